What follows belongs to an exercise in optimizing a design on an open flow for small area; a production flow would make more cautious choices.
RTL that was checked went through simulation tests only; none was proved equivalent to the original.
The runs stand in the order in which they began. Some may have run side by side, so a run need not build on the results above it, and the first need not be the original design.
The series may have gaps, and a smaller design here may also do less where the tests do not look.
Only the layout flow was run in run 4; the RTL was not checked for function there.
No activity file was given, so power comes from the tool's default toggle rates.

==> design/flow/design.v <==
module button_sync (
  input   clk100_i,
  input   btn_i,
  output  btn_was_pressed
);
reg  [2:0] btn_start_sync;
always @( posedge clk100_i )
begin
  btn_start_sync[0] <= ~btn_i;
  btn_start_sync[1] <= btn_start_sync[0];
  btn_start_sync[2] <= btn_start_sync[1];
end
assign btn_was_pressed = ~btn_start_sync[2] & btn_start_sync[1];
endmodule
module fifo (
  input        clk100_i,
  input        rstn_i,
  input  [7:0] data_i,
  input        we_i,
  input        re_i,
  output reg [7:0] data_o,
  output       full_o,
  output       empty_o
);
localparam fifo_size =  4;  
integer i;
reg [7:0] mem [0 : fifo_size**2 - 1];
reg [fifo_size - 1 : 0] read_address;
reg [fifo_size - 1 : 0] write_address;
reg                     full_reg;
wire do_write = we_i && ~full_reg;
wire do_read  = re_i && ~empty_o;
assign empty_o = (write_address == 0) && ~full_reg;
assign full_o  = full_reg;
always @( posedge clk100_i or negedge rstn_i ) begin
  if ( !rstn_i ) begin
    read_address <= 0;
    write_address <= 0;
    full_reg <= 0;
    for (i = 0; i < fifo_size**2; i = i + 1)
      mem[i] <= 0;
  end
  else begin
    if ( do_read ) begin
      data_o <= mem[0];
      for (i = 1; i < fifo_size**2; i = i + 1)
        mem[i-1] <= mem[i];
    end
    if ( do_write ) begin
      if ( do_read )
        mem[write_address - 1] <= data_i;
      else
        mem[write_address] <= data_i;
    end
    if ( do_write && ~do_read ) begin
      write_address <= write_address + 1;
      if (write_address == fifo_size**2 - 1)
        full_reg <= 1'b1;
    end
    else if ( do_read && ~do_write ) begin
      write_address <= write_address - 1;
      full_reg <= 1'b0;
    end
  end
end
endmodule
module transmitter (
  input               clk100_i,
  input               rstn_i,
  input               start_i,
  input       [7:0]   data_i,
  output              busy,
  output reg  [7:0]   tx
);
reg [3:0] counter;
reg device_running;
assign busy = device_running;
always @( posedge clk100_i or negedge rstn_i ) begin
  if ( ~rstn_i ) begin
    tx                <= 0;
    counter           <= 0;
    device_running    <= 0;
  end
  else begin
    if ( start_i == 1'b1 && ~device_running ) begin
      counter        <= 1'b1;
      device_running <= 1'b1;
    end
    else if ( device_running && counter == 4'b1111 ) begin
      tx                <= data_i;
      counter           <= 0;
      device_running    <= 0;
    end
    else if ( device_running ) begin
      counter <= counter + 1;
    end
  end
end
endmodule
module fsm_with_fifo(
  input       clk100_i,
  input       rstn_i,
  input       btn_i,
  output      full_o,
  output  [7:0]    transmit_lane_o
);
localparam idle = 2'b00;
localparam load = 2'b01;
localparam transmit = 2'b10;
localparam w8_trans_to_compl =  2'b11;
reg  [1:0] state;
reg  [7:0] counter;
wire       btn_was_pressed;
wire [7:0] data_from_fifo_to_transmitter;
wire       fifo_is_empty;
wire       fifo_re;
wire       transmitter_is_busy;
wire       start_transaction;
always @(posedge clk100_i or negedge rstn_i) begin
  if ( !rstn_i ) begin
    state <= 2'b00;
  end
  else begin    
  case (state)
    idle:
      if (fifo_is_empty | transmitter_is_busy)
        state <= idle;
      else 
        state <= load;
    load: state <= transmit;
    transmit: state <= idle;
  endcase
  end
end
assign fifo_re = (state == load);
assign start_transaction = (state == transmit);
always @(posedge clk100_i or negedge rstn_i) begin
  if ( !rstn_i ) begin
    counter <= 8'b0;
  end
  else if ( btn_was_pressed ) begin
    if (counter == 8'b1111_1111) counter <= 0;
    else counter <= counter + 1;
  end
end
button_sync bs1(
  .clk100_i        ( clk100_i               ),
  .btn_i           ( btn_i           ),
  .btn_was_pressed ( btn_was_pressed  )
);
fifo fifo_input_buffer(
  .clk100_i  (clk100_i),
  .rstn_i    (rstn_i),
  .we_i      (btn_was_pressed),
  .re_i      (fifo_re),
  .data_i    (counter),
  .data_o    (data_from_fifo_to_transmitter),
  .empty_o   (fifo_is_empty),
  .full_o    (full_o)
);
 transmitter my_transmitter(
  .clk100_i  (clk100_i),
  .rstn_i    (rstn_i),
  .start_i     (start_transaction),
  .busy      (transmitter_is_busy),
  .data_i      (data_from_fifo_to_transmitter),
  .tx        (transmit_lane_o)
 );
endmodule
==> design/flow/run.sh <==
#!/bin/bash
# synth_recipe.tcl (not shown) runs the flow's synth.tcl, then flattens the netlist and writes it again
# the make line also repeats each setting of config.mk as NAME=value (left out here)
make -C /OpenROAD-flow-scripts/flow DESIGN_CONFIG=/design/flow/config.mk WORK_HOME=/design/flow/orfs CLKGATE_MAP_FILE= SYNTH_SCRIPT=/design/flow/synth_recipe.tcl finish
==> design/flow/config.mk <==
export PLATFORM = sky130hd
export DESIGN_NAME = fsm_with_fifo
export DESIGN_NICKNAME = fsm_with_fifo
export VERILOG_FILES = /design/flow/design.v
export SDC_FILE = /design/flow/constraint.sdc
export NUM_CORES = 4
export LEC_CHECK = 0
export CAP_MARGIN = 20
export CORE_MARGIN = 2
export CORE_UTILIZATION = 40
export SLEW_MARGIN = 20
==> design/flow/constraint.sdc <==
create_clock -name core_clock -period 5.0 [get_ports {clk100_i}]
set_input_delay 1.0000 -clock core_clock [delete_from_list [all_inputs] [get_ports {clk100_i}]]
set_output_delay 1.0000 -clock core_clock [all_outputs]
set_load 0.01 [all_outputs]
==> flow_summary.toml, run 1 <==
[run_status]
status = "complete, no violations"

[worst_setup_path]
largest_fanout_on_the_critical_path = 40
crit_chain = "inv_1 > ha_1 > nor4b_4 > nor2_4 > inv_2 > ha_1 > or4_1 > a21oi_1 > xor2_1"
startpoint_type = "flip-flop"
cp_common_cell = "ha_1"
worst_ep_required_time_ns = 5.35
critical_path.startpoint = "fifo_input_buffer.write_address[0]"
cp.arrival_ns = 4.03
max_stage_delay_ns = 0.78
cpLargestDelayFamily = "simple AND/OR/NAND/NOR gates"
standard_cell_with_the_maximum_stage_delay_on_the_critical_path = "nor2_4"
cp-end-kind = "flip-flop"
path_class = "reg2reg"
crit-reg2reg-launch = "fifo_input_buffer.write_address[0]"
total_buffers_and_inverters_traversed_by_the_critical_path = 2

[detailed_routing]
final_ant_viol_nets = 0
wl_per_cell_um = 19.81
dr.first_iter.drc_count = 387
route.detailed.vias_per_inst = 5.994
vias = 5724
wirelength_mm = 18.92
first_pass_iters = 8
drcViolationCount = 0

[sta]
max_slew_margin = 0.3400
fin_skew_ns = 0.008226
rsz_0062_raised_after_global_routing = "false"
layout_worst_path_cycle_share = 0.7363
achievable-frequency_mhz = 271.6
final-hold-violation-count = 0
layout_min_cycle_time_ns = 3.681
finalSetupTns_ns = 0
timing.final.setup_violations = 0
final_max_slew_viol_count = 0
worst-slew-pin-transition_ns = 0.9876

[clock_network]
cts.reportedPaths.clkPinSlew_ns = 0.06
tritoncts = "done"
cts_sinks = 167
cts.repair.resized = 0
clk_path_buf_depth = 2
cts_root_buf = "clkbuf_16"
cts.hold.buffers_added = 0
clk-insertion-delay-late_ns = 0.43
post-cts-setup-buffer-count = 0
numCtsBuffers = 17
clock_tree.htree_level_count = 4

[yosys]
postSynth.topFlopCell = "dfrtp_1"
postSynth.asyncResetShare = 0.9341
yosysSeqAreaShare = 0.5506
synthesized_instance_count = 709
synth-seq-cells = 167
synth_enable_flop_cells = 8
post-synth-top-area-cell = "dfrtp_1"
synth_most_common_cell = "dfrtp_1"
synthesis.area_per_instance_um2 = 10.77
synth.top_cell.area_share = 0.5113
syn_area_um2 = 7635
syn-num-nets = 723
synthDistinctLibCells = 63
count_of_warnings_emitted_by_yosys = 5
synth.area.top_cells = "dfrtp_1 (51%), o22ai_1 (5.1%), nor2_1 (4.6%)"
ys_top_cells_by_count = "dfrtp_1 (156), nor2_1 (93), o22ai_1 (62)"

[die]
placeableCoreArea_um2 = 18710
fp-row-count = 50
count_of_pins_on_the_block_boundary = 12
die_h_um = 142.2
die_area_um2 = 20210
floorplan.initialDensity = 0.4082
dieWidth_um = 142.2

[hold_path]
min_path_type = "reg2reg"
worstHoldStart = "bs1.btn_start_sync[0]"

[place]
dp.final_hpwl_mm = 12.62
numPortBuffers = 11
placed_cells = 923
gp_congestion = 0.9111

[global_routing]
global_route_wire_length_before_repair_mm = 31.23
pin_count_of_the_biggest_net_entering_global_routing = 68
global_route.peak_usage_layer = "met2"
global_route.usage.met3 = 0.04206
grt_util_met2 = 0.3336
grt.total_usage = 0.1972
grt_pass1_vias = 5860
grt.met1_usage = 0.2509
grt_remaining_overflow = 0
number_of_antenna_violations_at_the_first_check_in_global_routing = 0

[layout]
n_fill_cell = 1718
post_layout_nonfiller_instances = 955
area_delta_synth_final_pct = 10.77
nets = 722
insertedDiodeCount = 0
layout-drive-gt1-share = 0.1262
registers.top_by_ff_count = "fifo_input_buffer.mem"
largest_register_ffs = 128

[run]
drv.max_cap_violation_count = 0

[power_and_ir_drop]
vdd.ir_drop.worst_mv = 0.4696
cellPowerDensity_nw_per_um2 = 678.7
leakage_nw = 3.508
## worst paths after layout
kind	end	slack [ns]	cells after the start
max	fifo_input_buffer.write_address[3]	1.32	9
min	bs1.btn_start_sync[1]	0.33	0
max reg2reg	fifo_input_buffer.write_address[3]	1.32	9
min reg2reg	bs1.btn_start_sync[1]	0.33	0
max in group asynchronous	fifo_input_buffer.mem[10][5]	3.34	2
min in group asynchronous	my_transmitter.tx[4]	0.56	1
## cell type report
class	count	area, um2	area share
clock buffer	20	436.7	0.05163
clock inverter	12	128.9	0.01524
inverter	22	82.58	0.009765
multi-input combinational	487	3186	0.3767
sequential	167	4204	0.4971
tap	234	292.8	0.03462
timing repair buffer	13	126.4	0.01494
## per-stage QoR
step	instance area [um2]	utilization	power [mW]	hold slack, ns	setup slack (ns)
final	8457	0.4521	5.740	0.3293	1.319
after global routing	8457	0.4521	6.115	0.3461	1.088
after CTS	8457	0.4521	5.757	0.3319	1.366
after detailed placement	7891	0.4219	4.468	0.3164	1.407
after global placement	7891	0.4219	4.375	0.3121	1.609
after floorplan	7635	-	3.906	0.3096	2.398
## layout by cell type (no fill, tap or decap), drive strengths merged, types with 8 or more instances in the layout
master,count
o21ai,28
o22ai,62
nand2,58
nand3,8
nand2b,35
edfxtp,8
or3,13
a21oi,33
a22oi,8
inv,24
clkbuf,20
nor2,96
mux2,8
dfrtp,156
o221a,48
clkdlybuf4s50,10
ha,11
## cell families after synthesis
family	count (synthesis)	synth area share
AO/OA/AOI/OAI	210	0.2129
XOR/XNOR	11	0.01262
flip-flops	167	0.5506
adder cells (fa/ha/maj)	11	0.01803
buffers and inverters	55	0.03278
multiplexers	9	0.01311
AND/OR/NAND/NOR	246	0.1599
## metal layers
metal  wire length [um]  share of wire  up-vias
met2               9501           0.50      137
met5                  0              0        -
met3                765          0.040       26
met4                391          0.021        0
met1               8259           0.44     2946
li1                   -              -     2615
## power by group
group	total (mW)	leakage, nW	switching, mW	internal, mW
registers	2.53	1.93	0.549	1.98
clock network	1.27	0.264	0.532	0.734
logic	1.95	1.31	1.02	0.926
==> inputs of run 2 (changes only) <==
==> design/flow/design.v (replaced) <==
module fsm_with_fifo(
  input        clk100_i,
  input        rstn_i,
  input        btn_i,
  output       full_o,
  output [7:0] transmit_lane_o
);
reg  [2:0] sync;
always @(posedge clk100_i) begin
  sync[0] <= ~btn_i;
  sync[1] <= sync[0];
  sync[2] <= sync[1];
end
wire press = sync[1] & ~sync[2];
reg  [4:0] n;
wire full  = n[4];
wire empty = ~|n;
assign full_o = full;
reg  [4:0] ph;
wire rd  = (ph == 5'd1);
wire fin = (ph == 5'd17);
wire wr  = press & ~full;
wire drop = press & full;
reg  [3:0] k;
reg  [3:0] mem [0:15];
integer i;
always @(posedge clk100_i) begin
  if (wr) begin
    mem[0] <= k;
    for (i = 1; i < 16; i = i + 1)
      mem[i] <= mem[i-1];
  end
end
reg  [3:0] head;
always @* begin
  head = mem[4'd15];
  for (i = 1; i < 16; i = i + 1)
    if (n[3:0] == i) head = mem[i-1];
end
reg  [3:0] dd;
always @(posedge clk100_i)
  if (rd) dd <= head;
reg  [7:0] tx;
assign transmit_lane_o = tx;
always @(posedge clk100_i or negedge rstn_i) begin
  if (!rstn_i) begin
    n  <= 5'd0;
    ph <= 5'd0;
    k  <= 4'd0;
    tx <= 8'd0;
  end
  else begin
    if (wr & ~rd)
      n <= n + 5'd1;
    else if (rd & ~wr)
      n <= n - 5'd1;
    if (wr)
      k <= 4'd1;
    else if (drop)
      k <= k + 4'd1;
    if (fin) begin
      ph <= 5'd0;
      tx <= tx + {4'd0, dd};
    end
    else if (ph != 5'd0 || !empty)
      ph <= ph + 5'd1;
  end
end
endmodule
==> run 2 against run 1 <==
  * Still clean on timing, DRC and antenna
  * Clock-buffer cell count is 9 lower
  * Flip-flop and latch count down 74
  * Synthesized area decreased by 43%
  * Synthesized cell count down 52%
  * Setup slack better by 0.74 ns
  * Core utilization down 0.95 points
  * Routed wire length is 58% lower
  * Design area down 44%
==> flow_summary.toml, run 2 <==
[yosys]
postSynth.asyncResetShare = 0.2366
synth-seq-cells = 93
syn-num-nets = 356
synth.top_cell.area_share = 0.4703
ys_top_cells_by_count = "edfxtp_1 (68), dfrtp_1 (22), o21ai_0 (22)"
synthesis.area_per_instance_um2 = 12.81
syn_area_um2 = 4342
post-synth-top-area-cell = "edfxtp_1"
postSynth.topFlopCell = "edfxtp_1"
synth_enable_flop_cells = 68
synthDistinctLibCells = 62
synthesized_instance_count = 339
yosysSeqAreaShare = 0.6110
synth_most_common_cell = "edfxtp_1"
count_of_warnings_emitted_by_yosys = 2
synth.area.top_cells = "edfxtp_1 (47%), dfrtp_1 (13%), ha_1 (3.5%)"

[detailed_routing]
final_ant_viol_nets = 0
dr.first_iter.drc_count = 191
route.detailed.vias_per_inst = 5.340
wirelength_mm = 7.948
wl_per_cell_um = 16.09
first_pass_iters = 4
drcViolationCount = 0
vias = 2638

[global_routing]
number_of_antenna_violations_at_the_first_check_in_global_routing = 0
grt_remaining_overflow = 0
grt_pass1_vias = 2611
pin_count_of_the_biggest_net_entering_global_routing = 66
grt.total_usage = 0.1524
global_route_wire_length_before_repair_mm = 13.57

[layout]
nets = 366
most-common-layout-cells = "edfxtp_1 (68), o21ai_0 (22), dfrtp_1 (22)"
area_delta_synth_final_pct = 9.049
multi_input_area_um2 = 1521
mostFrequentLayoutCell = "edfxtp_1"
registers.top_by_ff_count = "mem"
n_fill_cell = 991
insertedDiodeCount = 0
layout-drive-gt1-share = 0.1243
biggestRegsByFlops = "mem (64), tx (8)"
seq_area_um2 = 2653
largest_register_ffs = 64

[sta]
fin_skew_ns = 0.01507
final-hold-violation-count = 0
final_max_slew_viol_count = 0
finalSetupTns_ns = 0
layout_worst_path_cycle_share = 0.5873
achievable-frequency_mhz = 340.5
layout_min_cycle_time_ns = 2.937
worst-slew-pin-transition_ns = 0.9329
timing.final.setup_violations = 0
rsz_0062_raised_after_global_routing = "false"
max_slew_margin = 0.3780

[power_and_ir_drop]
cellPowerDensity_nw_per_um2 = 581.4
leakage_nw = 1.761
pwr-share-comb = 0.391
internal-power_mw = 1.729
vdd.ir_drop.worst_mv = 0.3250
seq_power_share = 0.434
switching_share = 0.3720
switching_power_mw = 1.024
clkPwrFrac = 0.176
p_total_mw = 2.753

[place]
gp_congestion = 0.7689
dp.final_hpwl_mm = 5.146
numPortBuffers = 11

[die]
fp-row-count = 38
placeableCoreArea_um2 = 10700
die_area_um2 = 11700
die_h_um = 108.2
floorplan.initialDensity = 0.4058
dieWidth_um = 108.2
count_of_pins_on_the_block_boundary = 12

[clock_network]
clk_path_buf_depth = 2
clock_tree.htree_level_count = 3
cts_sinks = 93
cts_root_buf = "clkbuf_8"
cts.hold.buffers_added = 0
clk-insertion-delay-late_ns = 0.37
cts.repair.resized = 0
tritoncts = "done"
numCtsBuffers = 9
cts.reportedPaths.clkPinSlew_ns = 0.08
post-cts-setup-buffer-count = 0

[worst_setup_path]
worst_ep_required_time_ns = 5.25
largest_fanout_on_the_critical_path = 65
startpoint_type = "flip-flop"
cp.arrival_ns = 3.18
cp-end-kind = "flip-flop"
path_class = "reg2reg"

[hold_path]
min_path_type = "reg2reg"

[run]
drv.max_cap_violation_count = 0

[run_status]
status = "complete, no violations"
## run 2: cell count changes in the layout (fill, tap and decap cells not counted), moves of 9 or more
cell and delta:
dfrtp_1 -134, nor2_1 -75, edfxtp_1 +60, o22ai_1 -57, nand2_1 -38, nand2b_1 -27
o221a_1 -27, o221a_2 -20, clkbuf_16 -16, or3_1 -12, clkbuf_8 +10, o21ai_0 +10
a21oi_1 -9, o21ai_2 -9
## run 2: final cells by class
| type | count | share of cell area |
|---|---|---|
| Sequential cell | 93 | 0.5603 |
| Multi-Input combinational cell | 215 | 0.3214 |
| Tap cell | 140 | 0.03700 |
| Clock buffer | 11 | 0.03436 |
| Timing Repair Buffer | 15 | 0.02854 |
| Inverter | 15 | 0.01189 |
| Clock inverter | 5 | 0.006607 |
## run 2: worst max-delay path, cell delays in order, from the launching register on
cell and delay (ns):
dfxtp_1 0.30, nand2b_1 0.27, nor2_4 0.12, buf_4 0.64
ha_1 0.31, inv_1 0.10, fa_1 0.41, a21o_1 0.17
a21oi_1 0.16, xnor2_1 0.14, nor2_1 0.07, xor2_1 0.14
## run 2: per-layer routing
layer | up-vias | part of all wire | GRT usage
met2 | 31 | 0.45 | 0.2129
li1 | 1280 | - | -
met4 | 0 | 0.018 | 0.06593
met5 | - | 0 | 0
met1 | 1316 | 0.50 | 0.2206
met3 | 11 | 0.034 | 0.04400
## run 2: per-stage QoR
step	cells	util	area (um2)	hold WS, ns	worst slack, ns
floorplan	339	-	4344	0.3096	1.066
global placement	478	0.4249	4546	0.3260	2.070
detailed placement	478	0.4249	4546	0.3154	2.015
CTS	494	0.4430	4740	0.3426	2.014
global route	494	0.4426	4735	0.3544	1.772
finish	494	0.4426	4735	0.3392	2.063
## run 2: cell families (layout without fill, tap and decap cells)
family                     Yosys count  count (layout)  synth area share
adders and majority gates           14              14           0.04380
xor gates and xnor gates            12              12           0.02421
muxes                               14              14           0.03833
and+or+nand+nor                     87              87            0.1086
DFF                                 93              93            0.6110
buffers and inverters               31              46           0.04035
AOI/OAI and AO/OA                   88              88            0.1337
## run 2: power by group through the flow
stage | sequential, mW | combinational (mW) | clock (mW)
6_report | 1.19 | 1.08 | 0.484
2_1_floorplan | 1.14 | 0.903 | 0
5_1_grt | 1.22 | 1.22 | 0.533
3_3_place_gp | 1.20 | 1.06 | 0
4_1_cts | 1.19 | 1.08 | 0.507
3_5_place_dp | 1.21 | 1.08 | 0
## run 2: worst paths after layout
kind / startpoint / to / slack (ns) / cells past startpoint
worst max register to register: sync[2] / n[4] / 2.06 / 11
min in group asynchronous: rstn_i / tx[3] / 0.59 / 1
worst max-delay path: sync[2] / n[4] / 2.06 / 11
worst min-delay path: sync[0] / sync[1] / 0.34 / 0
worst min register to register: sync[0] / sync[1] / 0.34 / 0
max in group asynchronous: rstn_i / k[1] / 4.06 / 1
==> inputs of run 3 (changes only) <==
--- a/design/flow/design.v
+++ b/design/flow/design.v
@@ -20,13 +20,12 @@
 wire rd  = (ph == 5'd1);
 wire fin = (ph == 5'd17);
 wire wr  = press & ~full;
-wire drop = press & full;
-reg  [3:0] k;
+reg  [3:0] cnt;
 reg  [3:0] mem [0:15];
 integer i;
 always @(posedge clk100_i) begin
   if (wr) begin
-    mem[0] <= k;
+    mem[0] <= cnt;
     for (i = 1; i < 16; i = i + 1)
       mem[i] <= mem[i-1];
   end
@@ -37,30 +36,30 @@
   for (i = 1; i < 16; i = i + 1)
     if (n[3:0] == i) head = mem[i-1];
 end
-reg  [3:0] dd;
+reg  [3:0] dout;
 always @(posedge clk100_i)
-  if (rd) dd <= head;
+  if (rd) dout <= head;
 reg  [7:0] tx;
 assign transmit_lane_o = tx;
 always @(posedge clk100_i or negedge rstn_i) begin
   if (!rstn_i) begin
-    n  <= 5'd0;
-    ph <= 5'd0;
-    k  <= 4'd0;
-    tx <= 8'd0;
+    n   <= 5'd0;
+    ph  <= 5'd0;
+    cnt <= 4'd0;
+    tx  <= 8'd0;
   end
   else begin
     if (wr & ~rd)
       n <= n + 5'd1;
     else if (rd & ~wr)
       n <= n - 5'd1;
-    if (wr)
-      k <= 4'd1;
-    else if (drop)
-      k <= k + 4'd1;
+    if (press)
+      cnt <= cnt + 4'd1;
     if (fin) begin
       ph <= 5'd0;
-      tx <= tx + {4'd0, dd};
+      tx[3:0] <= dout;
+      if (dout < tx[3:0])
+        tx[7:4] <= tx[7:4] + 4'd1;
     end
     else if (ph != 5'd0 || !empty)
       ph <= ph + 5'd1;
==> run 3 against run 2 <==
  * Synthesized area fell by 6.3%
  * Clock skew fell by 0.0063 ns
  * Sequential power fell by 3%
  * Flip-flop and latch count did not move
  * Clock power fell by 9.9%
  * Setup slack improved by 0.42 ns
==> flow_summary.toml, run 3 <==
[yosys]
count_of_warnings_emitted_by_yosys = 2
synthesized_instance_count = 290
synth_most_common_cell = "edfxtp_1"
postSynth.topFlopCell = "edfxtp_1"
postSynth.asyncResetShare = 0.2366
synthDistinctLibCells = 48
synth.area.top_cells = "edfxtp_1 (50%), dfrtp_1 (14%), ha_1 (3.7%)"
synth-seq-cells = 93
synth_enable_flop_cells = 68
ys_top_cells_by_count = "edfxtp_1 (68), dfrtp_1 (22), a21oi_1 (17), nand2_1 (17), o21ai_0 (17)"
yosysSeqAreaShare = 0.6517
synthesis.area_per_instance_um2 = 14.04
synth.top_cell.area_share = 0.5017
syn-num-nets = 306
syn_area_um2 = 4070
post-synth-top-area-cell = "edfxtp_1"

[sta]
worst-slew-pin-transition_ns = 0.8116
fin_skew_ns = 0.008753
max_slew_margin = 0.4589
final_max_slew_viol_count = 0
finalSetupTns_ns = 0
rsz_0062_raised_after_global_routing = "false"
layout_min_cycle_time_ns = 2.517
achievable-frequency_mhz = 397.3
layout_worst_path_cycle_share = 0.5034
timing.final.setup_violations = 0
final-hold-violation-count = 0

[layout]
nets = 318
layout-drive-gt1-share = 0.1173
largest_register_ffs = 64
biggestRegsByFlops = "mem (64), tx (8)"
most-common-layout-cells = "edfxtp_1 (68), dfrtp_1 (22), nand2_1 (17), o21ai_0 (17), a21oi_1 (17)"
registers.top_by_ff_count = "mem"
area_delta_synth_final_pct = 9.407
postLayoutCellArea_um2 = 4453
mostFrequentLayoutCell = "edfxtp_1"
insertedDiodeCount = 0

[die]
dieWidth_um = 104.9
die_h_um = 104.9
count_of_pins_on_the_block_boundary = 12
floorplan.initialDensity = 0.4145
die_area_um2 = 11000
placeableCoreArea_um2 = 9819
fp-row-count = 36

[worst_setup_path]
cp_common_cell = "ha_1"
reg2reg_slack_ns = 2.48
crit-reg2reg-launch = "ph[1]"
startpoint_type = "flip-flop"
standard_cell_with_the_maximum_stage_delay_on_the_critical_path = "dfrtp_1"
max_stage_delay_ns = 0.41
cp-end-kind = "flip-flop"
timing.rr.end = "n[4]"
worst_ep_required_time_ns = 5.24
crit_chain = "inv_1 > ha_1 > nand2b_1 > or3_1 > ha_1 > inv_1 > ha_1 > a21o_1 > a21oi_1 > xnor2_1 > nor2_1 > xor2_1"
timing.reg2reg.worst_path_depth = 12
path_class = "reg2reg"
cp.arrival_ns = 2.76
largest_fanout_on_the_critical_path = 4

[global_routing]
global_route_wire_length_before_repair_mm = 11.84
grt_pass1_vias = 2245
number_of_antenna_violations_at_the_first_check_in_global_routing = 0
grt.total_usage = 0.1390
pin_count_of_the_biggest_net_entering_global_routing = 65
grt_remaining_overflow = 0

[place]
numPortBuffers = 11
gp_congestion = 0.7695
dp.final_hpwl_mm = 4.627
placedInstanceArea_um2 = 4295

[power_and_ir_drop]
cellPowerDensity_nw_per_um2 = 549.2
vdd.ir_drop.worst_mv = 0.2734
leakage_nw = 1.598
p_total_mw = 2.446

[clock_network]
clock_tree.htree_level_count = 3
numCtsBuffers = 9
cts.repair.resized = 0
clk-insertion-delay-late_ns = 0.36
cts_sinks = 93
clk_path_buf_depth = 2
post-cts-setup-buffer-count = 0
cts.reportedPaths.clkPinSlew_ns = 0.08
tritoncts = "done"
cts.hold.buffers_added = 0
cts_root_buf = "clkbuf_8"

[detailed_routing]
dr.first_iter.drc_count = 100
vias = 2257
first_pass_iters = 4
final_ant_viol_nets = 0
drcViolationCount = 0
route.detailed.vias_per_inst = 5.130
wirelength_mm = 7.102
wl_per_cell_um = 16.14

[run_status]
status = "complete, no violations"

[hold_path]
timing.hold.worst_endpoint = "sync[1]"
worstHoldStart = "sync[0]"
hold_path_depth = 0
min_path_type = "reg2reg"

[run]
drv.max_cap_violation_count = 0
-- run 3: cell count changes in the layout (fill, tap and decap cells not counted), moves of 5 or more --
cell      before  now
a21o_1         8    2
nand2b_1       8    2
mux2i_1        5   10
nor2_1        18   13
o21ai_0       22   17
-- run 3: worst max-delay path by stage --
stage / endpoint / from / slack [ns]
5_1_grt: n[4] / ph[1] / 2.28
2_1_floorplan: n[4] / sync[1] / 0.98
3_5_place_dp: n[4] / ph[1] / 2.46
6_report: n[4] / ph[1] / 2.48
4_1_cts: n[4] / ph[1] / 2.46
3_3_place_gp: n[4] / ph[1] / 2.56
-- run 3: critical path: cells and delay by family (launching register included) --
family          cells  cell delay [ns]
xor+xnor            2             0.28
compound gates      2             0.36
simple gates        3             0.46
buf+inv             2             0.23
fa+ha+maj           3             0.67
flops               1             0.41
-- run 3: logic make-up (layout without fill, tap and decap cells) --
kind of cell / after synthesis / after routing / synth area share
buf+inv: 25 / 42 / 0.03105
fa+ha+maj: 13 / 13 / 0.04181
mux: 24 / 24 / 0.07440
flops: 93 / 93 / 0.6517
simple gates: 59 / 59 / 0.07655
xor+xnor: 14 / 14 / 0.03013
compound gates: 62 / 62 / 0.09437
-- run 3: area by class of cell --
class / count / area, um2
fill: 925 / 5366
sequential: 93 / 2653
multi-input combinational: 172 / 1299
tap: 133 / 166.4
clock buffer: 14 / 152.6
timing repair buffer: 14 / 127.6
inverter: 12 / 45.04
clock inverter: 2 / 10.01
-- run 3: layer usage --
layer	GRT usage	up-vias	wire length, um
li1	-	1106	-
met1	0.2033	1114	3582
met2	0.1985	26	3184
met3	0.02558	11	219
met4	0.06857	0	115
met5	0	-	0
-- run 3: per-stage QoR --
stage | hold slack [ns] | cells | setup WS [ns] | utilization
after floorplan | 0.3096 | 290 | 0.9797 | -
after global placement | 0.3174 | 424 | 2.557 | 0.4374
after detailed placement | 0.3189 | 424 | 2.459 | 0.4374
after CTS | 0.3373 | 440 | 2.456 | 0.4540
after global routing | 0.3506 | 440 | 2.281 | 0.4535
final | 0.3323 | 440 | 2.483 | 0.4535
-- run 3: where the power goes --
group	total, mW	switching, mW	internal, mW
registers	1.15	0.144	1.01
logic	0.860	0.469	0.392
clock network	0.436	0.242	0.194
==> inputs of run 4 (changes only) <==
--- a/design/flow/design.v
+++ b/design/flow/design.v
@@ -32,9 +32,9 @@
 end
 reg  [3:0] head;
 always @* begin
-  head = mem[4'd15];
-  for (i = 1; i < 16; i = i + 1)
-    if (n[3:0] == i) head = mem[i-1];
+  head = 4'd0;
+  for (i = 0; i < 16; i = i + 1)
+    head = head | ({4{n[3:0] == i}} & mem[(i + 15) % 16]);
 end
 reg  [3:0] dout;
 always @(posedge clk100_i)
--- a/design/flow/config.mk
+++ b/design/flow/config.mk
@@ -7,5 +7,6 @@
 export LEC_CHECK = 0
 export CAP_MARGIN = 20
 export CORE_MARGIN = 2
-export CORE_UTILIZATION = 40
+export CORE_UTILIZATION = 60
+export CTS_BUF_LIST = sky130_fd_sc_hd__clkbuf_4 sky130_fd_sc_hd__clkbuf_8
 export SLEW_MARGIN = 20
==> run 4 against run 3 <==
  * Combinational power down 7.7%
  * Global-route usage is 5.2 points higher
  * Die area fell by 33%
  * Critical path type unchanged
  * Largest power group unchanged
  * Highest routed layer unchanged
==> flow_summary.toml, run 4 <==
[run_status]
status = "complete, no violations"

[detailed_routing]
first_pass_iters = 4
drcViolationCount = 0
vias = 2223
dr.first_iter.drc_count = 128
wl_per_cell_um = 17.26
wirelength_mm = 6.507
final_ant_viol_nets = 0
route.detailed.vias_per_inst = 5.897

[die]
die_area_um2 = 7417
dieWidth_um = 86.12
fp-row-count = 29
die_h_um = 86.12
placeableCoreArea_um2 = 6422
floorplan.initialDensity = 0.6300
count_of_pins_on_the_block_boundary = 12

[layout]
largest_register_ffs = 64
most-common-layout-cells = "edfxtp_1 (68), dfrtp_1 (22), o21ai_0 (15), nand2_1 (15), a21oi_1 (13)"
layout-drive-gt1-share = 0.1333
mostFrequentLayoutCell = "edfxtp_1"
insertedDiodeCount = 0
nets = 311
biggestRegsByFlops = "mem (64), tx (8)"
registers.top_by_ff_count = "mem"
area_delta_synth_final_pct = 9.307

[worst_setup_path]
startpoint_type = "flip-flop"
reg2reg_slack_ns = 2.32
worst_ep_required_time_ns = 5.21
cp.arrival_ns = 2.90
cp_common_cell = "ha_1"
timing.rr.end = "n[4]"
cp-end-kind = "flip-flop"
timing.reg2reg.worst_path_depth = 10
path_class = "reg2reg"
crit_chain = "inv_1 > ha_1 > nand2b_4 > or3_1 > ha_1 > inv_1 > ha_1 > a21o_1 > a2111oi_0 > o31ai_1"
largest_fanout_on_the_critical_path = 6
standard_cell_with_the_maximum_stage_delay_on_the_critical_path = "dfrtp_1"
crit-reg2reg-launch = "ph[1]"
max_stage_delay_ns = 0.41

[global_routing]
grt_pass1_vias = 2097
grt.total_usage = 0.1910
number_of_antenna_violations_at_the_first_check_in_global_routing = 0
grt_remaining_overflow = 0
global_route_wire_length_before_repair_mm = 10.61
pin_count_of_the_biggest_net_entering_global_routing = 65

[sta]
layout_min_cycle_time_ns = 2.682
finalSetupTns_ns = 0
worst-slew-pin-transition_ns = 0.9000
fin_skew_ns = 0.009813
rsz_0062_raised_after_global_routing = "false"
timing.final.setup_violations = 0
final-hold-violation-count = 0
layout_worst_path_cycle_share = 0.5364
achievable-frequency_mhz = 372.9
max_slew_margin = 0.4000
final_max_slew_viol_count = 0

[place]
dp.final_hpwl_mm = 4.149
numPortBuffers = 11
gp_congestion = 0.7702

[clock_network]
cts.reportedPaths.clkPinSlew_ns = 0.08
post-cts-setup-buffer-count = 0
cts.repair.resized = 0
cts_root_buf = "clkbuf_8"
numCtsBuffers = 9
tritoncts = "done"
clk-insertion-delay-late_ns = 0.35
clock_tree.htree_level_count = 3
cts.hold.buffers_added = 0
clk_path_buf_depth = 2
cts_sinks = 93

[yosys]
syn-num-nets = 298
synth_enable_flop_cells = 68
postSynth.topFlopCell = "edfxtp_1"
synth_most_common_cell = "edfxtp_1"
synth-seq-cells = 93
post-synth-top-area-cell = "edfxtp_1"
yosysSeqAreaShare = 0.6555
synth.area.top_cells = "edfxtp_1 (50%), dfrtp_1 (14%), ha_1 (3.7%)"
synth.top_cell.area_share = 0.5046
ys_top_cells_by_count = "edfxtp_1 (68), dfrtp_1 (22), nand2_1 (15), o21ai_0 (15), a21oi_1 (13)"
postSynth.asyncResetShare = 0.2366
synthesis.area_per_instance_um2 = 14.35
syn_area_um2 = 4046
synthesized_instance_count = 282
count_of_warnings_emitted_by_yosys = 2
synthDistinctLibCells = 49

[power_and_ir_drop]
p_total_mw = 2.502
leakage_nw = 1.614
cellPowerDensity_nw_per_um2 = 565.7
vdd.ir_drop.worst_mv = 0.3236

[hold_path]
min_path_type = "reg2reg"
hold_path_depth = 0
timing.hold.worst_endpoint = "sync[1]"
worstHoldStart = "sync[0]"

[run]
drv.max_cap_violation_count = 0
==> run 4: cell count changes after synthesis, sizes merged, moves of 3 or more <==
cell	previous run	this run
and3	0	4
nand4	2	6
nor2	13	4
a2bb2oi	4	0
a221oi	0	3
o2111ai	0	3
a22oi	4	0
nand2b	2	8
nor3	2	8
nor3b	1	4
a21oi	17	13
o21ai	20	15
xor2	5	2
==> run 4: cell type report <==
type | instances | area, um2
flip-flops and latches | 93 | 2653
fillers | 448 | 1999
multi-input cells | 166 | 1274
clock buffers | 14 | 167.7
repair buffers | 15 | 135.1
well taps | 77 | 96.34
clock inverters | 2 | 60.06
inverters | 10 | 37.54
==> run 4: how the worst max path moves through the flow <==
stage | from | to | slack, ns | cells past startpoint
2_1_floorplan | sync[1] | n[4] | 0.89 | 8
3_3_place_gp | ph[1] | n[4] | 2.43 | 10
3_5_place_dp | ph[1] | n[4] | 2.32 | 10
4_1_cts | ph[1] | n[4] | 2.31 | 10
5_1_grt | ph[1] | n[4] | 2.07 | 10
6_report | ph[1] | n[4] | 2.32 | 10
==> run 4: report_power, final <==
| part | switching, mW | total [mW] | internal, mW |
|---|---|---|---|
| Sequential | 0.146 | 1.15 | 1.01 |
| Combinational | 0.434 | 0.794 | 0.360 |
| Clock | 0.236 | 0.554 | 0.318 |
==> run 4: cell families (layout without fill, tap and decap cells) <==
kind of cell               after synthesis  after routing  share of synthesized area
AOI/OAI and AO/OA                       49             49                    0.07762
adders and majority gates               13             13                    0.04205
xor gates and xnor gates                10             10                    0.02165
DFF                                     93             93                     0.6555
buffers and inverters                   23             41                    0.03154
and+or+nand+nor                         71             71                     0.1048
muxes                                   23             23                    0.06679
==> run 4: through the flow <==
stage | cells | cell area (um2) | worst slack, ns | hold slack, ns | utilization
finish | 377 | 4423 | 2.318 | 0.3425 | 0.6887
global route | 377 | 4423 | 2.071 | 0.3520 | 0.6887
detailed placement | 361 | 4200 | 2.316 | 0.3289 | 0.6540
CTS | 377 | 4428 | 2.309 | 0.3489 | 0.6895
floorplan | 282 | 4049 | 0.8945 | 0.3096 | -
global placement | 361 | 4200 | 2.427 | 0.3331 | 0.6540
==> run 4: routing by layer <==
metal / global-route usage / wire, um
met4: 0.09524 / 178
met2: 0.2622 / 2726
met3: 0.03754 / 172
met5: 0 / 0
met1: 0.2915 / 3429
==> run 4: worst max-delay path: cells and delay by family (launching register included) <==
| kind | cells | cell delay (ns) |
|---|---|---|
| compound gates | 3 | 0.77 |
| fa+ha+maj | 3 | 0.72 |
| buf+inv | 2 | 0.26 |
| flops | 1 | 0.41 |
| simple gates | 2 | 0.39 |
==> inputs of run 5 (changes only) <==
--- a/design/flow/design.v
+++ b/design/flow/design.v
@@ -13,12 +13,33 @@
 end
 wire press = sync[1] & ~sync[2];
 reg  [4:0] n;
-wire full  = n[4];
-wire empty = ~|n;
+wire empty = ~n[4] & ~n[2] & ~n[0];
+wire full  =  n[4] & ~n[3] &  n[2];
 assign full_o = full;
+wire n_up = ~n[4] | (n[2] & ~n[1]);    
+wire n_dn = ~n[0] | (n[4] & ~n[1]);    
+wire [16:1] occ;
+assign occ[1]  = ~n[3] & ~n[1] &  n[0];
+assign occ[2]  = ~n[4] & ~n[2] &  n[1];
+assign occ[3]  = ~n[3] &  n[2] &  n[0];
+assign occ[4]  = ~n[4] &  n[3] &  n[1];
+assign occ[5]  =  n[4] &  n[2] &  n[0];
+assign occ[6]  =  n[3] &  n[1] & ~n[0];
+assign occ[7]  =  n[3] & ~n[1] & ~n[0];
+assign occ[8]  =  n[4] & ~n[2] & ~n[1];
+assign occ[9]  = ~n[2] & ~n[0];
+assign occ[10] = ~n[3] &  n[2] & ~n[1];
+assign occ[11] = ~n[4] &  n[3] & ~n[2];
+assign occ[12] =  n[4] & ~n[3] &  n[0];
+assign occ[13] = ~n[4] &  n[1] & ~n[0];
+assign occ[14] =  n[2] & ~n[1] &  n[0];
+assign occ[15] =  n[3] & ~n[2] &  n[1];
+assign occ[16] =  n[4] & ~n[3] &  n[2];
 reg  [4:0] ph;
-wire rd  = (ph == 5'd1);
-wire fin = (ph == 5'd17);
+wire idle = ~|ph;
+wire rd   = ~ph[4] & ~ph[1] &  ph[0];
+wire fin  =  ph[4] & ~ph[3] & ~ph[0];
+wire ph_in = (~ph[4] & ph[0]) | (ph[4] & ph[3] & ~ph[1]) | (idle & ~empty);
 wire wr  = press & ~full;
 reg  [3:0] cnt;
 reg  [3:0] mem [0:15];
@@ -34,7 +55,7 @@
 always @* begin
   head = 4'd0;
   for (i = 0; i < 16; i = i + 1)
-    head = head | ({4{n[3:0] == i}} & mem[(i + 15) % 16]);
+    head = head | ({4{occ[i+1]}} & mem[i]);
 end
 reg  [3:0] dout;
 always @(posedge clk100_i)
@@ -50,19 +71,17 @@
   end
   else begin
     if (wr & ~rd)
-      n <= n + 5'd1;
+      n <= {n[3:0], n_up};
     else if (rd & ~wr)
-      n <= n - 5'd1;
+      n <= {n_dn, n[4:1]};
     if (press)
       cnt <= cnt + 4'd1;
+    ph <= {ph[3:0], ph_in};
     if (fin) begin
-      ph <= 5'd0;
       tx[3:0] <= dout;
       if (dout < tx[3:0])
         tx[7:4] <= tx[7:4] + 4'd1;
     end
-    else if (ph != 5'd0 || !empty)
-      ph <= ph + 5'd1;
   end
 end
 endmodule
--- a/design/flow/config.mk
+++ b/design/flow/config.mk
@@ -7,6 +7,5 @@
 export LEC_CHECK = 0
 export CAP_MARGIN = 20
 export CORE_MARGIN = 2
-export CORE_UTILIZATION = 60
-export CTS_BUF_LIST = sky130_fd_sc_hd__clkbuf_4 sky130_fd_sc_hd__clkbuf_8
+export CORE_UTILIZATION = 40
 export SLEW_MARGIN = 20
==> run 5 against run 4 <==
  * Still clean on timing, DRC and antenna
  * Via count fell by 4.0%
  * Clock power fell by 5.8%
  * Synthesized cell count fell by 10%
  * Die area rose by 34%
  * Setup slack got worse by 0.78 ns
  * Register-to-register slack improved by 0.29 ns
  * Sequential power rose by 6%
  * Hold slack got worse by 0.0089 ns
  * Largest power group unchanged
==> flow_summary.toml, run 5 <==
[detailed_routing]
vias = 2134
dr.first_iter.drc_count = 202
final_ant_viol_nets = 0
wirelength_mm = 6.560
wl_per_cell_um = 17.35
route.detailed.vias_per_inst = 5.646
drcViolationCount = 0
first_pass_iters = 5

[layout]
registers.top_by_ff_count = "mem"
mostFrequentLayoutCell = "edfxtp_1"
layout-drive-gt1-share = 0.06667
multi_input_area_um2 = 939.7
area_delta_synth_final_pct = 11.22
most-common-layout-cells = "edfxtp_1 (68), dfrtp_1 (22), nand2_1 (16)"
nets = 274
biggestRegsByFlops = "mem (64), tx (8)"
insertedDiodeCount = 0
n_fill_cell = 769
post_layout_nonfiller_instances = 378
largest_register_ffs = 64
seq_area_um2 = 2653

[sta]
final-hold-violation-count = 0
layout_worst_path_cycle_share = 0.6916
timing.final.setup_violations = 0
finalSetupTns_ns = 0
final_max_slew_viol_count = 0
max_slew_margin = 0.4725
worst-slew-pin-transition_ns = 0.7912
fin_skew_ns = 0.01285
layout_min_cycle_time_ns = 3.458
rsz_0062_raised_after_global_routing = "false"
achievable-frequency_mhz = 289.2

[clock_network]
cts.repair.resized = 0
tritoncts = "done"
clk_path_buf_depth = 2
cts_root_buf = "clkbuf_8"
numCtsBuffers = 9
clock_tree.htree_level_count = 3
post-cts-setup-buffer-count = 0
clk-insertion-delay-late_ns = 0.35
cts.hold.buffers_added = 0
cts.reportedPaths.clkPinSlew_ns = 0.09
cts_sinks = 93

[yosys]
synth_most_common_cell = "edfxtp_1"
yosysSeqAreaShare = 0.7231
synth_enable_flop_cells = 68
synthesis.area_per_instance_um2 = 14.50
syn-num-nets = 262
syn_area_um2 = 3669
synth.top_cell.area_share = 0.5566
synth.area.top_cells = "edfxtp_1 (56%), dfrtp_1 (15%), a22oi_1 (2.7%)"
ys_top_cells_by_count = "edfxtp_1 (68), dfrtp_1 (22), nand2_1 (16)"
count_of_warnings_emitted_by_yosys = 2
postSynth.asyncResetShare = 0.2366
synthesized_instance_count = 253
synthDistinctLibCells = 42
postSynth.topFlopCell = "edfxtp_1"
post-synth-top-area-cell = "edfxtp_1"
synth-seq-cells = 93

[worst_setup_path]
crit_chain = "inv_2 > nor3_1 > clkdlybuf4s50_1"
path_class = "reg2out"
cp.depth = 3
max_stage_delay_ns = 0.76
critical_path.startpoint = "n[2]"
worst_ep_required_time_ns = 4.00
crit-reg2reg-launch = "n[2]"
startpoint_type = "flip-flop"
timing.reg2reg.worst_path_depth = 8
largest_fanout_on_the_critical_path = 21
cp-end-kind = "primary output"
standard_cell_with_the_maximum_stage_delay_on_the_critical_path = "dfrtp_1"
cpLargestDelayFamily = "buffers and inverters"
total_buffers_and_inverters_traversed_by_the_critical_path = 2
cp.arrival_ns = 2.46

[global_routing]
number_of_antenna_violations_at_the_first_check_in_global_routing = 0
grt_remaining_overflow = 0
pin_count_of_the_biggest_net_entering_global_routing = 65
grt.total_usage = 0.1407
global_route_wire_length_before_repair_mm = 10.67
grt_pass1_vias = 2071

[die]
dieWidth_um = 99.77
fp-row-count = 34
count_of_pins_on_the_block_boundary = 12
die_h_um = 99.77
placeableCoreArea_um2 = 8806
die_area_um2 = 9953
floorplan.initialDensity = 0.4166

[run_status]
status = "complete, no violations"

[power_and_ir_drop]
leakage_nw = 1.442
cellPowerDensity_nw_per_um2 = 571.4
vdd.ir_drop.worst_mv = 0.2886

[run]
drv.max_cap_violation_count = 0

[hold_path]
worstHoldStart = "sync[0]"
min_path_type = "reg2reg"
hold_path_depth = 0

[place]
gp_congestion = 0.7847
dp.final_hpwl_mm = 4.214
numPortBuffers = 11
placed_cells = 362
run 5: cell count changes after synthesis, moves of 5 or more:
cell,before,now
a22oi_1,0,13
o21ai_1,0,13
mux2i_1,9,4
o21ai_0,15,5
mux2_2,12,0
buf_4,6,0
nor2_1,4,9
a21oi_1,13,8
ha_1,12,6
clkbuf_1,2,7
nor3_1,8,3
run 5: power breakdown:
part | total, mW | leakage [nW] | switching [mW] | internal (mW)
clock network | 0.522 | 0.0989 | 0.239 | 0.283
registers | 1.22 | 0.925 | 0.203 | 1.01
logic | 0.592 | 0.417 | 0.312 | 0.280
run 5: kinds of logic (layout without fill, tap and decap cells):
logic type | after synthesis | after routing | share of synthesized area
xor gates and xnor gates | 6 | 6 | 0.01432
and+or+nand+nor | 57 | 57 | 0.08186
DFF | 93 | 93 | 0.7231
adders and majority gates | 6 | 6 | 0.02046
buffers and inverters | 21 | 38 | 0.02285
AOI/OAI and AO/OA | 63 | 63 | 0.1173
muxes | 7 | 7 | 0.02012
run 5: metal layers:
layer,part of all wire,wire [um],vias up,global-route usage
li1,-,-,987,-
met5,0,0,-,0
met1,0.48,3137,1063,0.1940
met4,0.015,97,0,0.04847
met3,0.051,333,10,0.04146
met2,0.46,2991,74,0.2141
run 5: through the flow:
stage | total power [mW] | utilization | instance area [um2] | hold slack [ns] | setup slack, ns
5_1_grt | 2.479 | 0.4633 | 4080 | 0.3469 | 1.387
3_5_place_dp | 1.821 | 0.4409 | 3882 | 0.3157 | 1.968
6_report | 2.332 | 0.4633 | 4080 | 0.3337 | 1.542
2_1_floorplan | 1.610 | - | 3669 | 0.3096 | 0.02152
4_1_cts | 2.346 | 0.4639 | 4085 | 0.3394 | 1.542
3_3_place_gp | 1.804 | 0.4409 | 3882 | 0.3207 | 1.994
run 5: final timing paths:
check,endpoint,slack [ns]
max,full_o,1.54
min in group asynchronous,tx[2],0.62
max in group asynchronous,cnt[3],4.02
min reg2reg,sync[1],0.33
max reg2reg,n[0],2.61
min,sync[1],0.33
run 5: layout make-up:
class                           instances  area share
Sequential cell                        93      0.6501
Clock inverter                          2     0.01472
Multi-Input combinational cell        139      0.2303
Clock buffer                           14     0.03496
Timing Repair Buffer                   12     0.02760
Inverter                               10    0.009200
Tap cell                              108     0.03312
==> inputs of run 6 (changes only) <==
--- a/design/flow/config.mk
+++ b/design/flow/config.mk
@@ -7,5 +7,5 @@
 export LEC_CHECK = 0
 export CAP_MARGIN = 20
 export CORE_MARGIN = 2
-export CORE_UTILIZATION = 40
+export CORE_UTILIZATION = 55
 export SLEW_MARGIN = 20
==> run 6 against run 5 <==
  * Final cell count fell by 8.2%
  * Maximum frequency fell by 0.83%
  * Sequential share of layout area rose by 0.73 points
  * Critical path depth did not move
  * Total power fell by 2.0%
  * Flip-flop and latch count did not move
  * Routed wire length fell by 3.5%
  * Highest routed layer unchanged
  * Non-clock buffer count did not move
  * Design area fell by 1.1%
  * Sequential power barely moved
  * Register-to-register slack barely moved
==> flow_summary.toml, run 6 <==
[run_status]
status = "complete, no violations"

[worst_setup_path]
critical_path.startpoint = "n[2]"
startpoint_type = "flip-flop"
cp.arrival_ns = 2.49
largest_fanout_on_the_critical_path = 21
path_class = "reg2out"
crit-reg2reg-launch = "n[2]"
timing.reg2reg.worst_path_depth = 8
timing.rr.end = "n[0]"
cp-end-kind = "primary output"
reg2reg_slack_ns = 2.60
worst_ep_required_time_ns = 4.00

[detailed_routing]
wirelength_mm = 6.329
final_ant_viol_nets = 0
first_pass_iters = 4
drcViolationCount = 0
dr.first_iter.drc_count = 152
wl_per_cell_um = 18.24
route.detailed.vias_per_inst = 5.873
vias = 2038

[run]
drv.max_cap_violation_count = 0

[sta]
max_slew_margin = 0.4776
final_max_slew_viol_count = 0
timing.final.setup_violations = 0
final-hold-violation-count = 0
finalSetupTns_ns = 0
worst-slew-pin-transition_ns = 0.7836
rsz_0062_raised_after_global_routing = "false"
layout_worst_path_cycle_share = 0.6973
finalHoldWorstSlack_ns = 0.3353
achievable-frequency_mhz = 286.8
fin_skew_ns = 0.01272
layout_min_cycle_time_ns = 3.487

[clock_network]
cts.hold.buffers_added = 0
post-cts-setup-buffer-count = 0
clk-insertion-delay-late_ns = 0.36
cts_root_buf = "clkbuf_8"
cts_sinks = 93
tritoncts = "done"
clk_path_buf_depth = 2
numCtsBuffers = 9
cts.repair.resized = 0
cts.reportedPaths.clkPinSlew_ns = 0.10
clock_tree.htree_level_count = 3

[global_routing]
grt_pass1_vias = 1919
global_route_wire_length_before_repair_mm = 10.51
pin_count_of_the_biggest_net_entering_global_routing = 65
grt_remaining_overflow = 0
grt.total_usage = 0.1915
number_of_antenna_violations_at_the_first_check_in_global_routing = 0

[place]
gp_congestion = 0.7622
numPortBuffers = 11
dp.final_hpwl_mm = 4.190

[layout]
nets = 274
registers.top_by_ff_count = "mem"
layout.core_utilization = 0.6319
area_delta_synth_final_pct = 9.993
most-common-layout-cells = "edfxtp_1 (68), dfrtp_1 (22), nand2_1 (16)"
layout-drive-gt1-share = 0.08519
insertedDiodeCount = 0
largest_register_ffs = 64
biggestRegsByFlops = "mem (64), tx (8)"
mostFrequentLayoutCell = "edfxtp_1"

[hold_path]
worstHoldStart = "sync[0]"
timing.hold.worst_endpoint = "sync[1]"
min_path_type = "reg2reg"
hold_path_depth = 0

[yosys]
synth.top_cell.area_share = 0.5566
post-synth-top-area-cell = "edfxtp_1"
ys_top_cells_by_count = "edfxtp_1 (68), dfrtp_1 (22), nand2_1 (16)"
synthDistinctLibCells = 42
count_of_warnings_emitted_by_yosys = 2
synth.area.top_cells = "edfxtp_1 (56%), dfrtp_1 (15%), a22oi_1 (2.7%)"
postSynth.asyncResetShare = 0.2366
postSynth.topFlopCell = "edfxtp_1"
synth_most_common_cell = "edfxtp_1"
synthesized_instance_count = 253
synth-seq-cells = 93
syn_area_um2 = 3669
syn-num-nets = 262
yosysSeqAreaShare = 0.7231
synth_enable_flop_cells = 68
synthesis.area_per_instance_um2 = 14.50

[power_and_ir_drop]
internal-power_mw = 1.511
seq_power_share = 0.533
leakage_nw = 1.446
vdd.ir_drop.worst_mv = 0.2793
switching_share = 0.3382
pwr-share-comb = 0.256
switching_power_uw = 772.5
clkPwrFrac = 0.211
cellPowerDensity_nw_per_um2 = 566.0

[die]
floorplan.initialDensity = 0.5745
placeableCoreArea_um2 = 6386
die_h_um = 85.67
fp-row-count = 29
dieWidth_um = 85.67
count_of_pins_on_the_block_boundary = 12
die_area_um2 = 7339
## run 6: cell counts after synthesis
Identical to the previous run, type by type.
## run 6: area by class of cell
cell class              count  area (um2)
inverters                  10       37.54
clock buffers              10       148.9
well taps                  77       96.34
repair buffers             12       112.6
multi-input cells         139       939.7
flip-flops and latches     93        2653
clock inverters             6       47.55
fillers                   497        2351
## run 6: layer usage
| metal | global-route usage | part of all wire | up-vias |
|---|---|---|---|
| li1 | - | - | 989 |
| met1 | 0.3165 | 0.51 | 991 |
| met2 | 0.2450 | 0.43 | 50 |
| met3 | 0.04042 | 0.047 | 8 |
| met4 | 0.07792 | 0.013 | 0 |
| met5 | 0 | 0 | - |
## run 6: stage by stage
| stage | instance area [um2] | cells | power [mW] | setup slack (ns) |
|---|---|---|---|---|
| after floorplan | 3669 | 253 | 1.610 | 0.02152 |
| after global placement | 3844 | 331 | 1.812 | 1.915 |
| after detailed placement | 3844 | 331 | 1.822 | 1.898 |
| after CTS | 4040 | 347 | 2.303 | 1.501 |
| after global routing | 4035 | 347 | 2.440 | 1.380 |
| final | 4035 | 347 | 2.284 | 1.513 |
## run 6: worst max path at each step
stage,endpoint,slack (ns),cells past startpoint
finish,full_o,1.51,3
global placement,full_o,1.92,3
CTS,full_o,1.50,3
detailed placement,full_o,1.90,3
global route,full_o,1.38,3
floorplan,n[0],0.02,10
## run 6: power by group through the flow
| stage | clock network [mW] | registers, mW | logic (mW) |
|---|---|---|---|
| 3_5_place_dp | 0 | 1.23 | 0.588 |
| 4_1_cts | 0.495 | 1.22 | 0.592 |
| 5_1_grt | 0.528 | 1.24 | 0.668 |
| 3_3_place_gp | 0 | 1.23 | 0.582 |
| 6_report | 0.482 | 1.22 | 0.585 |
| 2_1_floorplan | 0 | 1.13 | 0.478 |
## run 6: critical path: stages, from the launching register on
cell             delay [ns]
dfrtp_1                0.78
inv_2                  0.23
nor3_1                 0.49
clkdlybuf4s50_1        0.64
## run 6: logic make-up after synthesis
logic type,synth area share
buf+inv,0.02285
simple gates,0.08186
flops,0.7231
mux,0.02012
fa+ha+maj,0.02046
xor+xnor,0.01432
compound gates,0.1173
==> inputs of run 7 (changes only) <==
--- a/design/flow/config.mk
+++ b/design/flow/config.mk
@@ -8,4 +8,7 @@
 export CAP_MARGIN = 20
 export CORE_MARGIN = 2
 export CORE_UTILIZATION = 55
+export CTS_BUF_LIST = sky130_fd_sc_hd__clkbuf_16
+export CTS_CLUSTER_DIAMETER = 100
+export CTS_CLUSTER_SIZE = 50
 export SLEW_MARGIN = 20
==> run 7 against run 6 <==
  * Final cell count did not move
  * Setup slack worse by 0.0053 ns
  * Synthesized area unchanged
  * Maximum frequency shrank 0.15%
  * Die area did not move
  * Critical path type unchanged
  * Largest cell class unchanged
  * Critical endpoint unchanged
  * Non-clock buffer count stayed put
  * Largest power group unchanged
  * Global-route usage grew 0.30 points
  * Flip-flop and latch count did not move
  * First-iteration DRC count up 14%
  * Routed wire length increased by 1.9%
==> flow_summary.toml, run 7 <==
[run_status]
status = "complete, no violations"

[yosys]
post-synth-top-area-cell = "edfxtp_1"
syn_area_um2 = 3669
synthesized_instance_count = 253
synth.area.top_cells = "edfxtp_1 (56%), dfrtp_1 (15%), a22oi_1 (2.7%)"
synthesis.area_per_instance_um2 = 14.50
postSynth.asyncResetShare = 0.2366
synthDistinctLibCells = 42
ys_top_cells_by_count = "edfxtp_1 (68), dfrtp_1 (22), nand2_1 (16)"
count_of_warnings_emitted_by_yosys = 2
synth-seq-cells = 93
syn-num-nets = 262
synth_most_common_cell = "edfxtp_1"
synth.top_cell.area_share = 0.5566
synth_enable_flop_cells = 68
yosysSeqAreaShare = 0.7231
postSynth.topFlopCell = "edfxtp_1"

[die]
count_of_pins_on_the_block_boundary = 12
placeableCoreArea_um2 = 6386
die_h_um = 85.67
fp-row-count = 29
dieWidth_um = 85.67
floorplan.initialDensity = 0.5745
die_area_um2 = 7339

[detailed_routing]
final_ant_viol_nets = 0
first_pass_iters = 4
wirelength_mm = 6.447
vias = 2066
route.detailed.vias_per_inst = 5.954
wl_per_cell_um = 18.58
dr.first_iter.drc_count = 174
drcViolationCount = 0

[power_and_ir_drop]
leakage_nw = 1.493
cellPowerDensity_nw_per_um2 = 596.7
vdd.ir_drop.worst_mv = 0.3716

[global_routing]
grt.total_usage = 0.1945
pin_count_of_the_biggest_net_entering_global_routing = 65
grt_pass1_vias = 1948
global_route_wire_length_before_repair_mm = 10.65
number_of_antenna_violations_at_the_first_check_in_global_routing = 0
grt_remaining_overflow = 0

[sta]
fin_skew_ns = 0.007634
worst-slew-pin-transition_ns = 0.8271
max_slew_margin = 0.4486
final-hold-violation-count = 0
timing.final.setup_violations = 0
rsz_0062_raised_after_global_routing = "false"
achievable-frequency_mhz = 286.4
layout_worst_path_cycle_share = 0.6984
layout_min_cycle_time_ns = 3.492
finalSetupTns_ns = 0
final_max_slew_viol_count = 0

[worst_setup_path]
cp-end-kind = "primary output"
cp.arrival_ns = 2.49
standard_cell_with_the_maximum_stage_delay_on_the_critical_path = "dfrtp_1"
worst_ep_required_time_ns = 4.00
max_stage_delay_ns = 0.77
cp.depth = 3
cpLargestDelayFamily = "buffers and inverters"
crit_path_end = "full_o"
crit-reg2reg-launch = "n[2]"
startpoint_type = "flip-flop"
reg2reg_slack_ns = 2.57
largest_fanout_on_the_critical_path = 21
total_buffers_and_inverters_traversed_by_the_critical_path = 2
critical_path.startpoint = "n[2]"
timing.rr.end = "n[0]"
timing.reg2reg.worst_path_depth = 8
crit_chain = "inv_2 > nor3_1 > clkdlybuf4s50_1"
path_class = "reg2out"

[clock_network]
cts.repair.resized = 0
post-cts-setup-buffer-count = 0
cts.hold.buffers_added = 0
tritoncts = "done"
clk_path_buf_depth = 2
clk-insertion-delay-late_ns = 0.33
cts_sinks = 93
clock_tree.htree_level_count = 3
cts.reportedPaths.clkPinSlew_ns = 0.07
numCtsBuffers = 9
cts_root_buf = "clkbuf_16"

[place]
placedInstanceArea_um2 = 3844
dp.final_hpwl_mm = 4.190
gp_congestion = 0.7622
placed_cells = 331
numPortBuffers = 11

[layout]
most-common-layout-cells = "edfxtp_1 (68), dfrtp_1 (22), nand2_1 (16)"
biggestRegsByFlops = "mem (64), tx (8)"
area_delta_synth_final_pct = 12.76
nets = 274
insertedDiodeCount = 0
postLayoutCellArea_um2 = 4136
registers.top_by_ff_count = "mem"
post_layout_nonfiller_instances = 347
n_fill_cell = 486
largest_register_ffs = 64
mostFrequentLayoutCell = "edfxtp_1"
layout.core_utilization = 0.6477
multi_input_area_um2 = 939.7
seq_area_um2 = 2653
layout-drive-gt1-share = 0.08519

[run]
drv.max_cap_violation_count = 0

[hold_path]
min_path_type = "reg2reg"
[run 7: cell counts after synthesis]
Identical to the previous run, type by type.
[run 7: area by class of cell]
| cell class | count | area share |
|---|---|---|
| Timing Repair Buffer | 12 | 0.02722 |
| Clock buffer | 10 | 0.06050 |
| Inverter | 10 | 0.009074 |
| Multi-Input combinational cell | 139 | 0.2272 |
| Clock inverter | 6 | 0.01149 |
| Tap cell | 77 | 0.02329 |
| Sequential cell | 93 | 0.6413 |
[run 7: worst register-to-register path, delay by kind of cell, from the launching register on]
kind / cells / cell delay (ns)
adder cells (fa/ha/maj): 1 / 0.31
buffers and inverters: 1 / 0.23
flip-flops: 1 / 0.77
AND/OR/NAND/NOR: 4 / 0.89
AO/OA/AOI/OAI: 2 / 0.11
[run 7: routing by layer]
| layer | global-route usage | part of all wire |
|---|---|---|
| met3 | 0.04042 | 0.047 |
| met5 | 0 | 0 |
| met2 | 0.2557 | 0.43 |
| met1 | 0.3162 | 0.51 |
| met4 | 0.07792 | 0.012 |
[run 7: stage by stage]
step           setup slack (ns)  total power [mW]  hold slack [ns]
2_1_floorplan           0.02152             1.610           0.3096
3_3_place_gp              1.915             1.812           0.3098
3_5_place_dp              1.898             1.822           0.3136
4_1_cts                   1.537             2.483           0.3302
5_1_grt                   1.413             2.623           0.3346
6_report                  1.508             2.468           0.3284
[run 7: cell families after synthesis]
logic type                 after synthesis  synth area share
DFF                                     93            0.7231
AOI/OAI and AO/OA                       63            0.1173
and+or+nand+nor                         57           0.08186
buffers and inverters                   21           0.02285
muxes                                    7           0.02012
xor gates and xnor gates                 6           0.01432
adders and majority gates                6           0.02046
[run 7: power breakdown]
group          total, mW  switching [mW]  internal (mW)
logic              0.588           0.309          0.280
registers           1.22           0.206           1.02
clock network      0.659           0.285          0.374
[run 7: worst min path at each step]
stage / start / to / slack (ns) / depth (start not counted)
CTS: sync[0] / sync[1] / 0.33 / 0
finish: sync[0] / sync[1] / 0.33 / 0
global route: sync[0] / sync[1] / 0.33 / 0
global placement: sync[0] / sync[1] / 0.31 / 0
floorplan: sync[0] / sync[1] / 0.31 / 0
detailed placement: sync[0] / sync[1] / 0.31 / 0
==> inputs of run 8 (changes only) <==
--- a/design/flow/config.mk
+++ b/design/flow/config.mk
@@ -8,7 +8,7 @@
 export CAP_MARGIN = 20
 export CORE_MARGIN = 2
 export CORE_UTILIZATION = 55
-export CTS_BUF_LIST = sky130_fd_sc_hd__clkbuf_16
-export CTS_CLUSTER_DIAMETER = 100
-export CTS_CLUSTER_SIZE = 50
+export CTS_BUF_LIST = sky130_fd_sc_hd__clkbuf_8
+export CTS_CLUSTER_DIAMETER = 50
+export CTS_CLUSTER_SIZE = 24
 export SLEW_MARGIN = 20
==> run 8 against run 7 <==
  * Flip-flop and latch count stayed put
  * Non-clock buffer count unchanged
  * Design area down 2.3%
  * Sequential power barely moved
  * Die area stayed put
  * Final cell count did not move
  * Clock skew up 0.0042 ns
  * Highest routed layer unchanged
  * Critical path depth is the same
  * Synthesized cell count is the same
  * Register-to-register slack gained 0.02 ns
  * Setup slack worse by 0.00075 ns
  * First-iteration DRC count increased by 9.2%
==> flow_summary.toml, run 8 <==
[run_status]
status = "complete, no violations"

[layout]
mostFrequentLayoutCell = "edfxtp_1"
nets = 274
most-common-layout-cells = "edfxtp_1 (68), dfrtp_1 (22), nand2_1 (16)"
layout-drive-gt1-share = 0.08519
largest_register_ffs = 64
biggestRegsByFlops = "mem (64), tx (8)"
layout.core_utilization = 0.6326
registers.top_by_ff_count = "mem"
insertedDiodeCount = 0
area_delta_synth_final_pct = 10.13

[global_routing]
global_route.usage.met3 = 0.04042
pin_count_of_the_biggest_net_entering_global_routing = 65
grt.met1_usage = 0.3165
global_route.peak_usage_layer = "met1"
grt.total_usage = 0.1915
global_route_wire_length_before_repair_mm = 10.51
grt_remaining_overflow = 0
number_of_antenna_violations_at_the_first_check_in_global_routing = 0
grt_util_met2 = 0.2450
grt_pass1_vias = 1919

[worst_setup_path]
crit_chain = "inv_2 > nor3_1 > clkdlybuf4s50_1"
worst_ep_required_time_ns = 4.00
cp.arrival_ns = 2.49
largest_fanout_on_the_critical_path = 21
critical_path.startpoint = "n[2]"
standard_cell_with_the_maximum_stage_delay_on_the_critical_path = "dfrtp_1"
startpoint_type = "flip-flop"
crit-reg2reg-launch = "n[2]"
cp-end-kind = "primary output"
max_stage_delay_ns = 0.79
path_class = "reg2out"
reg2reg_slack_ns = 2.59

[clock_network]
clk-insertion-delay-late_ns = 0.36
post-cts-setup-buffer-count = 0
cts_root_buf = "clkbuf_8"
cts.hold.buffers_added = 0
numCtsBuffers = 9
clk_path_buf_depth = 2
cts.reportedPaths.clkPinSlew_ns = 0.10
clock_tree.htree_level_count = 3
cts_sinks = 93
cts.repair.resized = 0
tritoncts = "done"

[detailed_routing]
drcViolationCount = 0
vias = 2053
dr.first_iter.drc_count = 190
wirelength_mm = 6.364
first_pass_iters = 4
wl_per_cell_um = 18.34
final_ant_viol_nets = 0
route.detailed.vias_per_inst = 5.916

[place]
dp.final_hpwl_mm = 4.190
pre_cts_ws_ns = 1.898
gp_congestion = 0.7622
numPortBuffers = 11

[yosys]
synth_enable_flop_cells = 68
synth.area.top_cells = "edfxtp_1 (56%), dfrtp_1 (15%), a22oi_1 (2.7%)"
postSynth.topFlopCell = "edfxtp_1"
ys_top_cells_by_count = "edfxtp_1 (68), dfrtp_1 (22), nand2_1 (16)"
muxShareOfSynthArea = 0.02012
synth_fa_ha_area_frac = 0.02046
count_of_warnings_emitted_by_yosys = 2
synth_most_common_cell = "edfxtp_1"
synthXorXnorAreaFrac = 0.01432
syn-num-nets = 262
synthDistinctLibCells = 42
synth_compound_gate_area_share = 0.1173
synth-simple-area-share = 0.08186
synth.top_cell.area_share = 0.5566
synthesized_instance_count = 253
synthesis.area_per_instance_um2 = 14.50
yosysSeqAreaShare = 0.7231
combinational_family_with_the_most_area_after_synthesis = "compound AO/OA/AOI/OAI gates"
syn_area_um2 = 3669
synth-seq-cells = 93
postSynth.asyncResetShare = 0.2366
post-synth-top-area-cell = "edfxtp_1"

[power_and_ir_drop]
leakage_nw = 1.448
vdd.ir_drop.worst_mv = 0.2793
cellPowerDensity_nw_per_um2 = 570.6

[sta]
worst-slew-pin-transition_ns = 0.7899
post-route-worst-setup-slack_ns = 1.507
timing.final.setup_violations = 0
fin_skew_ns = 0.01182
layout_min_cycle_time_ns = 3.493
final_max_slew_viol_count = 0
max_slew_margin = 0.4734
finalSetupTns_ns = 0
achievable-frequency_mhz = 286.3
layout_worst_path_cycle_share = 0.6985
final-hold-violation-count = 0
rsz_0062_raised_after_global_routing = "false"

[die]
count_of_pins_on_the_block_boundary = 12
placeableCoreArea_um2 = 6386
fp-row-count = 29
floorplan.initialDensity = 0.5745
die_area_um2 = 7339
dieWidth_um = 85.67
die_h_um = 85.67

[run]
drv.max_cap_violation_count = 0

[hold_path]
min_path_type = "reg2reg"
worstHoldStart = "sync[0]"
[run 8: cell count changes in the layout (fill, tap and decap cells not counted), sizes merged]
| cell | before | now |
|---|---|---|
| bufinv | 0 | 1 |
| clkbuf | 10 | 9 |
[run 8: worst paths after layout]
check                           to  cells past startpoint
setup / recovery            full_o                      3
hold / removal             sync[1]                      0
setup reg to reg              n[0]                      8
hold reg to reg            sync[1]                      0
max in group asynchronous   cnt[2]                      1
min in group asynchronous    tx[1]                      1
[run 8: routing by layer]
| metal | part of all wire | vias up | wire, um |
|---|---|---|---|
| met4 | 0.013 | 0 | 80 |
| met1 | 0.51 | 1004 | 3267 |
| met5 | 0 | - | 0 |
| met3 | 0.048 | 9 | 304 |
| met2 | 0.43 | 51 | 2711 |
| li1 | - | 989 | - |
[run 8: logic make-up after synthesis]
kind of cell,after synthesis
AND/OR/NAND/NOR,57
adder cells (fa/ha/maj),6
flip-flops,93
AO/OA/AOI/OAI,63
XOR/XNOR,6
buffers and inverters,21
multiplexers,7
[run 8: metrics by stage]
step	total power, mW	hold slack [ns]	cells	area, um2
floorplan	1.610	0.3096	253	3669
finish	2.305	0.3353	347	4040
global route	2.460	0.3437	347	4040
global placement	1.812	0.3098	331	3844
CTS	2.323	0.3377	347	4045
detailed placement	1.822	0.3136	331	3844
[run 8: critical path: cells and delay by family, from the launching register on]
| kind | cells | cell delay (ns) |
|---|---|---|
| buffers and inverters | 2 | 0.86 |
| AND/OR/NAND/NOR | 1 | 0.49 |
| flip-flops | 1 | 0.79 |
[run 8: where the power goes]
group          leakage (nW)  switching, mW  internal [mW]
combinational         0.417          0.305          0.279
clock                 0.105          0.265          0.238
sequential            0.925          0.203           1.01
[run 8: final cells by class]
cell class | instances | area [um2]
repair buffers | 12 | 112.6
clock inverters | 7 | 77.57
clock buffers | 9 | 123.9
multi-input cells | 139 | 939.7
well taps | 77 | 96.34
flip-flops and latches | 93 | 2653
fillers | 497 | 2346
inverters | 10 | 37.54
==> inputs of run 9 (changes only) <==
==> design/flow/flow/run.sh (new file) <==
#!/bin/bash
# The standard layout, with plain buf_1 cells as the port buffers.
set -euo pipefail
export BUFFER_PORTS_ARGS="-buffer_cell sky130_fd_sc_hd__buf_1"
bash standard.sh > standard.log 2>&1
==> design/flow/standard.sh (new file) <==
#!/bin/bash
# synth_recipe.tcl (not shown) runs the flow's synth.tcl, then flattens the netlist and writes it again
# the make line also repeats each setting of config.mk as NAME=value (left out here)
make -C /OpenROAD-flow-scripts/flow DESIGN_CONFIG=/design/flow/config.mk WORK_HOME=/design/flow/orfs CLKGATE_MAP_FILE= SYNTH_SCRIPT=/design/flow/synth_recipe.tcl "${@:-finish}"
==> design/flow/config.mk (replaced) <==
export PLATFORM = sky130hd
export DESIGN_NAME = fsm_with_fifo
export DESIGN_NICKNAME = fsm_with_fifo
export VERILOG_FILES = /design/flow/design.v
export SDC_FILE = /design/flow/constraint.sdc
export NUM_CORES = 4
export LEC_CHECK = 0
export CAP_MARGIN = 20
export CORE_MARGIN = 2
export CORE_UTILIZATION = 40
export SLEW_MARGIN = 20
removed: design/flow/run.sh
==> run 9 against run 8 <==
  * Still clean on timing, DRC and antenna
  * Routed wire length is 1.0% higher
  * Maximum frequency is 18% higher
  * Clock skew is 0.0021 ns lower
  * Sequential share of layout area is 0.51 points higher
  * Register-to-register slack better by 0.12 ns
  * Critical path depth stayed put
  * Synthesized cell count stayed put
  * Core utilization is 18 points lower
  * Non-clock buffer count is 1 higher
  * Global-route usage is 4.9 points lower
  * Hold slack hardly changed
  * Clock power is 4.0% lower
==> flow_summary.toml, run 9 <==
[run_status]
status = "complete, no violations"

[sta]
worst-slew-pin-transition_ns = 0.7928
rsz_0062_raised_after_global_routing = "false"
timing.final.setup_violations = 0
post-route-worst-setup-slack_ns = 2.044
fin_skew_ns = 0.009685
achievable-frequency_mhz = 338.3
finalSetupTns_ns = 0
final_max_slew_viol_count = 0
layout_worst_path_cycle_share = 0.5912
layout_min_cycle_time_ns = 2.956
max_slew_margin = 0.4714
final-hold-violation-count = 0

[worst_setup_path]
startpoint_type = "flip-flop"
crit-reg2reg-launch = "n[0]"
max_stage_delay_ns = 0.76
cp.arrival_ns = 1.96
critical_path.startpoint = "n[2]"
timing.reg2reg.worst_path_depth = 4
path_class = "reg2out"
crit_chain = "inv_2 > nor3_1 > buf_1"
cp-end-kind = "primary output"
standard_cell_with_the_maximum_stage_delay_on_the_critical_path = "dfrtp_1"
largest_fanout_on_the_critical_path = 21
worst_ep_required_time_ns = 4.00

[clock_network]
cts.hold.buffers_added = 0
clock_tree.htree_level_count = 3
cts_sinks = 93
cts.repair.resized = 0
clk-insertion-delay-late_ns = 0.35
numCtsBuffers = 9
tritoncts = "done"
post-cts-setup-buffer-count = 0
cts.reportedPaths.clkPinSlew_ns = 0.08
cts_root_buf = "clkbuf_8"
clk_path_buf_depth = 2

[power_and_ir_drop]
leakage_nw = 1.414
cellPowerDensity_nw_per_um2 = 561.0
vdd.ir_drop.worst_mv = 0.2485

[yosys]
syn_area_um2 = 3669
synthesis.area_per_instance_um2 = 14.50
post-synth-top-area-cell = "edfxtp_1"
synth.area.top_cells = "edfxtp_1 (56%), dfrtp_1 (15%), a22oi_1 (2.7%)"
yosysSeqAreaShare = 0.7231
count_of_warnings_emitted_by_yosys = 2
postSynth.topFlopCell = "edfxtp_1"
synth_most_common_cell = "edfxtp_1"
synthDistinctLibCells = 42
syn-num-nets = 262
synth-seq-cells = 93
synthesized_instance_count = 253
synth.top_cell.area_share = 0.5566
postSynth.asyncResetShare = 0.2366
ys_top_cells_by_count = "edfxtp_1 (68), dfrtp_1 (22), nand2_1 (16)"
synth_enable_flop_cells = 68

[hold_path]
hold_path_depth = 0
min_path_type = "reg2reg"
worstHoldStart = "sync[0]"

[detailed_routing]
final_ant_viol_nets = 0
wl_per_cell_um = 16.96
first_pass_iters = 5
dr.first_iter.drc_count = 182
drcViolationCount = 0
route.detailed.vias_per_inst = 5.530
wirelength_mm = 6.429
vias = 2096

[place]
pre_cts_ws_ns = 2.421
gp_congestion = 0.7745
numPortBuffers = 11
dp.final_hpwl_mm = 4.174
placed_cells = 363

[global_routing]
grt_pass1_vias = 2042
grt.total_usage = 0.1427
global_route_wire_length_before_repair_mm = 10.67
grt_remaining_overflow = 0
pin_count_of_the_biggest_net_entering_global_routing = 65
number_of_antenna_violations_at_the_first_check_in_global_routing = 0

[die]
die_h_um = 99.77
floorplan.initialDensity = 0.4166
fp-row-count = 34
count_of_pins_on_the_block_boundary = 12
die_area_um2 = 9953
placeableCoreArea_um2 = 8806
dieWidth_um = 99.77

[layout]
nets = 275
biggestRegsByFlops = "mem (64), tx (8)"
mostFrequentLayoutCell = "edfxtp_1"
layout.core_utilization = 0.4552
layout-drive-gt1-share = 0.07011
area_delta_synth_final_pct = 9.277
post_layout_nonfiller_instances = 379
most-common-layout-cells = "edfxtp_1 (68), dfrtp_1 (22), nand2_1 (16)"
registers.top_by_ff_count = "mem"
insertedDiodeCount = 0
largest_register_ffs = 64

[run]
drv.max_cap_violation_count = 0
-- run 9: logic make-up (layout without fill, tap and decap cells) --
kind of cell	count (synthesis)	after routing	synth area share
adder cells (fa/ha/maj)	6	6	0.02046
buffers and inverters	21	39	0.02285
XOR/XNOR	6	6	0.01432
multiplexers	7	7	0.02012
AND/OR/NAND/NOR	57	57	0.08186
flip-flops	93	93	0.7231
AO/OA/AOI/OAI	63	63	0.1173
-- run 9: worst max-delay path: cells and delay by family (launching register included) --
family,cells,cell delay (ns)
buffers and inverters,2,0.43
AND/OR/NAND/NOR,1,0.42
flip-flops,1,0.76
-- run 9: through the flow --
step / hold WS, ns / instance area [um2] / total power [mW]
3_3_place_gp: 0.3211 / 3821 / 1.765
3_5_place_dp: 0.3150 / 3821 / 1.781
6_report: 0.3351 / 4009 / 2.249
4_1_cts: 0.3409 / 4009 / 2.266
2_1_floorplan: 0.3096 / 3669 / 1.610
5_1_grt: 0.3476 / 4009 / 2.400
-- run 9: worst paths after layout --
check / endpoint / slack, ns
max in group asynchronous: cnt[0] / 4.15
setup reg to reg: dout[3] / 2.71
setup / recovery: full_o / 2.04
hold reg to reg: sync[1] / 0.34
hold / removal: sync[1] / 0.34
min in group asynchronous: tx[3] / 0.61
-- run 9: layer usage --
layer	wire length [um]	share of wire	GRT usage	vias to the layer above
met1	3026	0.47	0.2004	1027
met3	342	0.053	0.04146	6
met5	0	0	0	-
li1	-	-	-	988
met4	55	0.0086	0.05374	0
met2	3004	0.47	0.2115	75
-- run 9: cell type report --
| class | instances | area [um2] |
|---|---|---|
| clock buffers | 14 | 152.6 |
| clock inverters | 2 | 35.03 |
| fillers | 775 | 4797 |
| inverters | 10 | 37.54 |
| multi-input cells | 139 | 939.7 |
| flip-flops and latches | 93 | 2653 |
| well taps | 108 | 135.1 |
| repair buffers | 13 | 56.30 |
-- run 9: power breakdown --
group / switching (mW) / leakage (nW) / internal (mW) / total [mW]
registers: 0.205 / 0.925 / 1.01 / 1.22
clock network: 0.238 / 0.0947 / 0.245 / 0.483
logic: 0.306 / 0.394 / 0.241 / 0.546
total: 0.748 / 1.41 / 1.50 / 2.25
==> inputs of run 10 (changes only) <==
==> design/flow/flow/run.sh (replaced) <==
#!/bin/bash
# The standard layout, with plain buf_1 cells as the port buffers and a
# clock tree of smaller buffers without dummy loads.
set -euo pipefail
export BUFFER_PORTS_ARGS="-buffer_cell sky130_fd_sc_hd__buf_1"
export CTS_ARGS="-sink_clustering_enable -repair_clock_nets -dont_use_dummy_load -buf_list {sky130_fd_sc_hd__clkbuf_4 sky130_fd_sc_hd__clkbuf_8} -sink_clustering_buffer sky130_fd_sc_hd__clkbuf_8 -sink_clustering_size 16 -sink_clustering_max_diameter 60"
bash standard.sh > standard.log 2>&1
==> run 10 against run 9 <==
  * Clock-buffer cell count is 5 lower
  * Routed wire length is 0.65% higher
  * Combinational power hardly changed
  * Flip-flop and latch count stayed put
  * Clock power is about 20% lower
  * Sequential power hardly changed
  * Maximum frequency is 0.98% lower
  * Sequential share of layout area is 1.1 points higher
  * Via count hardly changed
==> flow_summary.toml, run 10 <==
[layout]
layout-drive-gt1-share = 0.06061
area_delta_synth_final_pct = 7.537
seq_area_um2 = 2653
most-common-layout-cells = "edfxtp_1 (68), dfrtp_1 (22), nand2_1 (16)"
largest_register_ffs = 64
insertedDiodeCount = 0
layout.core_utilization = 0.4480
mostFrequentLayoutCell = "edfxtp_1"
multi_input_area_um2 = 939.7
registers.top_by_ff_count = "mem"
postLayoutCellArea_um2 = 3945
biggestRegsByFlops = "mem (64), tx (8)"
nets = 275
post_layout_nonfiller_instances = 372
n_fill_cell = 782

[clock_network]
numCtsBuffers = 9
cts.reportedPaths.clkPinSlew_ns = 0.07
cts_sinks = 93
post-cts-setup-buffer-count = 0
cts_root_buf = "clkbuf_8"
cts.repair.resized = 0
clock_tree.htree_level_count = 3
clk-insertion-delay-late_ns = 0.36
cts.hold.buffers_added = 0
clk_path_buf_depth = 2
tritoncts = "done"

[yosys]
post-synth-top-area-cell = "edfxtp_1"
synth.top_cell.area_share = 0.5566
synthesized_instance_count = 253
yosysSeqAreaShare = 0.7231
synth-seq-cells = 93
syn-num-nets = 262
synth_enable_flop_cells = 68
synth_most_common_cell = "edfxtp_1"
ys_top_cells_by_count = "edfxtp_1 (68), dfrtp_1 (22), nand2_1 (16)"
postSynth.asyncResetShare = 0.2366
postSynth.topFlopCell = "edfxtp_1"
synthDistinctLibCells = 42
count_of_warnings_emitted_by_yosys = 2
synth.area.top_cells = "edfxtp_1 (56%), dfrtp_1 (15%), a22oi_1 (2.7%)"
synthesis.area_per_instance_um2 = 14.50
syn_area_um2 = 3669

[sta]
timing.final.setup_violations = 0
worst-slew-pin-transition_ns = 0.7878
final-hold-violation-count = 0
max_slew_margin = 0.4748
fin_skew_ns = 0.01892
finalSetupTns_ns = 0
final_max_slew_viol_count = 0
layout_worst_path_cycle_share = 0.5971
layout_min_cycle_time_ns = 2.985
finalHoldWorstSlack_ns = 0.3345
rsz_0062_raised_after_global_routing = "false"
achievable-frequency_mhz = 335.0

[run_status]
status = "complete, no violations"

[detailed_routing]
route.detailed.vias_per_inst = 5.637
final_ant_viol_nets = 0
drcViolationCount = 0
wirelength_mm = 6.471
first_pass_iters = 6
vias = 2097
dr.first_iter.drc_count = 178
wl_per_cell_um = 17.40

[global_routing]
grt.total_usage = 0.1411
number_of_antenna_violations_at_the_first_check_in_global_routing = 0
global_route_wire_length_before_repair_mm = 10.60
grt_remaining_overflow = 0
pin_count_of_the_biggest_net_entering_global_routing = 65
grt_pass1_vias = 2046

[power_and_ir_drop]
vdd.ir_drop.worst_mv = 0.2469
cellPowerDensity_nw_per_um2 = 545.9
leakage_nw = 1.384

[worst_setup_path]
critical_path.startpoint = "n[2]"
cp.arrival_ns = 1.99
path_class = "reg2out"
largest_fanout_on_the_critical_path = 21
worst_ep_required_time_ns = 4.00
crit-reg2reg-launch = "n[2]"
timing.rr.end = "n[0]"
timing.reg2reg.worst_path_depth = 8
startpoint_type = "flip-flop"
crit_path_end = "full_o"
reg2reg_slack_ns = 2.67
cp-end-kind = "primary output"

[place]
placedInstanceArea_um2 = 3821
gp_congestion = 0.7745
placed_cells = 363
dp.final_hpwl_mm = 4.174
numPortBuffers = 11

[hold_path]
min_path_type = "reg2reg"

[die]
fp-row-count = 34
placeableCoreArea_um2 = 8806
die_area_um2 = 9953
floorplan.initialDensity = 0.4166
dieWidth_um = 99.77
count_of_pins_on_the_block_boundary = 12
die_h_um = 99.77

[run]
drv.max_cap_violation_count = 0
[run 10: cell types whose count changed in the layout (fill, tap and decap cells not counted), sizes merged]
cell / change
clkbuf: -5
bufinv: -1
clkinv: -1
[run 10: layer usage]
metal	part of all wire	routed length (um)	track usage
met5	0	0	0
met4	0.011	74	0.05058
met3	0.045	292	0.03935
met2	0.47	3055	0.2115
met1	0.47	3048	0.1982
[run 10: area by class of cell]
cell class,count,share of cell area
Timing Repair Buffer,13,0.01427
Inverter,10,0.009515
Multi-Input combinational cell,139,0.2382
Clock buffer,9,0.03140
Sequential cell,93,0.6724
Tap cell,108,0.03425
[run 10: worst min path at each step]
stage / start / to / cells after the start
2_1_floorplan: sync[0] / sync[1] / 0
3_3_place_gp: sync[0] / sync[1] / 0
3_5_place_dp: sync[0] / sync[1] / 0
4_1_cts: sync[0] / sync[1] / 0
5_1_grt: sync[0] / sync[1] / 0
6_report: sync[0] / sync[1] / 0
[run 10: critical path, stage by stage, from the launching register on]
cell     delay [ns]
dfrtp_1        0.77
inv_2          0.23
nor3_1         0.42
buf_1          0.21
[run 10: kinds of logic (layout without fill, tap and decap cells)]
family / after synthesis / after routing / synth area share
xor gates and xnor gates: 6 / 6 / 0.01432
DFF: 93 / 93 / 0.7231
muxes: 7 / 7 / 0.02012
AOI/OAI and AO/OA: 63 / 63 / 0.1173
adders and majority gates: 6 / 6 / 0.02046
buffers and inverters: 21 / 32 / 0.02285
and+or+nand+nor: 57 / 57 / 0.08186
[run 10: per-stage QoR]
step | total power [mW] | setup slack, ns
floorplan | 1.610 | 0.02152
global placement | 1.765 | 2.447
detailed placement | 1.781 | 2.421
CTS | 2.163 | 2.037
global route | 2.294 | 1.890
finish | 2.154 | 2.015
[run 10: power breakdown]
part | switching, mW | internal [mW]
Sequential | 0.206 | 1.01
Combinational | 0.307 | 0.241
Clock | 0.223 | 0.161
==> inputs of run 11 (changes only) <==
==> design/flow/flow/run.sh (replaced) <==
#!/bin/bash
# The standard layout, with plain buf_1 cells as the port buffers and a
# clock tree of smaller buffers without dummy loads.
set -euo pipefail
export BUFFER_PORTS_ARGS="-buffer_cell sky130_fd_sc_hd__buf_1"
export CTS_ARGS="-sink_clustering_enable -repair_clock_nets -dont_use_dummy_load -buf_list {sky130_fd_sc_hd__clkbuf_4 sky130_fd_sc_hd__clkbuf_8} -sink_clustering_buffer sky130_fd_sc_hd__clkbuf_4 -root_buf sky130_fd_sc_hd__clkbuf_8 -sink_clustering_size 16 -sink_clustering_max_diameter 60"
bash standard.sh > standard.log 2>&1
--- a/design/flow/config.mk
+++ b/design/flow/config.mk
@@ -7,5 +7,5 @@
 export LEC_CHECK = 0
 export CAP_MARGIN = 20
 export CORE_MARGIN = 2
-export CORE_UTILIZATION = 40
+export CORE_UTILIZATION = 65
 export SLEW_MARGIN = 20
==> run 11 against run 10 <==
  * Flip-flop and latch count unchanged
  * First-iteration DRC count increased by 61%
  * Sequential share of layout area increased by 0.78 points
  * Routed wire length decreased by 2.3%
  * Highest routed layer unchanged
  * Synthesized cell count unchanged
  * Clock-buffer cell count unchanged
  * Non-clock buffer count unchanged
  * Clock power decreased by 2%
==> flow_summary.toml, run 11 <==
[layout]
biggestRegsByFlops = "mem (64), tx (8)"
largest_register_ffs = 64
registers.top_by_ff_count = "mem"
seq_area_um2 = 2653
insertedDiodeCount = 0
area_delta_synth_final_pct = 6.310
layout-drive-gt1-share = 0.06061
most-common-layout-cells = "edfxtp_1 (68), dfrtp_1 (22), nand2_1 (16)"
nets = 275
multi_input_area_um2 = 939.7
mostFrequentLayoutCell = "edfxtp_1"
n_fill_cell = 374

[sta]
layout_min_cycle_time_ns = 3.016
finalSetupTns_ns = 0
max_slew_margin = 0.4760
final_max_slew_viol_count = 0
worst-slew-pin-transition_ns = 0.7860
timing.final.setup_violations = 0
rsz_0062_raised_after_global_routing = "false"
final-hold-violation-count = 0
achievable-frequency_mhz = 331.6
fin_skew_ns = 0.01767
layout_worst_path_cycle_share = 0.6031

[clock_network]
tritoncts = "done"
numCtsBuffers = 9
cts.hold.buffers_added = 0
cts.reportedPaths.clkPinSlew_ns = 0.08
post-cts-setup-buffer-count = 0
clk-insertion-delay-late_ns = 0.35
cts_sinks = 93
clk_path_buf_depth = 2
cts_root_buf = "clkbuf_8"
clock_tree.htree_level_count = 3
cts.repair.resized = 0

[detailed_routing]
wl_per_cell_um = 18.82
wirelength_mm = 6.323
first_pass_iters = 4
route.detailed.vias_per_inst = 6.137
dr.first_iter.drc_count = 286
vias = 2062
drcViolationCount = 0
final_ant_viol_nets = 0

[die]
dieWidth_um = 79.13
fp-row-count = 27
count_of_pins_on_the_block_boundary = 12
die_h_um = 79.13
die_area_um2 = 6261
placeableCoreArea_um2 = 5473
floorplan.initialDensity = 0.6703

[worst_setup_path]
timing.reg2reg.worst_path_depth = 8
cp.arrival_ns = 2.02
critical_path.startpoint = "n[2]"
reg2reg_slack_ns = 2.61
crit_path_end = "full_o"
startpoint_type = "flip-flop"
path_class = "reg2out"
crit-reg2reg-launch = "n[2]"
worst_ep_required_time_ns = 4.00
cp-end-kind = "primary output"
largest_fanout_on_the_critical_path = 21
timing.rr.end = "n[0]"

[yosys]
count_of_warnings_emitted_by_yosys = 2
syn_area_um2 = 3669
postSynth.topFlopCell = "edfxtp_1"
synth_enable_flop_cells = 68
synth_most_common_cell = "edfxtp_1"
syn-num-nets = 262
synth.area.top_cells = "edfxtp_1 (56%), dfrtp_1 (15%), a22oi_1 (2.7%)"
synthesized_instance_count = 253
synthesis.area_per_instance_um2 = 14.50
synth-seq-cells = 93
synthDistinctLibCells = 42
post-synth-top-area-cell = "edfxtp_1"
synth.top_cell.area_share = 0.5566
postSynth.asyncResetShare = 0.2366
ys_top_cells_by_count = "edfxtp_1 (68), dfrtp_1 (22), nand2_1 (16)"
yosysSeqAreaShare = 0.7231

[global_routing]
grt.total_usage = 0.2291
grt_remaining_overflow = 0
pin_count_of_the_biggest_net_entering_global_routing = 65
grt_pass1_vias = 1994
number_of_antenna_violations_at_the_first_check_in_global_routing = 0
global_route_wire_length_before_repair_mm = 10.38

[hold_path]
min_path_type = "reg2reg"

[place]
numPortBuffers = 11
gp_congestion = 0.8861
dp.final_hpwl_mm = 4.017

[power_and_ir_drop]
vdd.ir_drop.worst_mv = 0.3277
p_total_mw = 2.141
leakage_nw = 1.384
cellPowerDensity_nw_per_um2 = 549.1

[run_status]
status = "complete, no violations"

[run]
drv.max_cap_violation_count = 0
==> run 11: cell counts after synthesis <==
No cell type changed its count.
==> run 11: routing by layer <==
| metal | track usage | vias up | routed length, um |
|---|---|---|---|
| met5 | 0 | - | 0 |
| met4 | 0.1155 | 0 | 164 |
| met3 | 0.05341 | 13 | 412 |
| met2 | 0.3169 | 74 | 2813 |
| met1 | 0.3447 | 995 | 2932 |
| li1 | - | 980 | - |
==> run 11: cell type report <==
type | count | share of cell area
Multi-Input combinational cell | 139 | 0.2409
Timing Repair Buffer | 13 | 0.01444
Clock buffer | 9 | 0.03176
Sequential cell | 93 | 0.6801
Inverter | 10 | 0.009625
Tap cell | 72 | 0.02310
==> run 11: critical path: stages (launching register included) <==
cell	delay (ns)
dfrtp_1	0.78
inv_2	0.22
nor3_1	0.46
buf_1	0.20
==> run 11: per-stage QoR <==
stage	worst slack (ns)	utilization	hold slack (ns)	instances	cell area, um2
floorplan	0.02152	-	0.3096	253	3669
global placement	2.416	0.6900	0.3103	327	3776
detailed placement	2.355	0.6900	0.3223	327	3776
CTS	1.980	0.7126	0.3422	336	3900
global route	1.814	0.7126	0.3474	336	3900
finish	1.984	0.7126	0.3385	336	3900
==> run 11: cell families (layout without fill, tap and decap cells) <==
group | count (synthesis) | in the layout | synth area share
AO/OA/AOI/OAI | 63 | 63 | 0.1173
AND/OR/NAND/NOR | 57 | 57 | 0.08186
XOR/XNOR | 6 | 6 | 0.01432
adder cells (fa/ha/maj) | 6 | 6 | 0.02046
flip-flops | 93 | 93 | 0.7231
buffers and inverters | 21 | 32 | 0.02285
multiplexers | 7 | 7 | 0.02012
==> run 11: worst min path at each step <==
stage | from | end | cells after the start
after detailed placement | sync[0] | sync[1] | 0
after CTS | sync[0] | sync[1] | 0
after floorplan | sync[0] | sync[1] | 0
final | sync[0] | sync[1] | 0
after global placement | sync[0] | sync[1] | 0
after global routing | sync[0] | sync[1] | 0
==> run 11: power by group <==
group	internal [mW]	switching (mW)	total (mW)	leakage, nW
clock	0.161	0.214	0.375	0.0647
combinational	0.240	0.306	0.546	0.394
sequential	1.02	0.205	1.22	0.925
==> inputs of run 12 (changes only) <==
==> design/flow/flow/run.sh (replaced) <==
#!/bin/bash
# The standard layout, with plain buf_1 cells as the port buffers and a
# clock tree of smaller buffers without dummy loads.
set -euo pipefail
export BUFFER_PORTS_ARGS="-buffer_cell sky130_fd_sc_hd__buf_1"
export CTS_ARGS="-sink_clustering_enable -repair_clock_nets -dont_use_dummy_load -buf_list {sky130_fd_sc_hd__clkbuf_4 sky130_fd_sc_hd__clkbuf_8} -sink_clustering_buffer sky130_fd_sc_hd__clkbuf_8 -sink_clustering_size 16 -sink_clustering_max_diameter 60"
bash standard.sh > standard.log 2>&1
==> run 12 against run 11 <==
  * Still clean
  * Total power did not move
  * Design area did not move
  * Synthesized area did not move
  * Sequential power barely moved
  * Core utilization did not move
  * Clock power barely moved
  * Non-clock buffer count did not move
  * Hold slack did not move
  * Die area did not move
  * Maximum frequency did not move
  * Flip-flop and latch count did not move
  * Combinational power barely moved
  * Critical path type unchanged
  * Largest power group unchanged
  * Highest routed layer unchanged
==> flow_summary.toml, run 12 <==
[clock_network]
cts.repair.resized = 0
cts_root_buf = "clkbuf_8"
post-cts-setup-buffer-count = 0
clk-insertion-delay-late_ns = 0.35
cts_sinks = 93
clock_tree.htree_level_count = 3
tritoncts = "done"
clk_path_buf_depth = 2
cts.reportedPaths.clkPinSlew_ns = 0.08
numCtsBuffers = 9
cts.hold.buffers_added = 0

[hold_path]
worstHoldStart = "sync[0]"
min_path_type = "reg2reg"

[detailed_routing]
vias = 2062
detailroute.wirelength.met3_um = 412
route.detailed.vias_per_inst = 6.137
wl_per_cell_um = 18.82
wl_met1_mm = 2.932
final_ant_viol_nets = 0
first_pass_iters = 4
wirelength_mm = 6.323
met2RoutedLength_mm = 2.813
drcViolationCount = 0
route.top_layer_used = "met4"
dr.first_iter.drc_count = 286

[layout]
most-common-layout-cells = "edfxtp_1 (68), dfrtp_1 (22), nand2_1 (16)"
layout-drive-gt1-share = 0.06061
mostFrequentLayoutCell = "edfxtp_1"
insertedDiodeCount = 0
n_fill_cell = 374
largest_register_ffs = 64
nets = 275
area_delta_synth_final_pct = 6.310
registers.top_by_ff_count = "mem"
biggestRegsByFlops = "mem (64), tx (8)"

[sta]
timing.final.setup_violations = 0
achievable-frequency_mhz = 331.6
final_max_slew_viol_count = 0
final-hold-violation-count = 0
finalSetupTns_ns = 0
rsz_0062_raised_after_global_routing = "false"
fin_skew_ns = 0.01767
max_slew_margin = 0.4760
layout_min_cycle_time_ns = 3.016
layout_worst_path_cycle_share = 0.6031
worst-slew-pin-transition_ns = 0.7860

[die]
dieWidth_um = 79.13
placeableCoreArea_um2 = 5473
floorplan.initialDensity = 0.6703
fp-row-count = 27
die_area_um2 = 6261
die_h_um = 79.13
count_of_pins_on_the_block_boundary = 12

[run]
drv.max_cap_violation_count = 0

[power_and_ir_drop]
vdd.ir_drop.worst_mv = 0.3277
p_total_mw = 2.141
leakage_nw = 1.384
internal-power_mw = 1.416
seq_power_share = 0.570
pwr-share-comb = 0.255
cellPowerDensity_nw_per_um2 = 549.1
clkPwrFrac = 0.175
switching_share = 0.3387
switching_power_uw = 725.2

[worst_setup_path]
cp.arrival_ns = 2.02
path_class = "reg2out"
worst_ep_required_time_ns = 4.00
crit-reg2reg-launch = "n[2]"
standard_cell_with_the_maximum_stage_delay_on_the_critical_path = "dfrtp_1"
max_stage_delay_ns = 0.78
cp-end-kind = "primary output"
total_buffers_and_inverters_traversed_by_the_critical_path = 2
largest_fanout_on_the_critical_path = 21
cpLargestDelayFamily = "flip-flops"
reg2reg_slack_ns = 2.61
startpoint_type = "flip-flop"
critical_path.startpoint = "n[2]"
crit_chain = "inv_2 > nor3_1 > buf_1"

[yosys]
post-synth-top-area-cell = "edfxtp_1"
synth-seq-cells = 93
synthesis.area_per_instance_um2 = 14.50
synth.area.top_cells = "edfxtp_1 (56%), dfrtp_1 (15%), a22oi_1 (2.7%)"
syn_area_um2 = 3669
syn-num-nets = 262
postSynth.topFlopCell = "edfxtp_1"
synthesized_instance_count = 253
postSynth.asyncResetShare = 0.2366
ys_top_cells_by_count = "edfxtp_1 (68), dfrtp_1 (22), nand2_1 (16)"
synth_most_common_cell = "edfxtp_1"
yosysSeqAreaShare = 0.7231
count_of_warnings_emitted_by_yosys = 2
synth_enable_flop_cells = 68
synthDistinctLibCells = 42
synth.top_cell.area_share = 0.5566

[global_routing]
grt_remaining_overflow = 0
pin_count_of_the_biggest_net_entering_global_routing = 65
number_of_antenna_violations_at_the_first_check_in_global_routing = 0
grt_pass1_vias = 1994
grt.total_usage = 0.2291
global_route_wire_length_before_repair_mm = 10.38

[run_status]
status = "complete, no violations"

[place]
numPortBuffers = 11
dp.final_hpwl_mm = 4.017
gp_congestion = 0.8861
run 12: cell counts in the layout (fill, tap and decap cells not counted):
No cell type changed its count.
run 12: cell families (layout without fill, tap and decap cells):
group,after synthesis,count (layout),synth area share
xor+xnor,6,6,0.01432
compound gates,63,63,0.1173
simple gates,57,57,0.08186
mux,7,7,0.02012
buf+inv,21,32,0.02285
fa+ha+maj,6,6,0.02046
flops,93,93,0.7231
run 12: final timing paths:
path / endpoint / depth (start not counted)
max in group asynchronous: n[3] / 2
min reg2reg: sync[1] / 0
max: full_o / 3
min in group asynchronous: n[1] / 2
max reg2reg: n[0] / 8
min: sync[1] / 0
run 12: power by group through the flow:
stage                     logic (mW)  clock network [mW]  registers (mW)
after floorplan                0.478                   0            1.13
after global placement         0.535                   0            1.23
after detailed placement       0.547                   0            1.23
after CTS                      0.548               0.386            1.22
after global routing           0.617               0.414            1.25
final                          0.546               0.375            1.22
run 12: layout make-up:
type | count | area (um2) | area share
inverters | 10 | 37.54 | 0.009625
multi-input cells | 139 | 939.7 | 0.2409
clock buffers | 9 | 123.9 | 0.03176
flip-flops and latches | 93 | 2653 | 0.6801
well taps | 72 | 90.09 | 0.02310
repair buffers | 13 | 56.30 | 0.01444
run 12: metrics by stage:
stage          hold WS (ns)  instances  instance area [um2]  utilization  worst slack (ns)
2_1_floorplan        0.3096        253                 3669            -           0.02152
3_3_place_gp         0.3103        327                 3776       0.6900             2.416
3_5_place_dp         0.3223        327                 3776       0.6900             2.355
4_1_cts              0.3422        336                 3900       0.7126             1.980
5_1_grt              0.3474        336                 3900       0.7126             1.814
6_report             0.3385        336                 3900       0.7126             1.984
run 12: per-layer routing:
layer	global-route usage	vias up
met5	0	-
met4	0.1155	0
met2	0.3169	74
met3	0.05341	13
li1	-	980
met1	0.3447	995
==> inputs of run 13 (changes only) <==
==> design/flow/flow/run.sh (replaced) <==
#!/bin/bash
# The standard layout, with three changes:
# - synthesis maps the logic with an area-oriented ABC script (flow/area.script);
#   everything else in it is the standard flow's own synthesis script, synth_recipe.tcl;
# - the port buffers are buf_1 cells;
# - the clock tree leaves out dummy loads.
set -euo pipefail
work=$(pwd)
# synthesis script: synth_recipe.tcl with yosys's abc pass given flow/area.script
{
  head -n 1 synth_recipe.tcl
  cat <<TCL
proc abc {args} {
  set i [lsearch -exact \$args -script]
  if {\$i >= 0} { lset args [expr {\$i + 1}] $work/flow/area.script }
  yosys abc {*}\$args
}
TCL
  tail -n +2 synth_recipe.tcl
} > own_synth.tcl
sed "s#SYNTH_SCRIPT=[^ ]*synth_recipe.tcl#SYNTH_SCRIPT=$work/own_synth.tcl#" standard.sh > own_standard.sh
grep -q "SYNTH_SCRIPT=$work/own_synth.tcl" own_standard.sh
export BUFFER_PORTS_ARGS="-buffer_cell sky130_fd_sc_hd__buf_1"
export CTS_ARGS="-sink_clustering_enable -repair_clock_nets -dont_use_dummy_load -sink_clustering_size 16 -sink_clustering_max_diameter 60 -buf_list {sky130_fd_sc_hd__clkbuf_4 sky130_fd_sc_hd__clkbuf_8}"
bash own_standard.sh > standard.log 2>&1
==> design/flow/flow/area.script (new file) <==
&get -n
&st
&dc2
&dch
&nf -a -R 1000
&put
--- a/design/flow/config.mk
+++ b/design/flow/config.mk
@@ -7,5 +7,5 @@
 export LEC_CHECK = 0
 export CAP_MARGIN = 20
 export CORE_MARGIN = 2
-export CORE_UTILIZATION = 65
+export CORE_UTILIZATION = 40
 export SLEW_MARGIN = 20
==> run 13 against run 12 <==
  * Still clean
  * Combinational power is 3% higher
  * Critical path depth down 1
  * Clock skew is 0.012 ns higher
  * Design area down 2.6%
  * First-iteration DRC count is 21% higher
  * Critical path type unchanged
  * Critical endpoint unchanged
  * Largest power group unchanged
  * Highest routed layer unchanged
==> flow_summary.toml, run 13 <==
[yosys]
synth_fa_ha_area_frac = 0.02160
yosysSeqAreaShare = 0.7631
synth.area.top_cells = "edfxtp_1 (59%), dfrtp_1 (16%), a22oi_1 (2.6%)"
synthesized_instance_count = 215
synth_most_common_cell = "edfxtp_1"
post-synth-top-area-cell = "edfxtp_1"
ys_top_cells_by_count = "edfxtp_1 (68), dfrtp_1 (22), a22oi_1 (12), nand2_1 (12), nor2_1 (9)"
syn_area_um2 = 3476
synth.top_cell.area_share = 0.5875
synth-seq-cells = 93
muxShareOfSynthArea = 0.01296
postSynth.topFlopCell = "edfxtp_1"
synth_compound_gate_area_share = 0.1012
combinational_family_with_the_most_area_after_synthesis = "compound AO/OA/AOI/OAI gates"
synthesis.area_per_instance_um2 = 16.17
syn-num-nets = 224
synth-simple-area-share = 0.07739
synth_enable_flop_cells = 68
postSynth.asyncResetShare = 0.2366
synthXorXnorAreaFrac = 0.01512
synthDistinctLibCells = 29
count_of_warnings_emitted_by_yosys = 2

[place]
gp_congestion = 0.7717
dp.final_hpwl_mm = 4.319
pre_cts_ws_ns = 2.531
numPortBuffers = 11

[clock_network]
cts_root_buf = "clkbuf_8"
cts.repair.resized = 0
cts.reportedPaths.clkPinSlew_ns = 0.08
clk-insertion-delay-late_ns = 0.36
cts.hold.buffers_added = 0
post-cts-setup-buffer-count = 0
tritoncts = "done"
cts_sinks = 93
numCtsBuffers = 9
clk_path_buf_depth = 2
clock_tree.htree_level_count = 3

[worst_setup_path]
crit_chain = "and3_1 > buf_1"
startpoint_type = "flip-flop"
cpLargestDelayFamily = "flip-flops"
max_stage_delay_ns = 0.55
path_class = "reg2out"
cp-end-kind = "primary output"
cp.arrival_ns = 1.54
worst_ep_required_time_ns = 4.00
total_buffers_and_inverters_traversed_by_the_critical_path = 1
standard_cell_with_the_maximum_stage_delay_on_the_critical_path = "dfrtp_1"
largest_fanout_on_the_critical_path = 14

[hold_path]
min_path_type = "reg2reg"

[layout]
largest_register_ffs = 64
multi_input_area_um2 = 800.8
seq_area_um2 = 2653
nets = 248
registers.top_by_ff_count = "mem"
area_delta_synth_final_pct = 9.287
biggestRegsByFlops = "mem (64), tx (8)"
layout.core_utilization = 0.4442
n_fill_cell = 764
most-common-layout-cells = "edfxtp_1 (68), dfrtp_1 (22), nand2_1 (12), a22oi_1 (12), buf_1 (11)"
mostFrequentLayoutCell = "edfxtp_1"
layout-drive-gt1-share = 0.05063
insertedDiodeCount = 0

[run_status]
status = "complete, no violations"

[detailed_routing]
wl_per_cell_um = 19.27
route.detailed.vias_per_inst = 5.725
drcViolationCount = 0
wl_met1_mm = 3.082
wirelength_mm = 6.647
detailroute.wirelength.met3_um = 538
dr.first_iter.drc_count = 346
first_pass_iters = 5
route.top_layer_used = "met4"
final_ant_viol_nets = 0
met2RoutedLength_mm = 2.976
vias = 1975

[die]
dieWidth_um = 97.22
floorplan.initialDensity = 0.4065
fp-row-count = 34
count_of_pins_on_the_block_boundary = 12
die_area_um2 = 9451
placeableCoreArea_um2 = 8551
die_h_um = 97.22

[global_routing]
grt_pass1_vias = 1922
number_of_antenna_violations_at_the_first_check_in_global_routing = 0
grt_remaining_overflow = 0
grt.total_usage = 0.1474
global_route_wire_length_before_repair_mm = 10.56
pin_count_of_the_biggest_net_entering_global_routing = 46

[power_and_ir_drop]
cellPowerDensity_nw_per_um2 = 555.4
p_total_mw = 2.110
leakage_nw = 1.298
vdd.ir_drop.worst_mv = 0.2452

[sta]
layout_worst_path_cycle_share = 0.5078
layout_min_cycle_time_ns = 2.539
worst-slew-pin-transition_ns = 0.8550
achievable-frequency_mhz = 393.9
post-route-worst-setup-slack_ns = 2.461
rsz_0062_raised_after_global_routing = "false"
fin_skew_ns = 0.02932
max_slew_margin = 0.4288
final-hold-violation-count = 0
final_max_slew_viol_count = 0
finalSetupTns_ns = 0
timing.final.setup_violations = 0

[run]
drv.max_cap_violation_count = 0
-- run 13: changes by cell type after synthesis, sizes merged, moves of 7 or more --
cell and delta:
inv -9, clkinv +7, clkbuf -7, a221oi +7, o21ai -12
-- run 13: cell type report --
class,count,area share
clock buffer,9,0.03261
inverter,8,0.007905
tap,108,0.03557
multi-input combinational,114,0.2108
sequential,93,0.6983
timing repair buffer,13,0.01482
-- run 13: routing by layer --
metal,vias to the layer above,GRT usage
li1,890,-
met1,989,0.2098
met2,92,0.2190
met3,4,0.05036
met4,0,0.03846
met5,-,0
-- run 13: cells by family after synthesis --
family,count (synthesis)
buffers and inverters,8
adder cells (fa/ha/maj),6
AO/OA/AOI/OAI,47
XOR/XNOR,6
flip-flops,93
AND/OR/NAND/NOR,51
multiplexers,4
-- run 13: power by group --
part	total (mW)	leakage [nW]	switching [mW]	internal [mW]
Combinational	0.563	0.311	0.337	0.226
Clock	0.383	0.0647	0.221	0.162
Sequential	1.16	0.922	0.138	1.03
Total	2.11	1.30	0.696	1.41
-- run 13: final timing paths --
path / startpoint / endpoint / slack [ns] / cells after the start
setup / recovery: n[2] / full_o / 2.46 / 2
hold / removal: sync[0] / sync[1] / 0.34 / 0
max in group asynchronous: rstn_i / n[2] / 4.14 / 2
hold reg to reg: sync[0] / sync[1] / 0.34 / 0
setup reg to reg: n[3] / n[0] / 2.55 / 7
min in group asynchronous: rstn_i / tx[7] / 0.61 / 2
-- run 13: per-stage QoR --
step / instances / hold WS (ns) / area, um2
floorplan: 215 / 0.3096 / 3476
global placement: 336 / 0.3111 / 3675
detailed placement: 336 / 0.3231 / 3675
CTS: 345 / 0.3429 / 3799
global route: 345 / 0.3586 / 3799
finish: 345 / 0.3365 / 3799
==> inputs of run 14 (changes only) <==
--- a/design/flow/flow/run.sh
+++ b/design/flow/flow/run.sh
@@ -21,5 +21,5 @@
 sed "s#SYNTH_SCRIPT=[^ ]*synth_recipe.tcl#SYNTH_SCRIPT=$work/own_synth.tcl#" standard.sh > own_standard.sh
 grep -q "SYNTH_SCRIPT=$work/own_synth.tcl" own_standard.sh
 export BUFFER_PORTS_ARGS="-buffer_cell sky130_fd_sc_hd__buf_1"
-export CTS_ARGS="-sink_clustering_enable -repair_clock_nets -dont_use_dummy_load -sink_clustering_size 16 -sink_clustering_max_diameter 60 -buf_list {sky130_fd_sc_hd__clkbuf_4 sky130_fd_sc_hd__clkbuf_8}"
+export CTS_ARGS="-sink_clustering_enable -repair_clock_nets -dont_use_dummy_load -sink_clustering_size 8 -sink_clustering_max_diameter 30 -buf_list {sky130_fd_sc_hd__clkbuf_2 sky130_fd_sc_hd__clkbuf_4 sky130_fd_sc_hd__clkbuf_8}"
 bash own_standard.sh > standard.log 2>&1
==> run 14 against run 13 <==
  * Still clean
  * Clock-buffer cell count unchanged
  * Hold slack unchanged
  * Design area unchanged
  * Flip-flop and latch count unchanged
  * Setup slack unchanged
  * Clock power about the same
  * Maximum frequency unchanged
  * Global-route usage unchanged
  * Register-to-register slack about the same
  * Sequential power about the same
  * Die area unchanged
==> flow_summary.toml, run 14 <==
[power_and_ir_drop]
p_total_mw = 2.110
vdd.ir_drop.worst_mv = 0.2452
cellPowerDensity_nw_per_um2 = 555.4
leakage_nw = 1.298

[run_status]
status = "complete, no violations"

[worst_setup_path]
cp.arrival_ns = 1.54
worst_ep_required_time_ns = 4.00
crit_chain = "and3_1 > buf_1"
total_buffers_and_inverters_traversed_by_the_critical_path = 1
cpLargestDelayFamily = "flip-flops"
max_stage_delay_ns = 0.55
path_class = "reg2out"
startpoint_type = "flip-flop"
largest_fanout_on_the_critical_path = 14
standard_cell_with_the_maximum_stage_delay_on_the_critical_path = "dfrtp_1"
cp-end-kind = "primary output"

[yosys]
synthesis.area_per_instance_um2 = 16.17
syn-num-nets = 224
post-synth-top-area-cell = "edfxtp_1"
yosysSeqAreaShare = 0.7631
postSynth.asyncResetShare = 0.2366
synth-seq-cells = 93
postSynth.topFlopCell = "edfxtp_1"
synth.top_cell.area_share = 0.5875
syn_area_um2 = 3476
synth_most_common_cell = "edfxtp_1"
ys_top_cells_by_count = "edfxtp_1 (68), dfrtp_1 (22), a22oi_1 (12), nand2_1 (12), nor2_1 (9)"
synth_enable_flop_cells = 68
synthesized_instance_count = 215
synth.area.top_cells = "edfxtp_1 (59%), dfrtp_1 (16%), a22oi_1 (2.6%)"
count_of_warnings_emitted_by_yosys = 2
synthDistinctLibCells = 29

[sta]
post-route-worst-setup-slack_ns = 2.461
final-hold-violation-count = 0
finalHoldWorstSlack_ns = 0.3365
worst-slew-pin-transition_ns = 0.8550
layout_worst_path_cycle_share = 0.5078
layout_min_cycle_time_ns = 2.539
timing.final.setup_violations = 0
achievable-frequency_mhz = 393.9
final_max_slew_viol_count = 0
max_slew_margin = 0.4288
finalSetupTns_ns = 0
fin_skew_ns = 0.02932
rsz_0062_raised_after_global_routing = "false"

[detailed_routing]
wirelength_mm = 6.647
drcViolationCount = 0
dr.first_iter.drc_count = 346
wl_per_cell_um = 19.27
vias = 1975
final_ant_viol_nets = 0
route.detailed.vias_per_inst = 5.725
first_pass_iters = 5

[global_routing]
grt_pass1_vias = 1922
global_route_wire_length_before_repair_mm = 10.56
pin_count_of_the_biggest_net_entering_global_routing = 46
number_of_antenna_violations_at_the_first_check_in_global_routing = 0
grt.total_usage = 0.1474
grt_remaining_overflow = 0

[place]
dp.final_hpwl_mm = 4.319
placed_cells = 336
pre_cts_ws_ns = 2.531
numPortBuffers = 11
gp_congestion = 0.7717

[layout]
most-common-layout-cells = "edfxtp_1 (68), dfrtp_1 (22), nand2_1 (12), a22oi_1 (12), buf_1 (11)"
area_delta_synth_final_pct = 9.287
biggestRegsByFlops = "mem (64), tx (8)"
mostFrequentLayoutCell = "edfxtp_1"
insertedDiodeCount = 0
post_layout_nonfiller_instances = 345
largest_register_ffs = 64
nets = 248
layout-drive-gt1-share = 0.05063
registers.top_by_ff_count = "mem"

[clock_network]
cts.repair.resized = 0
cts.reportedPaths.clkPinSlew_ns = 0.08
cts_root_buf = "clkbuf_8"
clk-insertion-delay-late_ns = 0.36
cts_sinks = 93
cts.hold.buffers_added = 0
clock_tree.htree_level_count = 3
numCtsBuffers = 9
tritoncts = "done"
post-cts-setup-buffer-count = 0
clk_path_buf_depth = 2

[die]
die_area_um2 = 9451
fp-row-count = 34
floorplan.initialDensity = 0.4065
placeableCoreArea_um2 = 8551
dieWidth_um = 97.22
count_of_pins_on_the_block_boundary = 12
die_h_um = 97.22

[hold_path]
min_path_type = "reg2reg"

[run]
drv.max_cap_violation_count = 0
-- run 14: cell counts after synthesis --
Identical to the previous run, type by type.
-- run 14: area by class of cell --
class | count | area, um2
clock buffers | 9 | 123.9
fillers | 764 | 4752
inverters | 8 | 30.03
multi-input cells | 114 | 800.8
flip-flops and latches | 93 | 2653
well taps | 108 | 135.1
repair buffers | 13 | 56.30
-- run 14: cell families (layout without fill, tap and decap cells) --
kind of cell / Yosys count / count (layout) / share of synthesized area
buffers and inverters: 8 / 30 / 0.008640
multiplexers: 4 / 4 / 0.01296
AO/OA/AOI/OAI: 47 / 47 / 0.1012
flip-flops: 93 / 93 / 0.7631
adder cells (fa/ha/maj): 6 / 6 / 0.02160
XOR/XNOR: 6 / 6 / 0.01512
AND/OR/NAND/NOR: 51 / 51 / 0.07740
-- run 14: where the power goes --
group | switching [mW] | internal [mW] | leakage, nW
clock network | 0.221 | 0.162 | 0.0647
logic | 0.337 | 0.226 | 0.311
registers | 0.138 | 1.03 | 0.922
-- run 14: routing by layer --
metal | GRT usage | part of all wire
met4 | 0.03846 | 0.0074
met3 | 0.05036 | 0.081
met5 | 0 | 0
met2 | 0.2190 | 0.45
met1 | 0.2098 | 0.46
-- run 14: stage by stage --
step                area, um2    util
global route             3799  0.4442
global placement         3675  0.4298
finish                   3799  0.4442
floorplan                3476       -
detailed placement       3675  0.4298
CTS                      3799  0.4442
-- run 14: path summary, 6_finish.rpt --
path	start	endpoint	slack, ns	cells past startpoint
max	n[2]	full_o	2.46	2
min	sync[0]	sync[1]	0.34	0
max reg2reg	n[3]	n[0]	2.55	7
min reg2reg	sync[0]	sync[1]	0.34	0
max in group asynchronous	rstn_i	n[2]	4.14	2
min in group asynchronous	rstn_i	tx[7]	0.61	2
-- run 14: worst reg2reg max path, stage by stage (launching register included) --
cell	delay (ns)
dfrtp_1	0.44
clkinv_1	0.19
and3_1	0.31
nor2b_4	0.54
ha_1	0.43
nand2_1	0.11
a221oi_1	0.25
a21oi_1	0.06
==> inputs of run 15 (changes only) <==
--- a/design/flow/flow/run.sh
+++ b/design/flow/flow/run.sh
@@ -21,5 +21,5 @@
 sed "s#SYNTH_SCRIPT=[^ ]*synth_recipe.tcl#SYNTH_SCRIPT=$work/own_synth.tcl#" standard.sh > own_standard.sh
 grep -q "SYNTH_SCRIPT=$work/own_synth.tcl" own_standard.sh
 export BUFFER_PORTS_ARGS="-buffer_cell sky130_fd_sc_hd__buf_1"
-export CTS_ARGS="-sink_clustering_enable -repair_clock_nets -dont_use_dummy_load -sink_clustering_size 8 -sink_clustering_max_diameter 30 -buf_list {sky130_fd_sc_hd__clkbuf_2 sky130_fd_sc_hd__clkbuf_4 sky130_fd_sc_hd__clkbuf_8}"
+export CTS_ARGS="-sink_clustering_enable -repair_clock_nets -dont_use_dummy_load -buf_list {sky130_fd_sc_hd__clkbuf_4} -root_buf sky130_fd_sc_hd__clkbuf_16"
 bash own_standard.sh > standard.log 2>&1
--- a/design/flow/config.mk
+++ b/design/flow/config.mk
@@ -7,5 +7,5 @@
 export LEC_CHECK = 0
 export CAP_MARGIN = 20
 export CORE_MARGIN = 2
-export CORE_UTILIZATION = 40
+export CORE_UTILIZATION = 55
 export SLEW_MARGIN = 20
==> run 15 against run 14 <==
  * Clock-buffer cell count did not move
  * Flip-flop and latch count is the same
  * Largest cell class unchanged
  * First-iteration DRC count increased by 13%
  * Core utilization grew 20 points
==> flow_summary.toml, run 15 <==
[layout]
mostFrequentLayoutCell = "edfxtp_1"
largest_register_ffs = 64
area_delta_synth_final_pct = 10.83
nets = 247
biggestRegsByFlops = "mem (64), tx (8)"
layout-drive-gt1-share = 0.05085
most-common-layout-cells = "edfxtp_1 (68), dfrtp_1 (22), nand2_1 (12), a22oi_1 (12), buf_1 (10)"
n_fill_cell = 439
layout.core_utilization = 0.6393
insertedDiodeCount = 0
registers.top_by_ff_count = "mem"

[yosys]
synth_enable_flop_cells = 68
synth.area.top_cells = "edfxtp_1 (59%), dfrtp_1 (16%), a22oi_1 (2.6%)"
post-synth-top-area-cell = "edfxtp_1"
synth_most_common_cell = "edfxtp_1"
synth_compound_gate_area_share = 0.1012
synth_fa_ha_area_frac = 0.02160
synthXorXnorAreaFrac = 0.01512
synth-seq-cells = 93
syn-num-nets = 224
count_of_warnings_emitted_by_yosys = 2
syn_area_um2 = 3476
postSynth.topFlopCell = "edfxtp_1"
muxShareOfSynthArea = 0.01296
combinational_family_with_the_most_area_after_synthesis = "compound AO/OA/AOI/OAI gates"
postSynth.asyncResetShare = 0.2366
synthDistinctLibCells = 29
synthesized_instance_count = 215
synth.top_cell.area_share = 0.5875
synth-simple-area-share = 0.07739
ys_top_cells_by_count = "edfxtp_1 (68), dfrtp_1 (22), a22oi_1 (12), nand2_1 (12), nor2_1 (9)"
synthesis.area_per_instance_um2 = 16.17
yosysSeqAreaShare = 0.7631

[power_and_ir_drop]
leakage_nw = 1.342
vdd.ir_drop.worst_mv = 0.3123
cellPowerDensity_nw_per_um2 = 592.8

[die]
floorplan.initialDensity = 0.5768
die_area_um2 = 6971
fp-row-count = 28
placeableCoreArea_um2 = 6026
die_h_um = 83.50
dieWidth_um = 83.50
count_of_pins_on_the_block_boundary = 12

[clock_network]
numCtsBuffers = 9
cts.hold.buffers_added = 0
clk-insertion-delay-late_ns = 0.33
clk_path_buf_depth = 2
cts.reportedPaths.clkPinSlew_ns = 0.06
post-cts-setup-buffer-count = 0
cts.repair.resized = 0
tritoncts = "done"
cts_sinks = 93
clock_tree.htree_level_count = 3
cts_root_buf = "clkbuf_16"

[worst_setup_path]
reg2reg_slack_ns = 2.85
startpoint_type = "flip-flop"
cpLargestDelayFamily = "flip-flops"
crit_chain = "and3_1 > buf_1"
worst_ep_required_time_ns = 4.00
cp.depth = 2
timing.reg2reg.worst_path_depth = 4
cp.arrival_ns = 1.52
cp-end-kind = "primary output"
total_buffers_and_inverters_traversed_by_the_critical_path = 1
largest_fanout_on_the_critical_path = 14
standard_cell_with_the_maximum_stage_delay_on_the_critical_path = "dfrtp_1"
critical_path.startpoint = "n[2]"
path_class = "reg2out"
max_stage_delay_ns = 0.55
crit-reg2reg-launch = "n[3]"

[sta]
layout_worst_path_cycle_share = 0.5032
layout_min_cycle_time_ns = 2.516
final-hold-violation-count = 0
timing.final.setup_violations = 0
final_max_slew_viol_count = 0
fin_skew_ns = 0.01930
achievable-frequency_mhz = 397.4
worst-slew-pin-transition_ns = 0.7795
rsz_0062_raised_after_global_routing = "false"
max_slew_margin = 0.4803
finalSetupTns_ns = 0

[global_routing]
number_of_antenna_violations_at_the_first_check_in_global_routing = 0
grt.total_usage = 0.2035
grt_pass1_vias = 1872
global_route_wire_length_before_repair_mm = 10.47
pin_count_of_the_biggest_net_entering_global_routing = 65
grt_remaining_overflow = 0

[detailed_routing]
route.detailed.vias_per_inst = 6.383
wl_per_cell_um = 21.28
drcViolationCount = 0
first_pass_iters = 6
wirelength_mm = 6.618
dr.first_iter.drc_count = 392
vias = 1985
final_ant_viol_nets = 0

[place]
numPortBuffers = 11
gp_congestion = 0.9818
dp.final_hpwl_mm = 4.468

[run_status]
status = "complete, no violations"

[hold_path]
worstHoldStart = "sync[0]"
min_path_type = "reg2reg"
hold_path_depth = 0

[run]
drv.max_cap_violation_count = 0
## run 15: cell counts after synthesis
Identical to the previous run, type by type.
## run 15: cells by family (layout without fill, tap and decap cells)
group	count (synthesis)	count (layout)
xor gates and xnor gates	6	6
adders and majority gates	6	6
AOI/OAI and AO/OA	47	47
and+or+nand+nor	51	51
buffers and inverters	8	29
DFF	93	93
muxes	4	4
## run 15: final timing paths
kind,to
max,full_o
min,sync[1]
max reg2reg,mem[14][0]
min reg2reg,sync[1]
max in group asynchronous,tx[1]
min in group asynchronous,cnt[1]
## run 15: layout make-up
type	count	area [um2]	share of cell area
sequential	93	2653	0.6885
multi-input combinational	114	800.8	0.2079
clock buffer	9	225.2	0.05846
tap	75	93.84	0.02436
timing repair buffer	12	50.05	0.01299
inverter	8	30.03	0.007795
## run 15: per-stage QoR
step	area, um2	cells	setup WS, ns	power, mW	hold slack [ns]
3_3_place_gp	3626	302	2.888	1.713	0.3100
5_1_grt	3852	311	2.406	2.414	0.3439
2_1_floorplan	3476	215	0.1395	1.533	0.3096
6_report	3852	311	2.484	2.284	0.3342
4_1_cts	3851	311	2.503	2.293	0.3399
3_5_place_dp	3626	302	2.849	1.742	0.3248
## run 15: report_power, final
| part | switching (mW) | internal (mW) |
|---|---|---|
| Sequential | 0.138 | 1.03 |
| Clock | 0.233 | 0.316 |
| Combinational | 0.341 | 0.226 |
## run 15: layer usage
layer | track usage | up-vias | part of all wire
li1 | - | 890 | -
met1 | 0.3075 | 964 | 0.44
met2 | 0.2918 | 116 | 0.46
met3 | 0.04847 | 15 | 0.089
met4 | 0.07625 | 0 | 0.014
met5 | 0 | - | 0
==> inputs of run 16 (changes only) <==
--- a/design/flow/flow/run.sh
+++ b/design/flow/flow/run.sh
@@ -21,5 +21,5 @@
 sed "s#SYNTH_SCRIPT=[^ ]*synth_recipe.tcl#SYNTH_SCRIPT=$work/own_synth.tcl#" standard.sh > own_standard.sh
 grep -q "SYNTH_SCRIPT=$work/own_synth.tcl" own_standard.sh
 export BUFFER_PORTS_ARGS="-buffer_cell sky130_fd_sc_hd__buf_1"
-export CTS_ARGS="-sink_clustering_enable -repair_clock_nets -dont_use_dummy_load -buf_list {sky130_fd_sc_hd__clkbuf_4} -root_buf sky130_fd_sc_hd__clkbuf_16"
+export CTS_ARGS="-sink_clustering_enable -repair_clock_nets -dont_use_dummy_load -buf_list {sky130_fd_sc_hd__clkbuf_4} -root_buf sky130_fd_sc_hd__clkbuf_8"
 bash own_standard.sh > standard.log 2>&1
==> run 16 against run 15 <==
  * Design area fell by 2.6%
  * Routed wire length decreased by 0.82%
  * Clock-buffer cell count is the same
  * Clock skew is 0.0064 ns higher
  * Still clean on timing, DRC and antenna
  * Sequential power hardly changed
  * Register-to-register slack barely moved
  * Global-route usage down 0.13 points
==> flow_summary.toml, run 16 <==
[place]
numPortBuffers = 11
dp.final_hpwl_mm = 4.468
pre_cts_ws_ns = 2.849
gp_congestion = 0.9818

[global_routing]
grt_remaining_overflow = 0
number_of_antenna_violations_at_the_first_check_in_global_routing = 0
grt_pass1_vias = 1888
global_route_wire_length_before_repair_mm = 10.41
pin_count_of_the_biggest_net_entering_global_routing = 65
grt.total_usage = 0.2022

[worst_setup_path]
largest_fanout_on_the_critical_path = 14
path_class = "reg2out"
startpoint_type = "flip-flop"
crit_chain = "and3_1 > buf_1"
cp-end-kind = "primary output"
cp.arrival_ns = 1.55
cpLargestDelayFamily = "flip-flops"
max_stage_delay_ns = 0.57
standard_cell_with_the_maximum_stage_delay_on_the_critical_path = "dfrtp_1"
total_buffers_and_inverters_traversed_by_the_critical_path = 1
worst_ep_required_time_ns = 4.00

[sta]
finalSetupTns_ns = 0
finalHoldWorstSlack_ns = 0.3401
worst-slew-pin-transition_ns = 0.7827
final_max_slew_viol_count = 0
post-route-worst-setup-slack_ns = 2.455
timing.final.setup_violations = 0
layout_min_cycle_time_ns = 2.545
fin_skew_ns = 0.02569
max_slew_margin = 0.4782
rsz_0062_raised_after_global_routing = "false"
final-hold-violation-count = 0
achievable-frequency_mhz = 392.9
layout_worst_path_cycle_share = 0.5091

[layout]
layout.core_utilization = 0.6225
biggestRegsByFlops = "mem (64), tx (8)"
mostFrequentLayoutCell = "edfxtp_1"
largest_register_ffs = 64
insertedDiodeCount = 0
n_fill_cell = 455
most-common-layout-cells = "edfxtp_1 (68), dfrtp_1 (22), nand2_1 (12), a22oi_1 (12), buf_1 (10)"
layout-drive-gt1-share = 0.05085
registers.top_by_ff_count = "mem"
area_delta_synth_final_pct = 7.919
nets = 247

[clock_network]
cts.repair.resized = 0
cts.hold.buffers_added = 0
cts_root_buf = "clkbuf_8"
tritoncts = "done"
post-cts-setup-buffer-count = 0
clk-insertion-delay-late_ns = 0.34
cts.reportedPaths.clkPinSlew_ns = 0.09
numCtsBuffers = 9
clk_path_buf_depth = 2
clock_tree.htree_level_count = 3
cts_sinks = 93

[yosys]
ys_top_cells_by_count = "edfxtp_1 (68), dfrtp_1 (22), a22oi_1 (12), nand2_1 (12), nor2_1 (9)"
synth-seq-cells = 93
synth_fa_ha_area_frac = 0.02160
synthDistinctLibCells = 29
synth_most_common_cell = "edfxtp_1"
synthesized_instance_count = 215
syn_area_um2 = 3476
postSynth.asyncResetShare = 0.2366
syn-num-nets = 224
synth_compound_gate_area_share = 0.1012
yosysSeqAreaShare = 0.7631
synth.top_cell.area_share = 0.5875
synthXorXnorAreaFrac = 0.01512
postSynth.topFlopCell = "edfxtp_1"
count_of_warnings_emitted_by_yosys = 2
synth_enable_flop_cells = 68
combinational_family_with_the_most_area_after_synthesis = "compound AO/OA/AOI/OAI gates"
synth-simple-area-share = 0.07739
muxShareOfSynthArea = 0.01296
synthesis.area_per_instance_um2 = 16.17
synth.area.top_cells = "edfxtp_1 (59%), dfrtp_1 (16%), a22oi_1 (2.6%)"
post-synth-top-area-cell = "edfxtp_1"

[detailed_routing]
final_ant_viol_nets = 0
wirelength_mm = 6.564
vias = 1964
wl_per_cell_um = 21.11
drcViolationCount = 0
first_pass_iters = 5
dr.first_iter.drc_count = 354
route.detailed.vias_per_inst = 6.315

[power_and_ir_drop]
cellPowerDensity_nw_per_um2 = 561.8
leakage_nw = 1.296
p_total_mw = 2.107
vdd.ir_drop.worst_mv = 0.2707

[die]
die_area_um2 = 6971
placeableCoreArea_um2 = 6026
dieWidth_um = 83.50
die_h_um = 83.50
count_of_pins_on_the_block_boundary = 12
floorplan.initialDensity = 0.5768
fp-row-count = 28

[run_status]
status = "complete, no violations"

[hold_path]
min_path_type = "reg2reg"

[run]
drv.max_cap_violation_count = 0
[run 16: cell types whose count changed in the layout (fill, tap and decap cells not counted)]
cell,change
clkbuf_16,-9
clkbuf_8,+9
[run 16: area by class of cell]
type                    count  area, um2  share of cell area
multi-input cells         114      800.8              0.2135
flip-flops and latches     93       2653              0.7071
well taps                  75      93.84             0.02502
clock buffers               9      123.9             0.03302
repair buffers             12      50.05             0.01334
inverters                   8      30.03            0.008005
[run 16: cells by family after synthesis]
family,after synthesis
AO/OA/AOI/OAI,47
multiplexers,4
buffers and inverters,8
adder cells (fa/ha/maj),6
AND/OR/NAND/NOR,51
flip-flops,93
XOR/XNOR,6
[run 16: final timing paths]
check                         from         end  slack, ns  cells after the start
min in group asynchronous   rstn_i      cnt[1]       0.62                      1
max in group asynchronous   rstn_i       tx[1]       3.98                      1
setup reg to reg              n[3]  mem[13][1]       2.84                      4
hold / removal             sync[0]     sync[1]       0.34                      0
hold reg to reg            sync[0]     sync[1]       0.34                      0
setup / recovery              n[2]      full_o       2.45                      2
[run 16: worst register-to-register path, cell delays in order (launching register included)]
cell and delay, ns:
dfrtp_1 0.45, clkinv_1 0.19, and3_1 0.31, nor2b_4 0.16, buf_4 0.61
[run 16: power by group]
part           switching, mW  internal [mW]  leakage (nW)
registers              0.138           1.03         0.922
clock network          0.211          0.161        0.0647
logic                  0.344          0.226         0.310
total                  0.693           1.41          1.30
[run 16: layer usage]
metal | global-route usage | share of wire
met5 | 0 | 0
met3 | 0.03660 | 0.075
met2 | 0.2911 | 0.46
met1 | 0.3061 | 0.45
met4 | 0.08944 | 0.020
[run 16: through the flow]
step | instances | area [um2]
2_1_floorplan | 215 | 3476
3_3_place_gp | 302 | 3626
5_1_grt | 311 | 3751
4_1_cts | 311 | 3750
3_5_place_dp | 302 | 3626
6_report | 311 | 3751

re-timing with driven ports:
No port has a modelled driver above. Below, the same layouts with a new extraction and two added sets of constraints. Step 1 sets driving cells, clkbuf_16 on the clock port and buf_2 on the other inputs (assumed; they add their load-dependent delay and slew). Step 2 also shifts input and output timing later by t, the mid clock arrival at the registers, as if the neighbouring blocks saw the same clock. Three values: no drivers, after step 1, after step 2; two values: the first two.
| run | t, ns | setup slack, ns | clock arrival spread, ns | worst slew at a driven data input, ns | pins driven straight from the clock port |
|---|---|---|---|---|---|
| run 1 | 0.466 | 1.319 / 1.319 / 1.319 | 0.011 / 0.011 | 0.04 | 1 |
| run 2 | 0.400 | 2.063 / 2.063 / 2.063 | 0.016 / 0.017 | 0.03 | 1 |
| run 3 | 0.383 | 2.483 / 2.483 / 2.483 | 0.008 / 0.009 | 0.03 | 1 |
| run 4 | 0.372 | 2.318 / 2.318 / 2.318 | 0.010 / 0.010 | 0.03 | 1 |
| run 5 | 0.379 | 1.542 / 1.512 / 1.891 | 0.013 / 0.013 | 0.03 | 1 |
| run 6 | 0.381 | 1.513 / 1.483 / 1.863 | 0.013 / 0.013 | 0.03 | 1 |
| run 7 | 0.365 | 1.508 / 1.474 / 1.839 | 0.008 / 0.007 | 0.03 | 1 |
| run 8 | 0.382 | 1.507 / 1.477 / 1.859 | 0.012 / 0.012 | 0.03 | 1 |
| run 9 | 0.377 | 2.044 / 2.013 / 2.390 | 0.010 / 0.011 | 0.03 | 1 |
| run 10 | 0.378 | 2.015 / 1.984 / 2.361 | 0.019 / 0.019 | 0.03 | 1 |
| run 11 | 0.376 | 1.984 / 1.952 / 2.328 | 0.018 / 0.017 | 0.03 | 1 |
| run 12 | 0.376 | 1.984 / 1.952 / 2.328 | 0.018 / 0.017 | 0.03 | 1 |
| run 13 | 0.376 | 2.461 / 2.430 / 2.551 | 0.030 / 0.029 | 0.03 | 1 |
| run 14 | 0.376 | 2.461 / 2.430 / 2.551 | 0.030 / 0.029 | 0.03 | 1 |
| run 15 | 0.356 | 2.484 / 2.450 / 2.806 | 0.019 / 0.019 | 0.03 | 1 |
| run 16 | 0.361 | 2.455 / 2.424 / 2.785 | 0.026 / 0.026 | 0.03 | 1 |
After both steps every run listed still meets setup and hold.
